Background: an optimization exercise with open tools, aiming at small area. Do not read the settings as production practice. In this exercise RTL edits were held to simulation tests only and were not proved equivalent to the original. Order is by start time. A run may have started before the one above it ended, and the first run may already hold edits. Not every run is shown, and edits may drop behaviour that the tests do not exercise. No driver is modelled on the clock port, so clocking that relies on it looks cheaper here than on a real chip. Power figures rest on the tool's default switching activity, not on a simulated workload.

==> flow/design.v <==
module spi_drive#(
    parameter                           P_DATA_WIDTH        = 8                 ,  
    parameter                           P_OP_LEN            = 32                ,  
    parameter                           P_CPOL              = 0                 ,   
    parameter                           P_CPHL              = 0                 ,  
    parameter                           P_READ_DATA_WIDTH   = 8                 
)(
    input                               i_clk                               ,        
    input                               i_rst                               ,        
    output                              o_spi_clk                           ,        
    output                              o_spi_cs                            ,        
    output                              o_spi_mosi                          ,        
    input                               i_spi_miso                          ,        
    input   [P_OP_LEN- 1:0]             i_user_op_data                      ,        
    input   [1:0]                       i_user_op_type                      ,        
    input   [15:0]                      i_user_op_len                       ,        
    input   [15:0]                      i_user_clk_len                      ,        
    input                               i_user_op_valid                     ,        
    output                              o_user_op_ready                     ,        
    input   [P_DATA_WIDTH-1:0]          i_user_write_data                   ,        
    output                              o_user_write_req                    ,        
    output  [P_READ_DATA_WIDTH - 1:0]   o_user_read_data                    ,        
    output                              o_user_read_valid                            
);
localparam                                      P_OP_TYPE_INS   =   0       ,
                                                P_OP_READ       =   1       ,
                                                P_OP_WRITE      =   2       ;
reg                                                     ro_spi_clk                                              ;
reg                                                     ro_spi_cs                                               ;
reg                                                     ro_spi_mosi                                             ;
reg                                                     ro_user_op_ready                                        ; 
reg                                                     ro_user_write_req                                       ;     
reg [P_READ_DATA_WIDTH - 1:0]                           ro_user_read_data                                       ;     
reg                                                     ro_user_read_valid                                      ;     
assign                                                  o_spi_clk                =     ro_spi_clk               ;
assign                                                  o_spi_cs                 =     ro_spi_cs                ;
assign                                                  o_spi_mosi               =     ro_spi_mosi              ;
assign                                                  o_user_op_ready          =     ro_user_op_ready         ;
assign                                                  o_user_write_req         =     ro_user_write_req        ;
assign                                                  o_user_read_data         =     ro_user_read_data        ;
assign                                                  o_user_read_valid        =     ro_user_read_valid       ;
reg                                                     r_run                                                   ;
reg [15:0]                                              r_cnt                                                   ;
reg                                                     r_spi_cnt                                               ;
reg [15:0]                                              r_req_cnt                                               ;        
reg                                                     ro_user_write_req_1d                                    ;
reg [15:0]                                              r_read_cnt                                              ;
reg [P_OP_LEN - 1:0]                                    r_user_op_data                                          ;
reg [1:0]                                               r_user_op_type                                          ;
reg [15:0]                                              r_user_op_len                                           ;
reg [15:0]                                              r_user_clk_len                                          ;
reg [P_DATA_WIDTH - 1:0]                                r_user_write_data                                       ;
wire                                                    w_spi_active                                            ;
assign                                                  w_spi_active = i_user_op_valid & o_user_op_ready        ;
always@(posedge i_clk or posedge i_rst)
begin
    if (i_rst) begin
        r_user_op_type <= 'd0;
        r_user_op_len  <= 'd0;
        r_user_clk_len <= 'd0;
    end else if (w_spi_active) begin
        r_user_op_type <= i_user_op_type;
        r_user_op_len  <= i_user_op_len ;
        r_user_clk_len <= i_user_clk_len;
    end else begin
        r_user_op_type <= r_user_op_type;
        r_user_op_len  <= r_user_op_len ;
        r_user_clk_len <= r_user_clk_len;
    end
end
always@(posedge i_clk or posedge i_rst)
begin
    if (i_rst)
        r_run <= 'd0;
    else if (r_spi_cnt && r_cnt == r_user_clk_len - 1)                   
        r_run <= 'd0;
    else if (w_spi_active)
        r_run <= 'd1;
    else
        r_run <= r_run;
end
always@(posedge i_clk or posedge i_rst)
begin
    if (i_rst)
        r_spi_cnt <= 'd0;
    else if (r_run && r_spi_cnt)
        r_spi_cnt <= 'd0;
    else if (r_run)
        r_spi_cnt <= r_spi_cnt + 1;
    else 
        r_spi_cnt <= r_spi_cnt;
end
always@(posedge i_clk or posedge i_rst)
begin
    if (i_rst)
        r_cnt <= 'd0;
    else if (r_run && r_spi_cnt && r_cnt == r_user_clk_len - 1)
        r_cnt <= 'd0;
    else if (r_run && r_spi_cnt)
        r_cnt <= r_cnt + 1;
    else    
        r_cnt <= r_cnt;
end 
always@(posedge i_clk or posedge i_rst)
begin
    if (i_rst)
        ro_spi_clk <= P_CPOL;
    else if (r_run)
        ro_spi_clk <= ~ro_spi_clk;
    else    
        ro_spi_clk <= P_CPOL;
end
always@(posedge i_clk or posedge i_rst)
begin
    if (i_rst)
        ro_spi_cs <= 'd1;
    else if (w_spi_active)
        ro_spi_cs <= 'd0;
    else if (!r_run)                 
        ro_spi_cs <= 'd1;
    else 
        ro_spi_cs <= ro_spi_cs;
end
always@(posedge i_clk or posedge i_rst)
begin
    if (i_rst)
        ro_user_op_ready <= 'd1;
    else if (w_spi_active)
        ro_user_op_ready <= 'd0;
    else if (!r_run)
        ro_user_op_ready <= 'd1;         
    else 
        ro_user_op_ready <= ro_user_op_ready;
end
always@(posedge i_clk or posedge i_rst)
begin
    if (i_rst)
        r_user_op_data <= 'd0;
    else if (w_spi_active)
        r_user_op_data <= i_user_op_data << 1;
    else if (r_spi_cnt)
        r_user_op_data <= r_user_op_data << 1;
    else 
        r_user_op_data <= r_user_op_data;
end
always@(posedge i_clk or posedge i_rst)
begin
    if (i_rst)
        ro_user_write_req <= 'd0;
    else if (                       r_cnt > r_user_clk_len - 5                     ) 
        ro_user_write_req <= 'd0;
    else if (i_user_op_type == P_OP_WRITE && r_cnt === r_user_op_len -3 &&   r_spi_cnt   ||    i_user_op_type == P_OP_WRITE && r_req_cnt == 'd15           )
        ro_user_write_req <= 'd1;
    else 
        ro_user_write_req <= 'd0;
end
always@(posedge i_clk or posedge i_rst)
begin
    if (i_rst)
        r_req_cnt <= 'd0;
    else if (r_req_cnt == 'd15)
        r_req_cnt <= 'd0;
    else if (ro_user_write_req || (i_user_op_type == P_OP_WRITE && r_req_cnt > 0))
        r_req_cnt <= r_req_cnt + 1;
    else 
        r_req_cnt <= 'd0;
end
always@(posedge i_clk or posedge i_rst)
begin
    if (i_rst)
        ro_spi_mosi <= 'd0;
    else if (w_spi_active)  
        ro_spi_mosi <= i_user_op_data[i_user_op_len - 1];     
    else if (r_spi_cnt && r_cnt < r_user_op_len -1)
        ro_spi_mosi <= r_user_op_data[r_user_op_len - 1];
    else if (i_user_op_type == P_OP_WRITE && r_spi_cnt && r_cnt >= r_user_op_len -1)      
        ro_spi_mosi <= r_user_write_data[7];
    else 
        ro_spi_mosi <= ro_spi_mosi;
end
always@(posedge i_clk or posedge i_rst)
begin
    if (i_rst)
        ro_user_write_req_1d <= 'd0;
    else
        ro_user_write_req_1d <= ro_user_write_req;       
end
always@(posedge i_clk or posedge i_rst)
begin
    if (i_rst)
        r_user_write_data <= 'd0;
    else if (ro_user_write_req_1d)
        r_user_write_data <= i_user_write_data;
    else if (i_user_op_type == P_OP_WRITE && r_spi_cnt && r_cnt >= r_user_op_len -1)
        r_user_write_data <= r_user_write_data << 1;
    else 
        r_user_write_data <= r_user_write_data;
end
always@(posedge i_clk or posedge i_rst)
begin
    if (i_rst)
        r_read_cnt <= 'd0;
    else if (r_read_cnt == P_DATA_WIDTH - 1 && r_spi_cnt)                
        r_read_cnt <= 'd0;
    else if (r_user_op_type == P_OP_READ && r_cnt >= r_user_op_len && r_spi_cnt)
        r_read_cnt <= r_read_cnt + 1;
    else 
        r_read_cnt <= r_read_cnt;
end
always@(posedge i_clk or posedge i_rst)
begin
    if (i_rst)
        ro_user_read_data <= 'd0;
    else if (r_cnt == r_user_clk_len - 1 && r_spi_cnt)
        ro_user_read_data <= 'd0;
    else if (r_user_op_type == P_OP_READ && r_cnt >= r_user_op_len - 1 && r_spi_cnt)
        ro_user_read_data <= {ro_user_read_data[P_DATA_WIDTH-2:0], i_spi_miso};
    else 
        ro_user_read_data <= ro_user_read_data;
end
always@(posedge i_clk or posedge i_rst)
begin
    if (i_rst)
        ro_user_read_valid <= 'd0;
    else if (r_user_op_type == P_OP_READ && r_cnt >= r_user_op_len - 1 && r_read_cnt == P_READ_DATA_WIDTH - 2 && r_spi_cnt)
        ro_user_read_valid <= 'd1;
    else 
        ro_user_read_valid <= 'd0;
end
endmodule
==> flow/run.sh <==
#!/bin/bash
# synth_recipe.tcl (not shown) runs the flow's synth.tcl, then flattens the netlist and writes it again
# the make line also repeats each setting of config.mk as NAME=value (left out here)
make -C /OpenROAD-flow-scripts/flow DESIGN_CONFIG=/design/flow/config.mk WORK_HOME=/design/flow/orfs CLKGATE_MAP_FILE= SYNTH_SCRIPT=/design/flow/synth_recipe.tcl finish
==> flow/config.mk <==
export PLATFORM = sky130hd
export DESIGN_NAME = spi_drive
export DESIGN_NICKNAME = spi_drive
export VERILOG_FILES = /design/flow/design.v
export SDC_FILE = /design/flow/constraint.sdc
export NUM_CORES = 4
export LEC_CHECK = 0
export CAP_MARGIN = 20
export CORE_MARGIN = 2
export CORE_UTILIZATION = 40
export SLEW_MARGIN = 20
==> flow/constraint.sdc <==
create_clock -name core_clock -period 5.0 [get_ports {i_clk}]
set_input_delay 1.0000 -clock core_clock [delete_from_list [all_inputs] [get_ports {i_clk}]]
set_output_delay 1.0000 -clock core_clock [all_outputs]
set_load 0.01 [all_outputs]
==> metrics.csv, run 1 <==
stage,metric,value,unit
worst_setup_path,CP Class,reg -> reg,
clock_network,clock-pin slew on the worst setup and hold paths,0.07,ns
power,pwr dens,472.6,nW/um^2
worst_setup_path,CP arrival,4.37,ns
timing,worst-margin pin slew,0.9706,ns
worst_hold_path,hold crit path type,reg -> reg,
power,worst-case vdd ir drop,198.4,uV
worst_setup_path,worst-path cell chain,nor4_4 -> and3_1 -> nand4_1 -> xnor2_1 -> ha_1 -> nand4_1 -> or3_1 -> nor3_1 -> a211oi_1 -> nor3b_2 -> buf_4 -> mux2_1 -> a311o_1,
timing,"Slew Viols, Final",0,
detailed_routing,drt pass-1 iters,5,
yosys,Syn Area/Cell,9.737,um^2
clock_network,Hold Buf Count CTS,0,
floorplan,die area,25130,um^2
placement,Final GP Congestion,0.8775,
worst_hold_path,WHS Path Cells,1,
yosys,Netlist cell types,82,
timing,final setup fails,0,
global_routing,largest net degree at the start of global routing,99,
timing,Final TNS setup,0,ns
detailed_routing,vias post-DR,7326,
floorplan,Die W,158.5,um
worst_setup_path,CP endpoint kind,register,
global_routing,vias in the first global route,7105,
clock_network,post-CTS setup buffers,0,
floorplan,Core ar.,23470,um^2
timing,Rel. slew slack,34.81,%
timing,fmax,246.2,MHz
detailed_routing,wire per inst,16.09,um
timing,WHS,0.4254,ns
clock_network,root buffer cell,clkbuf_16,
floorplan,row count,56,
timing,final worst-path cycle share,81.22,%
detailed_routing,vias per cell,5.297,
yosys,Post-Syn Area,9552,um^2
clock_network,CTS Buf Count,17,
finish,fin nets,1186,
clock_network,post-CTS resize count,0,
worst_setup_path,most used cell along the critical path,nand4_1,
clock_network,Worst-Skew Late Latency,0.42,ns
finish,share of cells above drive strength 1,13.06,%
global_routing,initial antenna violation count,0,
worst_setup_path,Crit-path slowest cell,dfrtp_1,
worst_setup_path,Critical Path RT,5.31,ns
finish,Inserted Diodes,0,
placement,IO Port Bufs,91,
detailed_routing,Remaining DRCs,0,
clock_network,Sink Count,137,
floorplan,initial core utilization,40.69,%
timing,Final Hold Viols,0,
global_routing,first-pass GRT wire length,36.69,mm
yosys,register area share after synthesis,35.91,%
floorplan,Die H,158.5,um
worst_setup_path,Worst Path Max Fanout,10,
clock_network,CTS tree,built,
timing,final worst path period need,4.061,ns
run,Max Cap Violations,0,
yosys,Syn Inst Count,981,
power,Leak,4.771,nW
clock_network,H-Tree Depth,4,
yosys,top_reg_cell synth,dfrtp_1,
yosys,"EDFF count, synth",0,
finish,"most common cell after layout, fill and taps aside",dfrtp_1,
timing,RSZ-0062 raised after global routing,no,
placement,DP Wirelength,16.53,mm
run_status,status,finished clean,
floorplan,# IOs,92,
worst_setup_path,CP Launch Type,register,
finish,area growth from synthesis to layout,18.18,%
worst_setup_path,Worst path max stage delay,0.52,ns
global_routing,Total Routing Usage GR,18.51,%
clock_network,Clock Tree Buf Depth,2,
worst_setup_path,R2R cell count,13,
yosys,number of synthesis warnings,1,
yosys,asr flop ratio synth,100.0,%
detailed_routing,WL final,22.25,mm
timing,Layout Skew,0.01377,ns
finish,most frequent cells in the layout,"135 x dfrtp_1, 105 x nor2_1, 91 x clkdlybuf4s50_1",
yosys,syn nets,1116,
yosys,post-synthesis register bit count,137,
detailed_routing,post-route ant nets,0,
global_routing,total grt overflow,0,
detailed_routing,DR iter-0 viols,335,
[cells in the mapped netlist, types with 17 or more instances]
library cell,instances,area [um^2]
mux2i_1,54,540.5
xnor2_1,49,429.2
o21ai_0,31,155.2
nand4_1,18,112.6
a21oi_1,57,285.3
nor3_1,22,110.1
dfrtp_1,136,3403
nor2_1,105,394.1
and3_1,17,106.4
nand3_1,27,135.1
mux4_2,17,382.9
clkbuf_1,29,108.9
inv_1,38,142.6
ha_1,57,713.2
nand2_1,69,259.0
mux2_2,36,405.4
xor2_1,46,402.9
[critical path: cells and delay by family (launching register included)]
| kind | cells | cell delay (ns) |
|---|---|---|
| simple gates | 7 | 1.95 |
| flops | 1 | 0.52 |
| compound gates | 2 | 0.44 |
| mux | 1 | 0.34 |
| fa+ha+maj | 1 | 0.31 |
| buf+inv | 1 | 0.21 |
| xor+xnor | 1 | 0.16 |
[sequential cells by signal, indices dropped and copies added, names as in the netlist, 2 cells and up]
register	flops
r_req_cnt	16
r_cnt	16
r_user_op_len	16
r_user_op_type	2
ro_user_read_data	8
r_user_op_data	31
r_read_cnt	16
r_user_clk_len	16
r_user_write_data	8
[per-layer routing]
| metal | vias up | global-route usage, % | share of wire (%) |
|---|---|---|---|
| met5 | - | 0 | 0 |
| met4 | 0 | 5.877 | 1.5 |
| met2 | 143 | 27.58 | 45 |
| met3 | 22 | 2.776 | 3.6 |
| met1 | 3513 | 27.55 | 50 |
| li1 | 3648 | - | - |
[cells by family after synthesis]
kind of cell,Yosys count,share of synthesized area [%]
fa+ha+maj,57,7.467
simple gates,347,19.64
mux,109,14.27
xor+xnor,96,8.881
flops,137,35.91
buf+inv,89,3.982
compound gates,146,9.864
[per-stage QoR]
step	setup slack (ns)	instance area, um^2	instances	total power [mW]	util [%]
2_1_floorplan	0.3338	9552	981	3.582	-
3_3_place_gp	1.042	10730	1351	4.107	45.69
3_5_place_dp	0.9276	10730	1351	4.140	45.69
4_1_cts	0.9220	11290	1383	5.373	48.09
5_1_grt	0.5995	11290	1383	5.745	48.09
6_report	0.9389	11290	1383	5.334	48.09
[power by group]
group	switching [mW]	internal, mW
combinational	1.16	1.12
clock	0.558	0.655
sequential	0.460	1.39
total	2.17	3.16
[path summary, 6_finish.rpt]
kind | from | slack (ns) | to
setup / recovery | r_user_op_len[2]$_DFFE_PP0P_ | 0.94 | ro_spi_mosi$_DFFE_PP0P_
hold / removal | ro_spi_clk$_DFF_PP0_ | 0.43 | ro_spi_clk$_DFF_PP0_
setup reg to reg | r_user_op_len[2]$_DFFE_PP0P_ | 0.94 | ro_spi_mosi$_DFFE_PP0P_
hold reg to reg | ro_spi_clk$_DFF_PP0_ | 0.43 | ro_spi_clk$_DFF_PP0_
max in group asynchronous | i_rst | 2.99 | ro_spi_cs$_DFFE_PP1P_
min in group asynchronous | i_rst | 1.12 | r_user_op_data[9]$_DFFE_PP0P_
[layout make-up]
| type | instances | area (um^2) |
|---|---|---|
| clock buffer | 17 | 425.4 |
| fill | 2172 | 12180 |
| timing repair buffer | 102 | 993.5 |
| tap | 319 | 399.1 |
| inverter | 38 | 147.6 |
| clock inverter | 15 | 137.6 |
| multi-input combinational | 755 | 5754 |
| sequential | 137 | 3431 |
==> inputs of run 2 (changes only) <==
==> flow/design.v (replaced) <==
module spi_drive#(
    parameter                           P_DATA_WIDTH        = 8                 ,
    parameter                           P_OP_LEN            = 32                ,
    parameter                           P_CPOL              = 0                 ,
    parameter                           P_CPHL              = 0                 ,
    parameter                           P_READ_DATA_WIDTH   = 8
)(
    input                               i_clk                               ,
    input                               i_rst                               ,
    output                              o_spi_clk                           ,
    output                              o_spi_cs                            ,
    output                              o_spi_mosi                          ,
    input                               i_spi_miso                          ,
    input   [P_OP_LEN- 1:0]             i_user_op_data                      ,
    input   [1:0]                       i_user_op_type                      ,
    input   [15:0]                      i_user_op_len                       ,
    input   [15:0]                      i_user_clk_len                      ,
    input                               i_user_op_valid                     ,
    output                              o_user_op_ready                     ,
    input   [P_DATA_WIDTH-1:0]          i_user_write_data                   ,
    output                              o_user_write_req                    ,
    output  [P_READ_DATA_WIDTH - 1:0]   o_user_read_data                    ,
    output                              o_user_read_valid
);
reg             r_idle;          
reg             r_sck;           
reg [15:0]      r_rem;           
reg [1:0]       r_grp;           
reg             r_dph;           
reg [31:0]      r_dat;
wire            w_wr    = i_user_op_type[1];
wire            w_rd    = i_user_op_type[0];
wire            w_hi_nz = |r_rem[15:3];
wire            w_run   = w_hi_nz | (|r_rem[2:0]);
wire            w_lo1   = r_rem[2:0] == 3'd1;
wire            w_lo2   = r_rem[2:0] == 3'd2;
wire            w_last  = w_lo1 & (r_grp == 2'd0);       
wire            w_req   = ~r_idle & w_wr & w_lo2 & w_hi_nz & (r_dph | (r_grp == 2'd0));
always @(posedge i_clk or posedge i_rst)
begin
    if (i_rst) begin
        r_idle <= 1'b1;
        r_sck  <= 1'b0;
    end else begin
        r_idle <= r_idle ? ~i_user_op_valid : ~w_run;
        r_sck  <= ~r_idle & ~r_sck & w_run;
    end
end
wire [4:0]      w_len_m1 = i_user_op_len[4:0] - 5'd1;
always @(posedge i_clk)
begin
    if (r_idle) begin
        r_rem <= i_user_clk_len;
        r_grp <= w_len_m1[4:3];
        r_dph <= 1'b0;
    end else if (r_sck) begin
        r_rem <= r_rem - 16'd1;
        if (w_lo1)
            r_grp <= r_grp - 2'd1;
        if (w_last)
            r_dph <= 1'b1;
    end
end
always @(posedge i_clk)
begin
    if (r_idle)
        r_dat <= i_user_op_data;
    else begin
        if (w_req & r_sck & ~r_grp[0])
            r_dat[15:8] <= i_user_write_data;
        if (w_req & r_sck &  r_grp[0])
            r_dat[7:0]  <= i_user_write_data;
        if (r_sck & (r_dph | w_last))
            r_dat[31:24] <= {r_dat[30:24], i_spi_miso};
    end
end
wire [31:0]     w_perm;
genvar g, b;
generate
    for (g = 0; g < 4; g = g + 1) begin : gperm
        for (b = 0; b < 8; b = b + 1) begin : bperm
            assign w_perm[8*g + b] = r_dat[8*g + ((b + 7) % 8)];
        end
    end
endgenerate
wire [1:0]      w_sel_grp = r_dph ? {1'b0, r_grp[0]} : r_grp;
wire            w_bit     = w_perm[{w_sel_grp, r_rem[2:0]}];
assign o_spi_clk         = r_sck;
assign o_spi_cs          = r_idle;
assign o_user_op_ready   = r_idle;
assign o_spi_mosi        = r_dph ? (w_wr ? (w_bit & w_run) : r_dat[0]) : w_bit;
assign o_user_write_req  = w_req & ~r_sck;
assign o_user_read_data  = r_dat[31:24];
assign o_user_read_valid = ~r_idle & w_rd & r_dph & ~r_sck & w_lo1;
endmodule
==> run 2 against run 1 <==
Effect of this change:
- still clean on timing, DRC and antenna
- cell area is 66% lower
- global-route usage fell by 3.2 points
- critical path depth shrank 5
- clock power down 76%
- register-to-register slack improved by 1.5 ns
- clock-buffer cell count down 12
- die area fell by 68%
- clock skew shrank 0.0085 ns
- sequential power shrank 67%
==> metrics.csv, run 2 <==
stage,metric,value,unit
finish,Biggest register,r_dat,
timing,Layout Skew,0.005284,ns
finish,Inserted Diodes,0,
yosys,Syn Area/Cell,11.25,um^2
placement,Cells after DPL,421,
timing,RSZ-0062 raised after global routing,no,
run,Max Cap Violations,0,
worst_setup_path,Critical Path RT,4.00,ns
worst_setup_path,CP endpoint kind,primary output,
floorplan,row count,31,
worst_setup_path,CP Launch Type,register,
worst_setup_path,R2R Path End,r_dat[6]$_DFFE_PP_,
placement,Final GP Congestion,0.7697,
power,sequential share of power,52.8,%
timing,fmax,238.9,MHz
floorplan,Core ar.,7176,um^2
worst_setup_path,worst-path cell chain,inv_1 -> ha_1 -> ha_1 -> nor4b_1 -> nand4_1 -> a21oi_1 -> a311oi_1 -> clkdlybuf4s50_1,
worst_setup_path,R2R cell count,6,
finish,Top Registers,"r_dat: 32 flops, r_rem: 16 flops, r_grp: 2 flops",
power,sw frac,26.15,%
power,pwr dens,296.6,nW/um^2
worst_hold_path,WHS Path Cells,1,
power,Psw,298.6,uW
finish,most frequent cells in the layout,"80 x clkdlybuf4s50_1, 60 x nand2_1, 50 x edfxtp_1",
worst_setup_path,CP Class,reg -> out,
global_routing,total grt overflow,0,
clock_network,post-CTS resize count,0,
global_routing,first-pass GRT wire length,9.356,mm
detailed_routing,DR iter-0 viols,68,
worst_setup_path,Top delay family on crit path,flip-flops,
floorplan,die area,8043,um^2
clock_network,H-Tree Depth,2,
detailed_routing,vias per cell,4.862,
yosys,top-count cell post-synth,nand2_1,
global_routing,Total Routing Usage GR,15.31,%
global_routing,initial antenna violation count,0,
yosys,register area share after synthesis,53.56,%
yosys,post-synth top area share,51.13,%
clock_network,CTS tree,built,
placement,DP Wirelength,4.349,mm
timing,final setup fails,0,
clock_network,clock-pin slew on the worst setup and hold paths,0.09,ns
timing,final worst path period need,4.186,ns
floorplan,Die H,89.68,um
yosys,Synth area leader,edfxtp_1,
clock_network,CTS Buf Count,5,
worst_setup_path,worst r2r src,r_rem[0]$_DFFE_PN_,
yosys,"EDFF count, synth",50,
yosys,number of synthesis warnings,1,
worst_setup_path,Worst Path Max Fanout,17,
power,Int Power,843.1,uW
worst_setup_path,CP arrival,3.19,ns
finish,share of cells above drive strength 1,7.576,%
power,Logic pwr share,21.6,%
detailed_routing,WL final,5.976,mm
placement,IO Port Bufs,80,
worst_setup_path,most used cell along the critical path,ha_1,
clock_network,root buffer cell,clkbuf_8,
worst_setup_path,Worst path max stage delay,0.96,ns
timing,final worst-path cycle share,83.72,%
yosys,Synth area leaders,"edfxtp_1 51%, nand2_1 7.7%, mux2i_1 4.1%, mux2_2 3.5%, o21ai_0 3.2%",
detailed_routing,Remaining DRCs,0,
worst_hold_path,Hold EP,r_dat[26]$_DFFE_PP_,
timing,"Slew Viols, Final",0,
finish,Final Instance Area,3850,um^2
clock_network,Hold Buf Count CTS,0,
yosys,asr flop ratio synth,3.774,%
placement,DP Area,3737,um^2
run_status,status,finished clean,
power,clock share of power,25.7,%
worst_hold_path,hold crit path type,reg -> reg,
detailed_routing,drt pass-1 iters,4,
power,worst-case vdd ir drop,118.6,uV
timing,Rel. slew slack,38.81,%
detailed_routing,post-route ant nets,0,
timing,worst-margin pin slew,0.9178,ns
yosys,syn nets,344,
timing,Final Hold Viols,0,
clock_network,Worst-Skew Late Latency,0.31,ns
yosys,post-synthesis register bit count,53,
finish,"most common cell after layout, fill and taps aside",clkdlybuf4s50_1,
floorplan,Die W,89.68,um
global_routing,vias in the first global route,1993,
finish,number of flip-flops in the largest register,32,
clock_network,Sink Count,53,
finish,Layout Cells excl Fill,429,
detailed_routing,wire per inst,13.93,um
worst_hold_path,Hold Crit Start,r_dat[25]$_DFFE_PP_,
yosys,Syn Inst Count,261,
yosys,top_reg_cell synth,edfxtp_1,
worst_setup_path,Reg2Reg Setup Slack,2.42,ns
global_routing,largest net degree at the start of global routing,64,
floorplan,# IOs,92,
worst_setup_path,Setup crit start,r_rem[0]$_DFFE_PN_,
finish,area growth from synthesis to layout,31.10,%
yosys,Post-Syn Area,2937,um^2
yosys,Netlist cell types,44,
worst_setup_path,Crit path buffers/inverters,2,
yosys,Post-synth top cells,"60 x nand2_1, 50 x edfxtp_1, 19 x o21ai_0, 12 x mux2i_1",
detailed_routing,vias post-DR,2086,
timing,Final TNS setup,0,ns
worst_setup_path,Crit-path slowest cell,edfxtp_1,
finish,fin nets,412,
power,Leak,1.373,nW
clock_network,post-CTS setup buffers,0,
power,Tot Pwr,1.142,mW
floorplan,initial core utilization,40.92,%
clock_network,Clock Tree Buf Depth,2,
==> run 2: changes by cell type after synthesis, moves of 38 or more <==
cell and delta:
xnor2_1 -46, dfrtp_1 -135, edfxtp_1 +50, ha_1 -52, mux2i_1 -42, nor2_1 -95, a21oi_1 -53, xor2_1 -38
==> run 2: worst max-delay path by stage <==
| stage | to | slack [ns] | depth (start not counted) |
|---|---|---|---|
| finish | o_spi_mosi | 0.81 | 8 |
| global route | o_spi_mosi | 0.57 | 8 |
| CTS | o_spi_mosi | 0.74 | 8 |
| detailed placement | o_spi_mosi | 1.10 | 8 |
| global placement | o_spi_mosi | 1.10 | 8 |
| floorplan | o_spi_mosi | 2.18 | 4 |
==> run 2: worst reg2reg max path, delay by kind of cell (launching register included) <==
family,cells,cell delay (ns)
compound gates,2,0.84
flops,1,0.77
buf+inv,1,0.21
simple gates,2,0.24
fa+ha+maj,1,0.17
==> run 2: layout make-up <==
cell class / instances / area [um^2]
multi-input cells: 177 / 1187
clock buffers: 5 / 68.82
fillers: 654 / 3326
well taps: 99 / 123.9
inverters: 10 / 37.54
flip-flops and latches: 53 / 1573
repair buffers: 82 / 815.8
clock inverters: 3 / 43.79
==> run 2: per-stage QoR <==
step,setup slack (ns),hold slack (ns),util (%)
global route,0.5700,0.6464,53.65
detailed placement,1.104,0.6038,52.08
finish,0.8138,0.6215,53.65
floorplan,2.184,0.5476,-
global placement,1.102,0.5960,52.08
CTS,0.7393,0.6209,53.65
==> run 2: power groups by stage <==
stage	Sequential, mW	Combinational, mW	Clock, mW
6_report	0.602	0.246	0.293
5_1_grt	0.610	0.273	0.323
4_1_cts	0.602	0.251	0.303
3_5_place_dp	0.612	0.250	0
3_3_place_gp	0.612	0.246	0
2_1_floorplan	0.582	0.167	0
==> run 2: kinds of logic after synthesis <==
| kind of cell | count (synthesis) | share of synthesized area [%] |
|---|---|---|
| AOI/OAI and AO/OA | 34 | 6.988 |
| xor gates and xnor gates | 11 | 3.281 |
| adders and majority gates | 5 | 2.130 |
| buffers and inverters | 31 | 6.008 |
| DFF | 53 | 53.56 |
| muxes | 26 | 11.76 |
| and+or+nand+nor | 101 | 16.28 |
==> run 2: routing by layer <==
metal	share of wire (%)	GRT usage [%]	wire length (um)
met1	45	19.81	2664
met2	49	25.87	2958
met4	0.85	4.206	51
met3	5.1	3.473	302
met5	0	0	0
==> inputs of run 3 (changes only) <==
--- a/flow/design.v
+++ b/flow/design.v
@@ -32,10 +32,12 @@
 wire            w_rd    = i_user_op_type[0];
 wire            w_hi_nz = |r_rem[15:3];
 wire            w_run   = w_hi_nz | (|r_rem[2:0]);
+wire            w_lo0   = r_rem[2:0] == 3'd0;
 wire            w_lo1   = r_rem[2:0] == 3'd1;
 wire            w_lo2   = r_rem[2:0] == 3'd2;
 wire            w_last  = w_lo1 & (r_grp == 2'd0);       
 wire            w_req   = ~r_idle & w_wr & w_lo2 & w_hi_nz & (r_dph | (r_grp == 2'd0));
+wire            w_wload = w_req & r_sck;
 always @(posedge i_clk or posedge i_rst)
 begin
     if (i_rst) begin
@@ -46,19 +48,16 @@
         r_sck  <= ~r_idle & ~r_sck & w_run;
     end
 end
-wire [4:0]      w_len_m1 = i_user_op_len[4:0] - 5'd1;
 always @(posedge i_clk)
 begin
     if (r_idle) begin
         r_rem <= i_user_clk_len;
-        r_grp <= w_len_m1[4:3];
+        r_grp <= i_user_op_len[4:3];
         r_dph <= 1'b0;
-    end else if (r_sck) begin
-        r_rem <= r_rem - 16'd1;
-        if (w_lo1)
-            r_grp <= r_grp - 2'd1;
-        if (w_last)
-            r_dph <= 1'b1;
+    end else begin
+        r_rem <= r_rem - {15'd0, r_sck};
+        r_grp <= r_grp - {1'b0, r_sck & w_lo0};
+        r_dph <= r_dph | (r_sck & w_last);
     end
 end
 always @(posedge i_clk)
@@ -66,30 +65,26 @@
     if (r_idle)
         r_dat <= i_user_op_data;
     else begin
-        if (w_req & r_sck & ~r_grp[0])
-            r_dat[15:8] <= i_user_write_data;
-        if (w_req & r_sck &  r_grp[0])
-            r_dat[7:0]  <= i_user_write_data;
+        if (w_wload) begin
+            r_dat[7]    <= i_user_write_data[7];
+            r_dat[14:9] <= i_user_write_data[6:1];
+            if (r_grp[0])
+                r_dat[0] <= i_user_write_data[0];
+            else
+                r_dat[8] <= i_user_write_data[0];
+        end
         if (r_sck & (r_dph | w_last))
-            r_dat[31:24] <= {r_dat[30:24], i_spi_miso};
+            r_dat[23:16] <= {r_dat[22:16], i_spi_miso};
     end
 end
-wire [31:0]     w_perm;
-genvar g, b;
-generate
-    for (g = 0; g < 4; g = g + 1) begin : gperm
-        for (b = 0; b < 8; b = b + 1) begin : bperm
-            assign w_perm[8*g + b] = r_dat[8*g + ((b + 7) % 8)];
-        end
-    end
-endgenerate
-wire [1:0]      w_sel_grp = r_dph ? {1'b0, r_grp[0]} : r_grp;
-wire            w_bit     = w_perm[{w_sel_grp, r_rem[2:0]}];
+wire [31:0]     w_rot   = {r_dat[30:0], r_dat[31]};
+wire [1:0]      w_sel   = {r_grp[1] & ~r_dph, r_grp[0] | (r_dph & ~w_lo1)};
+wire            w_bit   = w_rot[{w_sel, r_rem[2:0]}];
 assign o_spi_clk         = r_sck;
 assign o_spi_cs          = r_idle;
 assign o_user_op_ready   = r_idle;
 assign o_spi_mosi        = r_dph ? (w_wr ? (w_bit & w_run) : r_dat[0]) : w_bit;
 assign o_user_write_req  = w_req & ~r_sck;
-assign o_user_read_data  = r_dat[31:24];
+assign o_user_read_data  = r_dat[23:16];
 assign o_user_read_valid = ~r_idle & w_rd & r_dph & ~r_sck & w_lo1;
 endmodule
--- a/flow/config.mk
+++ b/flow/config.mk
@@ -7,5 +7,5 @@
 export LEC_CHECK = 0
 export CAP_MARGIN = 20
 export CORE_MARGIN = 2
-export CORE_UTILIZATION = 40
+export CORE_UTILIZATION = 75
 export SLEW_MARGIN = 20
==> run 3 against run 2 <==
Effect of this change:
- the run now fails in 3_3_place_gp
- synthesized cell count fell by 11%
- area after synthesis fell by 10%
==> metrics.csv, run 3 <==
stage,metric,value,unit
yosys,Syn Area/Cell,11.41,um^2
yosys,top-count cell post-synth,edfxtp_1,
yosys,syn nets,312,
yosys,"EDFF count, synth",32,
yosys,Post-synth top cells,"32 x edfxtp_1, 27 x nand2_1, 19 x dfxtp_1, 16 x mux2_2, 16 x o21ai_0",
yosys,asr flop ratio synth,3.774,%
floorplan,# IOs,92,
yosys,Post-Syn Area,2635,um^2
run_status,First Err,[ERROR GPL-0301] Utilization 106.623 % exceeds 100%.,
yosys,post-synth top area share,36.47,%
run_status,status,did not finish,
floorplan,row count,21,
yosys,Synth area leaders,"edfxtp_1 36%, dfxtp_1 14%, mux2_2 6.8%, mux2i_1 5.3%, nand2_1 3.8%",
floorplan,initial core utilization,78.35,%
yosys,top_reg_cell synth,edfxtp_1,
yosys,post-synthesis register bit count,53,
yosys,Netlist cell types,38,
yosys,Syn Inst Count,231,
floorplan,Die H,63.28,um
yosys,Synth area leader,edfxtp_1,
run_status,Fail Step,3_3_place_gp,
floorplan,Die W,63.28,um
placement,IO Port Bufs,77,
yosys,number of synthesis warnings,1,
yosys,register area share after synthesis,52.85,%
==> run 3: kinds of logic after synthesis <==
logic type               synth area share (%)
multiplexers                            13.86
flip-flops                              52.85
buffers and inverters                   5.271
AND/OR/NAND/NOR                         14.58
adder cells (fa/ha/maj)                 1.425
XOR/XNOR                                4.986
AO/OA/AOI/OAI                           7.027
==> inputs of run 4 (changes only) <==
--- a/flow/config.mk
+++ b/flow/config.mk
@@ -7,5 +7,5 @@
 export LEC_CHECK = 0
 export CAP_MARGIN = 20
 export CORE_MARGIN = 2
-export CORE_UTILIZATION = 75
+export CORE_UTILIZATION = 55
 export SLEW_MARGIN = 20
==> run 4 against run 3 <==
Effect of this change:
- synthesized cell count unchanged
- area after synthesis unchanged
- now clean on timing, DRC and antenna
==> metrics.csv, run 4 <==
stage,metric,value,unit
global_routing,total grt overflow,0,
run_status,status,finished clean,
placement,IO Port Bufs,77,
floorplan,# IOs,92,
timing,RSZ-0062 raised after global routing,no,
yosys,top-count cell post-synth,edfxtp_1,
yosys,post-synthesis register bit count,53,
clock_network,clock-pin slew on the worst setup and hold paths,0.09,ns
worst_setup_path,R2R cell count,9,
clock_network,H-Tree Depth,2,
floorplan,initial core utilization,56.54,%
power,clock share of power,18.5,%
placement,DP Wirelength,3.792,mm
worst_hold_path,WHS Path Cells,2,
yosys,Syn Area/Cell,11.41,um^2
detailed_routing,wire per inst,14.67,um
detailed_routing,vias post-DR,1926,
finish,"most common cell after layout, fill and taps aside",clkdlybuf4s50_1,
yosys,register area share after synthesis,52.85,%
yosys,Post-Syn Area,2635,um^2
finish,Biggest register,r_dat,
finish,utilization after layout,74.63,%
clock_network,Worst-Skew Late Latency,0.30,ns
timing,"Slew Viols, Final",0,
clock_network,post-CTS resize count,0,
global_routing,initial antenna violation count,0,
yosys,top_reg_cell synth,edfxtp_1,
floorplan,Die H,73.22,um
floorplan,Die W,73.22,um
power,worst-case vdd ir drop,308.7,uV
timing,fmax,272.6,MHz
power,Leak,1.222,nW
global_routing,first-pass GRT wire length,8.659,mm
worst_setup_path,CP Class,reg -> out,
worst_setup_path,CP endpoint kind,primary output,
power,Int Power,1.018,mW
clock_network,Sink Count,53,
floorplan,Core ar.,4661,um^2
detailed_routing,WL final,5.164,mm
detailed_routing,DR iter-0 viols,182,
detailed_routing,Remaining DRCs,0,
timing,Rel. slew slack,64.21,%
yosys,Synth area leaders,"edfxtp_1 36%, dfxtp_1 14%, mux2_2 6.8%, mux2i_1 5.3%, nand2_1 3.8%",
yosys,post-synth top area share,36.47,%
global_routing,largest net degree at the start of global routing,60,
worst_setup_path,R2R Path End,r_rem[14]$_DFF_P_,
clock_network,Hold Buf Count CTS,0,
yosys,asr flop ratio synth,3.774,%
clock_network,root buffer cell,clkbuf_8,
worst_setup_path,Critical Path RT,4.00,ns
finish,most frequent cells in the layout,"77 x clkdlybuf4s50_1, 32 x edfxtp_1, 27 x nand2_1",
timing,final worst-path cycle share,73.36,%
timing,Final TNS setup,0,ns
timing,worst-margin pin slew,0.5361,ns
yosys,Synth area leader,edfxtp_1,
detailed_routing,drt pass-1 iters,4,
yosys,syn nets,312,
global_routing,Total Routing Usage GR,21.56,%
yosys,Post-synth top cells,"32 x edfxtp_1, 27 x nand2_1, 19 x dfxtp_1, 16 x mux2_2, 16 x o21ai_0",
worst_hold_path,Hold EP,r_rem[14]$_DFF_P_,
power,pwr dens,433.4,nW/um^2
finish,# fillers,348,
finish,area growth from synthesis to layout,32.00,%
worst_hold_path,hold crit path type,reg -> reg,
power,Logic pwr share,33.0,%
power,Psw,489.6,uW
floorplan,row count,25,
timing,final worst path period need,3.668,ns
yosys,number of synthesis warnings,1,
power,sw frac,32.48,%
finish,number of flip-flops in the largest register,32,
yosys,"EDFF count, synth",32,
yosys,Syn Inst Count,231,
global_routing,vias in the first global route,1817,
clock_network,post-CTS setup buffers,0,
clock_network,Clock Tree Buf Depth,2,
yosys,Netlist cell types,38,
worst_hold_path,Hold Crit Start,r_rem[14]$_DFF_P_,
power,sequential share of power,48.4,%
timing,final setup fails,0,
worst_setup_path,CP arrival,2.67,ns
finish,Top Registers,"r_dat: 32 flops, r_rem: 16 flops, r_grp: 2 flops",
clock_network,CTS Buf Count,5,
worst_setup_path,Reg2Reg Setup Slack,2.45,ns
worst_setup_path,worst r2r src,r_rem[0]$_DFF_P_,
finish,share of cells above drive strength 1,10.07,%
timing,Final Hold Viols,0,
run,Max Cap Violations,0,
placement,Final GP Congestion,0.8615,
timing,Layout Skew,0.003966,ns
finish,Inserted Diodes,0,
worst_setup_path,Worst Path Max Fanout,9,
clock_network,CTS tree,built,
detailed_routing,vias per cell,5.472,
worst_setup_path,CP Launch Type,register,
detailed_routing,post-route ant nets,0,
floorplan,die area,5360,um^2
finish,fin nets,378,
run 4: cell counts after synthesis:
Identical to the previous run, type by type.
run 4: kinds of logic after synthesis:
family                     synth area share [%]
AOI/OAI and AO/OA                         7.027
xor gates and xnor gates                  4.986
adders and majority gates                 1.425
buffers and inverters                     5.271
DFF                                       52.85
muxes                                     13.86
and+or+nand+nor                           14.58
run 4: critical path, cell delays in order (launching register included):
cell,delay (ns)
dfxtp_1,0.67
mux4_2,0.58
mux2_2,0.29
o221ai_1,0.19
a41oi_1,0.13
clkdlybuf4s50_1,0.51
run 4: how the worst max path moves through the flow:
stage	start	end	slack [ns]	cells after the start
3_5_place_dp	i_user_op_type[1]	o_user_write_req	1.42	5
6_report	r_rem[0]$_DFF_P_	o_spi_mosi	1.33	5
3_3_place_gp	i_user_op_type[1]	o_user_write_req	1.43	5
2_1_floorplan	r_rem[0]$_DFF_P_	o_spi_mosi	2.44	5
4_1_cts	r_rem[0]$_DFF_P_	o_spi_mosi	1.32	5
5_1_grt	r_rem[0]$_DFF_P_	o_spi_mosi	1.21	5
run 4: through the flow:
stage,hold slack [ns],cell area [um^2],std cells,power (mW),worst slack (ns)
after floorplan,0.5089,2635,231,1.062,2.437
after global placement,0.5266,3372,344,1.219,1.426
after detailed placement,0.5557,3372,344,1.234,1.419
after CTS,0.5778,3478,352,1.514,1.315
after global routing,0.6077,3478,352,1.610,1.206
final,0.5665,3478,352,1.507,1.332
run 4: per-layer routing:
metal | up-vias | part of all wire, % | track usage (%)
met1 | 904 | 44 | 28.93
li1 | 954 | - | -
met5 | - | 0 | 0
met4 | 0 | 1.4 | 7.407
met2 | 61 | 49 | 34.93
met3 | 7 | 5.8 | 4.282
run 4: final cells by class:
class,count,area [um^2],share of cell area (%)
multi-input combinational,152,1104,31.73
clock inverter,2,33.78,0.9712
clock buffer,6,72.57,2.086
tap,54,67.56,1.942
inverter,6,22.52,0.6475
sequential,53,1393,40.04
timing repair buffer,79,785.8,22.59
run 4: power groups by stage:
| stage | Combinational [mW] | Sequential (mW) | Clock (mW) |
|---|---|---|---|
| detailed placement | 0.494 | 0.740 | 0 |
| CTS | 0.499 | 0.730 | 0.285 |
| global route | 0.552 | 0.754 | 0.305 |
| finish | 0.498 | 0.730 | 0.279 |
| floorplan | 0.392 | 0.670 | 0 |
| global placement | 0.482 | 0.737 | 0 |
==> inputs of run 5 (changes only) <==
==> flow/flow/run.sh (new file) <==
#!/bin/bash
# Standard layout, with the smallest buffer on the ports instead of ORFS's default choice.
set -euo pipefail
export BUFFER_PORTS_ARGS="-buffer_cell sky130_fd_sc_hd__buf_1"
bash standard.sh finish > standard.log 2>&1
==> flow/standard.sh (new file) <==
#!/bin/bash
# synth_recipe.tcl (not shown) runs the flow's synth.tcl, then flattens the netlist and writes it again
# the make line also repeats each setting of config.mk as NAME=value (left out here)
make -C /OpenROAD-flow-scripts/flow DESIGN_CONFIG=/design/flow/config.mk WORK_HOME=/design/flow/orfs CLKGATE_MAP_FILE= SYNTH_SCRIPT=/design/flow/synth_recipe.tcl "${@:-finish}"
--- a/flow/config.mk
+++ b/flow/config.mk
@@ -7,5 +7,6 @@
 export LEC_CHECK = 0
 export CAP_MARGIN = 20
 export CORE_MARGIN = 2
-export CORE_UTILIZATION = 55
+export CORE_UTILIZATION = 75
+export CTS_BUF_LIST = sky130_fd_sc_hd__clkbuf_8
 export SLEW_MARGIN = 20
removed: flow/run.sh
==> run 5 against run 4 <==
Effect of this change:
- clock skew hardly changed
- clock-buffer cell count down 1
- global-route usage grew 9.5 points
- via count rose by 5.5%
- die area decreased by 25%
- largest cell class unchanged
- highest routed layer unchanged
==> metrics.csv, run 5 <==
stage,metric,value,unit
run_status,status,finished clean,
yosys,adder-cell share of the synthesized area,1.425,%
global_routing,largest net degree at the start of global routing,47,
finish,Top Registers,"r_dat: 32 flops, r_rem: 16 flops, r_grp: 2 flops",
yosys,top-count cell post-synth,edfxtp_1,
yosys,Syn Inst Count,231,
worst_setup_path,worst r2r src,r_rem[0]$_DFF_P_,
worst_setup_path,CP Launch Type,register,
yosys,Synth area leader,edfxtp_1,
worst_setup_path,CP endpoint kind,primary output,
yosys,"EDFF count, synth",32,
finish,Biggest register,r_dat,
finish,FF/Latch Area,1393,um^2
placement,Final GP Congestion,0.8859,
detailed_routing,M1 wire length,2.134,mm
floorplan,row count,21,
worst_setup_path,R2R Path End,r_rem[10]$_DFF_P_,
clock_network,root buffer cell,clkbuf_8,
global_routing,Total Routing Usage GR,31.09,%
timing,Layout Skew,0.004119,ns
run,Max Cap Violations,0,
finish,# fillers,179,
worst_setup_path,Critical Path RT,4.00,ns
floorplan,Die W,63.28,um
yosys,simple-gate portion of the synthesized area,14.58,%
worst_setup_path,worst-path cell chain,mux4_2 -> mux2_2 -> o221ai_1 -> a41oi_1 -> buf_1,
finish,Inserted Diodes,0,
global_routing,initial antenna violation count,0,
clock_network,CTS Buf Count,5,
detailed_routing,wire per inst,16.54,um
clock_network,post-CTS setup buffers,0,
worst_setup_path,Top delay family on crit path,flip-flops,
floorplan,# IOs,92,
finish,most frequent cells in the layout,"77 x buf_1, 32 x edfxtp_1, 27 x nand2_1",
yosys,number of synthesis warnings,1,
global_routing,total grt overflow,0,
yosys,asr flop ratio synth,3.774,%
timing,final setup fails,0,
timing,final worst path period need,3.643,ns
yosys,post-synthesis register bit count,53,
clock_network,clock-pin slew on the worst setup and hold paths,0.08,ns
floorplan,initial core utilization,78.35,%
global_routing,vias in the first global route,1979,
finish,number of flip-flops in the largest register,32,
yosys,post-synth top area share,36.47,%
placement,DP Wirelength,3.861,mm
worst_setup_path,Crit-path slowest cell,dfxtp_1,
worst_setup_path,Worst Path Max Fanout,16,
detailed_routing,vias per cell,5.921,
yosys,mux cell area share after synthesis,13.87,%
power,Tot Pwr,1.410,mW
finish,fin nets,377,
worst_setup_path,Crit path buffers/inverters,1,
clock_network,Hold Buf Count CTS,0,
detailed_routing,post-route ant nets,0,
finish,area taken by multi-input logic gates,1104,um^2
yosys,Syn Area/Cell,11.41,um^2
yosys,syn nets,312,
clock_network,Clock Tree Buf Depth,2,
placement,IO Port Bufs,77,
finish,utilization after layout,87.80,%
clock_network,Sink Count,53,
yosys,Netlist cell types,38,
detailed_routing,DR iter-0 viols,177,
worst_setup_path,Reg2Reg Setup Slack,2.46,ns
global_routing,first-pass GRT wire length,9.384,mm
finish,"most common cell after layout, fill and taps aside",buf_1,
yosys,Synth Area in XOR/XNOR,4.986,%
power,worst-case vdd ir drop,378.8,uV
power,pwr dens,477.6,nW/um^2
finish,area growth from synthesis to layout,12.06,%
timing,"Slew Viols, Final",0,
clock_network,H-Tree Depth,2,
timing,final worst-path cycle share,72.86,%
detailed_routing,DR top layer,met4,
yosys,register area share after synthesis,52.85,%
yosys,top_reg_cell synth,edfxtp_1,
detailed_routing,WL final,5.673,mm
detailed_routing,vias post-DR,2031,
worst_setup_path,R2R cell count,8,
timing,fmax,274.5,MHz
floorplan,die area,4004,um^2
detailed_routing,drt pass-1 iters,6,
worst_setup_path,CP arrival,2.64,ns
worst_setup_path,CP Class,reg -> out,
detailed_routing,WL met2,2.968,mm
timing,Rel. slew slack,38.47,%
yosys,Post-synth top cells,"32 x edfxtp_1, 27 x nand2_1, 19 x dfxtp_1, 16 x mux2_2, 16 x o21ai_0",
yosys,Post-Syn Area,2635,um^2
worst_setup_path,Worst path max stage delay,0.93,ns
detailed_routing,Remaining DRCs,0,
floorplan,Core ar.,3363,um^2
finish,share of cells above drive strength 1,9.428,%
clock_network,post-CTS resize count,0,
clock_network,Worst-Skew Late Latency,0.30,ns
worst_hold_path,hold crit path type,in -> async,
timing,RSZ-0062 raised after global routing,no,
floorplan,Die H,63.28,um
detailed_routing,met3 wire len,425,um
timing,Final TNS setup,0,ns
clock_network,CTS tree,built,
timing,Final Hold Viols,0,
yosys,Synth Area in Compound Gates,7.028,%
power,Leak,1.009,nW
yosys,combinational family with the most area after synthesis,simple AND/OR/NAND/NOR gates,
yosys,Synth area leaders,"edfxtp_1 36%, dfxtp_1 14%, mux2_2 6.8%, mux2i_1 5.3%, nand2_1 3.8%",
timing,worst-margin pin slew,0.9216,ns
==> run 5: logic make-up (layout without fill, tap and decap cells) <==
logic type / after synthesis / count (layout)
buf+inv: 26 / 92
simple gates: 70 / 70
compound gates: 32 / 32
fa+ha+maj: 3 / 3
mux: 32 / 32
xor+xnor: 15 / 15
flops: 53 / 53
==> run 5: layout make-up <==
class / count / share of cell area [%]
sequential: 53 / 47.16
tap: 46 / 1.949
multi-input combinational: 152 / 37.37
timing repair buffer: 78 / 10.04
clock buffer: 5 / 2.331
clock inverter: 3 / 0.3814
inverter: 6 / 0.7627
==> run 5: power breakdown <==
group	leakage [nW]	total, mW	switching (mW)	internal, mW
combinational	0.483	0.431	0.213	0.218
clock	0.0519	0.224	0.130	0.0936
sequential	0.474	0.756	0.175	0.581
total	1.01	1.41	0.518	0.892
==> run 5: worst max-delay path by stage <==
stage | slack, ns | startpoint | endpoint | depth (start not counted)
after floorplan | 2.44 | r_rem[0]$_DFF_P_ | o_spi_mosi | 5
after global placement | 1.74 | r_rem[0]$_DFF_P_ | o_spi_mosi | 5
after detailed placement | 1.72 | r_rem[0]$_DFF_P_ | o_spi_mosi | 5
after CTS | 1.38 | r_rem[0]$_DFF_P_ | o_spi_mosi | 5
after global routing | 1.19 | r_rem[0]$_DFF_P_ | o_spi_mosi | 5
final | 1.36 | r_rem[0]$_DFF_P_ | o_spi_mosi | 5
==> run 5: stage by stage <==
stage / setup WS, ns / hold WS [ns] / std cells / cell area, um^2
after floorplan: 2.437 / 0.5089 / 231 / 2635
after global placement: 1.740 / 0.5317 / 335 / 2873
after detailed placement: 1.722 / 0.5407 / 335 / 2873
after CTS: 1.378 / 0.5010 / 343 / 2953
after global routing: 1.190 / 0.4916 / 343 / 2953
final: 1.357 / 0.5040 / 343 / 2953
==> run 5: routing by layer <==
layer,GRT usage (%),up-vias
met5,0,-
met4,12.23,0
met3,7.500,22
met2,55.85,122
met1,35.68,930
li1,-,957
==> inputs of run 6 (changes only) <==
==> flow/flow/run.sh (replaced) <==
#!/bin/bash
# Standard layout, except: abc maps for area (flow/synth_area.tcl), and the ports get the
# smallest buffer instead of ORFS's default choice.
set -euo pipefail
export BUFFER_PORTS_ARGS="-buffer_cell sky130_fd_sc_hd__buf_1"
bash standard.sh SYNTH_SCRIPT="$PWD/flow/synth_area.tcl" finish > standard.log 2>&1
==> flow/flow/area.abc (new file) <==
&get -n
&st
&syn2
&synch2
&nf -a -R 1000
&put
==> flow/flow/synth_area.tcl (new file) <==
# The standard synthesis (synth_recipe.tcl), with abc mapping for area instead of speed:
# abc gets flow/area.abc as its script. Registers are mapped before abc, so they are unchanged.
set ::area_abc [file normalize [file join [file dirname [file normalize [info script]]] area.abc]]
proc ::swap_abc {n1 n2 op} {
  set i [lsearch -exact $::abc_args -script]
  if {$i >= 0} {
    set ::abc_args [lreplace $::abc_args [expr {$i + 1}] [expr {$i + 1}] $::area_abc]
  }
}
trace add variable ::abc_args write ::swap_abc
source [file join [file dirname [file dirname [file normalize [info script]]]] synth_recipe.tcl]
==> run 6 against run 5 <==
Effect of this change:
- cell area decreased by 3.1%
- combinational power is 17% lower
- critical path depth up 1
- wire length is 14% lower
- global-route usage shrank 2.4 points
- via count fell by 11%
- sequential power down 7.7%
- area after synthesis decreased by 5.8%
- sequential share of layout area grew 1.5 points
- cell count decreased by 6.4%
- worst hold slack got worse by 0.011 ns
- clock skew grew 0.0034 ns
- largest power group unchanged
==> metrics.csv, run 6 <==
stage,metric,value,unit
yosys,syn nets,281,
worst_setup_path,Top delay family on crit path,flip-flops,
clock_network,Sink Count,53,
power,worst-case vdd ir drop,303.1,uV
power,pwr dens,455.7,nW/um^2
finish,fin nets,357,
yosys,"EDFF count, synth",32,
yosys,Netlist cell types,30,
clock_network,post-CTS resize count,0,
worst_hold_path,hold crit path type,in -> async,
worst_setup_path,worst-path cell chain,nand2_1 -> a21oi_1 -> mux4_2 -> a41oi_1 -> o21ai_0 -> buf_1,
global_routing,Total Routing Usage GR,28.65,%
finish,most frequent cells in the layout,"77 x buf_1, 32 x edfxtp_1, 30 x nand2_1",
floorplan,# IOs,92,
yosys,Synth Area in XOR/XNOR,4.589,%
worst_setup_path,worst r2r src,r_rem[0]$_DFF_P_,
detailed_routing,drt pass-1 iters,4,
timing,final worst path period need,3.654,ns
timing,Layout Skew,0.007504,ns
global_routing,total grt overflow,0,
yosys,adder-cell share of the synthesized area,1.513,%
floorplan,initial core utilization,79.96,%
detailed_routing,post-route ant nets,0,
worst_setup_path,CP arrival,2.65,ns
clock_network,Worst-Skew Late Latency,0.31,ns
global_routing,vias in the first global route,1675,
timing,Rel. slew slack,54.10,%
detailed_routing,vias per cell,5.645,
timing,final setup fails,0,
worst_setup_path,Crit-path slowest cell,dfxtp_1,
global_routing,first-pass GRT wire length,7.389,mm
worst_setup_path,R2R cell count,9,
clock_network,post-CTS setup buffers,0,
yosys,Synth area leader,edfxtp_1,
worst_setup_path,Critical Path RT,4.00,ns
yosys,register area share after synthesis,56.13,%
detailed_routing,wire per inst,15.17,um
yosys,top_reg_cell synth,edfxtp_1,
yosys,number of synthesis warnings,1,
yosys,asr flop ratio synth,3.774,%
placement,DP Area,2765,um^2
run_status,status,finished clean,
timing,RSZ-0062 raised after global routing,no,
clock_network,clock-pin slew on the worst setup and hold paths,0.09,ns
timing,final worst-path cycle share,73.07,%
global_routing,initial antenna violation count,0,
power,Leak,0.9443,nW
placement,DP Wirelength,3.576,mm
detailed_routing,vias post-DR,1812,
worst_setup_path,CP endpoint kind,primary output,
finish,Top Registers,"r_dat: 32 flops, r_rem: 16 flops, r_grp: 2 flops",
detailed_routing,DR iter-0 viols,164,
yosys,top-count cell post-synth,edfxtp_1,
worst_setup_path,Crit path buffers/inverters,1,
yosys,mux cell area share after synthesis,16.69,%
worst_setup_path,Setup crit start,r_rem[0]$_DFF_P_,
floorplan,Core ar.,3103,um^2
yosys,Synth Area in Compound Gates,6.404,%
placement,Final GP Congestion,0.7828,
worst_setup_path,CP Class,reg -> out,
placement,IO Port Bufs,77,
yosys,post-synth top area share,38.73,%
worst_setup_path,R2R Path End,r_rem[12]$_DFF_P_,
timing,"Slew Viols, Final",0,
clock_network,CTS tree,built,
detailed_routing,WL final,4.869,mm
yosys,post-synthesis register bit count,53,
finish,number of flip-flops in the largest register,32,
worst_setup_path,CP Launch Type,register,
finish,Inserted Diodes,0,
yosys,simple-gate portion of the synthesized area,11.04,%
floorplan,die area,3784,um^2
clock_network,CTS Buf Count,5,
worst_setup_path,Worst path max stage delay,0.77,ns
yosys,combinational family with the most area after synthesis,multiplexers,
finish,share of cells above drive strength 1,7.220,%
yosys,Synth area leaders,"edfxtp_1 39%, dfxtp_1 15%, mux4_2 9.1%, mux2_1 6.8%, nand2_1 4.5%",
timing,fmax,273.7,MHz
yosys,Syn Inst Count,200,
detailed_routing,Remaining DRCs,0,
clock_network,root buffer cell,clkbuf_8,
yosys,Syn Area/Cell,12.41,um^2
clock_network,Clock Tree Buf Depth,2,
timing,Final TNS setup,0,ns
power,Tot Pwr,1.304,mW
clock_network,Hold Buf Count CTS,0,
worst_setup_path,Worst Path Max Fanout,11,
worst_setup_path,Reg2Reg Setup Slack,2.25,ns
floorplan,Die W,61.52,um
floorplan,row count,20,
yosys,Post-synth top cells,"32 x edfxtp_1, 30 x nand2_1, 19 x dfxtp_1, 18 x o21ai_0, 15 x mux2_1",
global_routing,largest net degree at the start of global routing,40,
finish,area growth from synthesis to layout,15.33,%
timing,worst-margin pin slew,0.6876,ns
clock_network,H-Tree Depth,2,
floorplan,Die H,61.52,um
timing,Final Hold Viols,0,
finish,Final Instance Area,2861,um^2
run,Max Cap Violations,0,
finish,"most common cell after layout, fill and taps aside",buf_1,
yosys,Post-Syn Area,2481,um^2
finish,Biggest register,r_dat,
==> run 6: how the worst max path moves through the flow <==
stage,endpoint,slack (ns),depth (start not counted)
after floorplan,o_spi_mosi,1.98,4
after global placement,o_spi_mosi,1.68,6
after detailed placement,o_spi_mosi,1.66,6
after CTS,o_spi_mosi,1.32,6
after global routing,o_spi_mosi,1.13,6
final,o_spi_mosi,1.35,6
==> run 6: power by group <==
| part | internal, mW | leakage, nW | switching (mW) | total, mW |
|---|---|---|---|---|
| clock | 0.112 | 0.0512 | 0.134 | 0.247 |
| combinational | 0.204 | 0.419 | 0.155 | 0.359 |
| sequential | 0.563 | 0.474 | 0.135 | 0.698 |
==> run 6: stage by stage <==
step / utilization, % / hold WS [ns] / setup slack (ns) / cells
after detailed placement: 89.11 / 0.4706 / 1.655 / 313
final: 92.22 / 0.4933 / 1.346 / 321
after global placement: 89.11 / 0.4619 / 1.679 / 313
after floorplan: - / 0.4506 / 1.985 / 200
after global routing: 92.22 / 0.4939 / 1.127 / 321
after CTS: 92.22 / 0.4930 / 1.322 / 321
==> run 6: layout make-up <==
cell class,instances,area (um^2)
fill,123,241.5
tap,44,55.05
multi-input combinational,132,998.5
timing repair buffer,78,296.5
inverter,6,22.52
sequential,53,1393
clock buffer,6,82.58
clock inverter,2,13.76
==> run 6: logic make-up after synthesis <==
kind of cell             Yosys count
flip-flops                        53
buffers and inverters             15
multiplexers                      27
XOR/XNOR                          13
adder cells (fa/ha/maj)            3
AO/OA/AOI/OAI                     29
AND/OR/NAND/NOR                   60
==> run 6: per-layer routing <==
metal	global-route usage, %	routed length (um)
met3	6.933	319
met5	0	0
met2	47.67	2400
met4	14.59	155
met1	34.93	1992
==> run 6: worst register-to-register path: stages (launching register included) <==
cell	delay, ns
dfxtp_1	0.53
clkinv_1	0.17
ha_1	0.19
ha_1	0.21
nor3b_1	0.45
nand2_1	0.18
or3_1	0.40
nor4_1	0.26
xnor2_1	0.17
o21ai_0	0.09
==> inputs of run 7 (changes only) <==
==> flow/flow/run.sh (replaced) <==
#!/bin/bash
# Standard layout, except: abc maps for area (flow/synth_area.tcl); the ports get the
# smallest buffer instead of ORFS's default choice; CTS adds no dummy loads, and each clock
# buffer is then sized down as far as the clock pin slews allow (flow/post_cts.tcl).
set -euo pipefail
export BUFFER_PORTS_ARGS="-buffer_cell sky130_fd_sc_hd__buf_1"
export CTS_ARGS="-sink_clustering_enable -repair_clock_nets -dont_use_dummy_load -buf_list sky130_fd_sc_hd__clkbuf_8"
export POST_CTS_TCL="$PWD/flow/post_cts.tcl"
bash standard.sh SYNTH_SCRIPT="$PWD/flow/synth_area.tcl" finish > standard.log 2>&1
==> flow/flow/post_cts.tcl (new file) <==
set clk_sizes {sky130_fd_sc_hd__clkbuf_2 sky130_fd_sc_hd__clkbuf_4 sky130_fd_sc_hd__clkbuf_8 sky130_fd_sc_hd__clkbuf_16}
set clk_slew_target 0.105

proc worst_clk_pin_slew {} {
  set w 0
  foreach pin [get_pins -hierarchical */CLK] {
    set s [get_property $pin slew_max]
    if {$s > $w} { set w $s }
  }
  return $w
}

set clk_bufs {}
foreach inst [[ord::get_db_block] getInsts] {
  if {[string match clkbuf_* [$inst getName]] && [string match sky130_fd_sc_hd__clkbuf_* [[$inst getMaster] getName]]} {
    lappend clk_bufs $inst
  }
}
# the root (clkbuf_0_*) first, then the leaves
set clk_bufs [lsort -command {apply {{a b} {string compare [$a getName] [$b getName]}}} $clk_bufs]
estimate_parasitics -placement
puts "post_cts: worst clock pin slew before [worst_clk_pin_slew]"
foreach inst $clk_bufs {
  set name [$inst getName]
  set orig [[$inst getMaster] getName]
  set chosen $orig
  foreach size $clk_sizes {
    if {$size eq $orig} { break }
    replace_cell [get_cells $name] $size
    estimate_parasitics -placement
    if {[worst_clk_pin_slew] < $clk_slew_target} { set chosen $size; break }
  }
  if {[[$inst getMaster] getName] ne $chosen} {
    replace_cell [get_cells $name] $chosen
  }
  puts "post_cts: $name $orig -> $chosen"
}
estimate_parasitics -placement
puts "post_cts: worst clock pin slew after [worst_clk_pin_slew]"
detailed_placement
check_placement -verbose
==> run 7 against run 6 <==
Effect of this change:
- wire length grew 1.6%
- via count up 0.72%
- critical path type unchanged
- cell count fell by 0.93%
- core utilization down 1.4 points
- clock skew up 0.014 ns
- maximum frequency down 2.7%
- sequential power barely moved
- non-clock buffer count did not move
- flip-flop and latch count unchanged
- largest cell class unchanged
- die area did not move
- combinational power is 2% higher
==> metrics.csv, run 7 <==
stage,metric,value,unit
run,Max Cap Violations,0,
timing,"Slew Viols, Final",0,
worst_setup_path,CP Class,reg -> out,
placement,DP Wirelength,3.576,mm
finish,share of cells above drive strength 1,6.204,%
detailed_routing,DR iter-0 viols,173,
yosys,register area share after synthesis,56.13,%
finish,Biggest register,r_dat,
yosys,Synth area leader,edfxtp_1,
timing,Final TNS setup,0,ns
power,Int Power,835.1,uW
yosys,Post-Syn Area,2481,um^2
power,Tot Pwr,1.254,mW
detailed_routing,Remaining DRCs,0,
floorplan,Core ar.,3103,um^2
placement,Final GP Congestion,0.7828,
timing,fmax,266.2,MHz
power,clock share of power,15.1,%
yosys,"EDFF count, synth",32,
power,sw frac,33.39,%
power,Leak,0.9234,nW
finish,Inserted Diodes,0,
yosys,number of synthesis warnings,1,
worst_setup_path,Top delay family on crit path,flip-flops,
finish,Top Registers,"r_dat: 32 flops, r_rem: 16 flops, r_grp: 2 flops",
worst_setup_path,worst-path cell chain,nand2_1 -> a21oi_1 -> mux4_2 -> a41oi_1 -> o21ai_0 -> buf_1,
worst_setup_path,CP Launch Type,register,
yosys,combinational family with the most area after synthesis,multiplexers,
finish,Final Instance Area,2819,um^2
global_routing,largest net degree at the start of global routing,40,
yosys,Post-synth top cells,"32 x edfxtp_1, 30 x nand2_1, 19 x dfxtp_1, 18 x o21ai_0, 15 x mux2_1",
yosys,Netlist cell types,30,
floorplan,Die H,61.52,um
timing,final worst-path cycle share,75.12,%
timing,Final Hold Viols,0,
detailed_routing,wire per inst,15.56,um
run_status,status,finished clean,
yosys,adder-cell share of the synthesized area,1.513,%
worst_setup_path,Worst path max stage delay,0.77,ns
placement,DP Area,2765,um^2
yosys,Syn Inst Count,200,
finish,number of flip-flops in the largest register,32,
floorplan,die area,3784,um^2
timing,RSZ-0062 raised after global routing,no,
global_routing,Total Routing Usage GR,28.99,%
power,sequential share of power,55.7,%
yosys,Synth area leaders,"edfxtp_1 39%, dfxtp_1 15%, mux4_2 9.1%, mux2_1 6.8%, nand2_1 4.5%",
worst_setup_path,Worst Path Max Fanout,11,
worst_hold_path,hold crit path type,in -> async,
floorplan,row count,20,
worst_setup_path,CP endpoint kind,primary output,
clock_network,Sink Count,53,
global_routing,vias in the first global route,1714,
timing,final worst path period need,3.756,ns
floorplan,# IOs,92,
yosys,top-count cell post-synth,edfxtp_1,
detailed_routing,post-route ant nets,0,
detailed_routing,drt pass-1 iters,4,
finish,fin nets,357,
yosys,post-synthesis register bit count,53,
yosys,asr flop ratio synth,3.774,%
power,Psw,418.7,uW
yosys,Syn Area/Cell,12.41,um^2
finish,area growth from synthesis to layout,13.62,%
timing,final setup fails,0,
yosys,syn nets,281,
timing,Layout Skew,0.02140,ns
global_routing,first-pass GRT wire length,7.438,mm
worst_setup_path,Crit path buffers/inverters,1,
yosys,mux cell area share after synthesis,16.69,%
timing,Rel. slew slack,54.45,%
clock_network,Worst-Skew Late Latency,0.42,ns
timing,worst-margin pin slew,0.6823,ns
power,worst-case vdd ir drop,309.5,uV
placement,pre-CTS WS,1.655,ns
finish,most frequent cells in the layout,"77 x buf_1, 32 x edfxtp_1, 30 x nand2_1",
detailed_routing,vias post-DR,1825,
yosys,Synth Area in XOR/XNOR,4.589,%
global_routing,total grt overflow,0,
timing,worst setup margin,1.244,ns
worst_setup_path,CP arrival,2.76,ns
detailed_routing,vias per cell,5.739,
power,Logic pwr share,29.2,%
floorplan,Die W,61.52,um
worst_setup_path,Crit-path slowest cell,dfxtp_1,
power,pwr dens,444.8,nW/um^2
yosys,Synth Area in Compound Gates,6.404,%
yosys,simple-gate portion of the synthesized area,11.04,%
finish,"most common cell after layout, fill and taps aside",buf_1,
global_routing,initial antenna violation count,0,
worst_setup_path,Critical Path RT,4.00,ns
yosys,top_reg_cell synth,edfxtp_1,
floorplan,initial core utilization,79.96,%
placement,IO Port Bufs,77,
clock_network,clock-pin slew on the worst setup and hold paths,0.08,ns
yosys,post-synth top area share,38.73,%
clock_network,CTS tree,built,
detailed_routing,WL final,4.948,mm
-- run 7: cell counts after synthesis --
Identical to the previous run, type by type.
-- run 7: area by class of cell --
cell class | instances | area [um^2]
sequential | 53 | 1393
multi-input combinational | 132 | 998.5
timing repair buffer | 78 | 296.5
fill | 130 | 284.0
tap | 44 | 55.05
clock buffer | 5 | 53.80
inverter | 6 | 22.52
-- run 7: cells by family after synthesis --
family                   Yosys count
buffers and inverters             15
adder cells (fa/ha/maj)            3
AO/OA/AOI/OAI                     29
multiplexers                      27
flip-flops                        53
AND/OR/NAND/NOR                   60
XOR/XNOR                          13
-- run 7: worst paths after layout --
path | depth (start not counted) | start | to | slack, ns
worst max-delay path | 6 | r_rem[0]$_DFF_P_ | o_spi_mosi | 1.24
worst min-delay path | 2 | i_rst | r_sck$_DFF_PP0_ | 0.41
worst max register to register | 9 | r_rem[0]$_DFF_P_ | r_rem[12]$_DFF_P_ | 2.33
worst min register to register | 2 | r_rem[6]$_DFF_P_ | r_rem[6]$_DFF_P_ | 0.50
max in group asynchronous | 2 | i_rst | r_idle$_DFF_PP1_ | 4.41
min in group core_clock | 2 | r_rem[6]$_DFF_P_ | r_rem[6]$_DFF_P_ | 0.50
-- run 7: per-layer routing --
layer  global-route usage [%]  vias up  wire (um)
met5                        0        -          0
met4                    17.33        0        189
met3                    5.252       20        368
met2                    49.17      108       2501
met1                    34.39      816       1889
li1                         -      881          -
-- run 7: per-stage QoR --
| step | hold WS, ns | util (%) | instances |
|---|---|---|---|
| after floorplan | 0.4506 | - | 200 |
| after global placement | 0.4619 | 89.11 | 313 |
| after detailed placement | 0.4706 | 89.11 | 313 |
| after global routing | 0.4110 | 90.85 | 318 |
| final | 0.4064 | 90.85 | 318 |
-- run 7: worst reg2reg max path, delay by kind of cell, from the launching register on --
kind	cells	cell delay, ns
flip-flops	1	0.53
AO/OA/AOI/OAI	1	0.09
adder cells (fa/ha/maj)	2	0.37
buffers and inverters	1	0.18
AND/OR/NAND/NOR	4	1.25
XOR/XNOR	1	0.17
-- run 7: power by group through the flow --
stage                     Clock, mW  Combinational, mW  Sequential [mW]
after floorplan                   0              0.294            0.666
after detailed placement          0              0.357            0.702
after global routing          0.203              0.402            0.716
final                         0.190              0.366            0.698
after global placement            0              0.340            0.699
==> inputs of run 8 (changes only) <==
--- a/flow/design.v
+++ b/flow/design.v
@@ -31,13 +31,22 @@
 wire            w_wr    = i_user_op_type[1];
 wire            w_rd    = i_user_op_type[0];
 wire            w_hi_nz = |r_rem[15:3];
-wire            w_run   = w_hi_nz | (|r_rem[2:0]);
+wire            w_run;
 wire            w_lo0   = r_rem[2:0] == 3'd0;
 wire            w_lo1   = r_rem[2:0] == 3'd1;
 wire            w_lo2   = r_rem[2:0] == 3'd2;
 wire            w_last  = w_lo1 & (r_grp == 2'd0);       
 wire            w_req   = ~r_idle & w_wr & w_lo2 & w_hi_nz & (r_dph | (r_grp == 2'd0));
 wire            w_wload = w_req & r_sck;
+wire [16:0]     w_zero;
+assign w_zero[0] = 1'b1;
+genvar k;
+generate
+    for (k = 0; k < 16; k = k + 1) begin : gzero
+        assign w_zero[k+1] = w_zero[k] & ~r_rem[k];
+    end
+endgenerate
+assign w_run = ~w_zero[16];
 always @(posedge i_clk or posedge i_rst)
 begin
     if (i_rst) begin
@@ -55,7 +64,7 @@
         r_grp <= i_user_op_len[4:3];
         r_dph <= 1'b0;
     end else begin
-        r_rem <= r_rem - {15'd0, r_sck};
+        r_rem <= r_rem ^ (w_zero[15:0] & {16{r_sck}});
         r_grp <= r_grp - {1'b0, r_sck & w_lo0};
         r_dph <= r_dph | (r_sck & w_last);
     end
==> flow/flow/run.sh (replaced) <==
#!/bin/bash
# Standard layout, except: abc maps for area (flow/synth_area.tcl) and maps the adders too
# (no ADDER_MAP_FILE); the ports get the
# smallest buffer instead of ORFS's default choice; CTS adds no dummy loads, and each clock
# buffer is then sized down as far as the clock pin slews allow (flow/post_cts.tcl).
set -euo pipefail
export BUFFER_PORTS_ARGS="-buffer_cell sky130_fd_sc_hd__buf_1"
export CTS_ARGS="-sink_clustering_enable -repair_clock_nets -dont_use_dummy_load -buf_list sky130_fd_sc_hd__clkbuf_8"
export POST_CTS_TCL="$PWD/flow/post_cts.tcl"
bash standard.sh SYNTH_SCRIPT="$PWD/flow/synth_area.tcl" ADDER_MAP_FILE= finish > standard.log 2>&1
==> run 8 against run 7 <==
Effect of this change:
- largest power group unchanged
- largest cell class unchanged
- worst hold slack better by 0.031 ns
- first-iteration DRC count down 15%
- area after synthesis down 1.4%
- cell count down 0.31%
- clock-buffer cell count unchanged
- register-to-register slack worse by 0.14 ns
- via count up 1.9%
==> metrics.csv, run 8 <==
stage,metric,value,unit
placement,pre-CTS WS,1.658,ns
timing,fmax,264.3,MHz
yosys,syn nets,277,
global_routing,largest net degree at the start of global routing,41,
timing,final setup fails,0,
global_routing,total grt overflow,0,
clock_network,Worst-Skew Late Latency,0.39,ns
power,Leak,0.9165,nW
yosys,asr flop ratio synth,3.774,%
detailed_routing,vias per cell,5.864,
detailed_routing,post-route ant nets,0,
yosys,post-synth top area share,39.26,%
yosys,Post-synth top cells,"32 x edfxtp_1, 30 x nand2_1, 19 x dfxtp_1, 16 x nor2_1, 16 x o21ai_0",
floorplan,initial core utilization,79.51,%
finish,fin nets,353,
yosys,top_reg_cell synth,edfxtp_1,
detailed_routing,Remaining DRCs,0,
clock_network,Sink Count,53,
floorplan,Die W,61.13,um
timing,RSZ-0062 raised after global routing,no,
yosys,Post-Syn Area,2447,um^2
power,worst-case vdd ir drop,333.4,uV
worst_setup_path,Critical Path RT,4.00,ns
finish,most frequent cells in the layout,"77 x buf_1, 32 x edfxtp_1, 30 x nand2_1",
worst_setup_path,R2R cell count,8,
yosys,post-synthesis register bit count,53,
worst_setup_path,CP Launch Type,register,
clock_network,CTS tree,built,
worst_setup_path,worst r2r src,r_rem[5]$_DFF_P_,
global_routing,Total Routing Usage GR,29.69,%
worst_setup_path,CP Class,reg -> out,
detailed_routing,drt pass-1 iters,4,
timing,Final TNS setup,0,ns
timing,worst setup margin,1.216,ns
timing,Final Hold Viols,0,
placement,Final GP Congestion,0.8114,
yosys,Synth area leaders,"edfxtp_1 39%, dfxtp_1 16%, mux4_2 9.2%, mux2_1 6.9%, nand2_1 4.6%",
detailed_routing,WL final,5.174,mm
finish,Biggest register,r_dat,
finish,utilization after layout,90.69,%
yosys,Syn Inst Count,199,
timing,final worst-path cycle share,75.68,%
detailed_routing,wire per inst,16.32,um
yosys,register area share after synthesis,56.90,%
finish,Inserted Diodes,0,
run,Max Cap Violations,0,
yosys,"EDFF count, synth",32,
floorplan,die area,3736,um^2
worst_setup_path,CP endpoint kind,primary output,
placement,DP Wirelength,3.721,mm
floorplan,Die H,61.13,um
worst_hold_path,hold crit path type,in -> async,
placement,Cells after DPL,312,
clock_network,clock-pin slew on the worst setup and hold paths,0.08,ns
finish,"most common cell after layout, fill and taps aside",buf_1,
detailed_routing,DR iter-0 viols,147,
worst_setup_path,R2R Path End,r_dat[12]$_DFFE_PP_,
run_status,status,finished clean,
yosys,Netlist cell types,31,
yosys,top-count cell post-synth,edfxtp_1,
finish,area growth from synthesis to layout,14.06,%
placement,IO Port Bufs,77,
yosys,Syn Area/Cell,12.30,um^2
timing,Layout Skew,0.01429,ns
global_routing,initial antenna violation count,0,
floorplan,Core ar.,3078,um^2
power,Tot Pwr,1.269,mW
finish,# fillers,131,
global_routing,vias in the first global route,1711,
worst_setup_path,Worst Path Max Fanout,14,
timing,"Slew Viols, Final",0,
floorplan,row count,20,
floorplan,# IOs,92,
finish,share of cells above drive strength 1,6.227,%
worst_setup_path,Reg2Reg Setup Slack,2.19,ns
timing,worst-margin pin slew,0.7562,ns
yosys,number of synthesis warnings,1,
timing,Rel. slew slack,49.52,%
power,pwr dens,454.7,nW/um^2
yosys,Synth area leader,edfxtp_1,
global_routing,first-pass GRT wire length,7.859,mm
finish,Top Registers,"r_dat: 32 flops, r_rem: 16 flops, r_grp: 2 flops",
worst_setup_path,CP arrival,2.78,ns
detailed_routing,vias post-DR,1859,
finish,number of flip-flops in the largest register,32,
finish,Layout Cells excl Fill,317,
timing,final worst path period need,3.784,ns
==> run 8: cell types whose count changed in the layout (fill, tap and decap cells not counted), sizes merged, moves of 2 or more <==
cell	previous run	this run
nor2	11	16
clkinv	6	3
a21oi	7	5
o21a	0	2
nand2b	0	2
nor3	4	8
nor4	4	2
o21ai	18	16
a31oi	1	3
nor3b	3	0
ha	3	0
==> run 8: how the worst max path moves through the flow <==
stage / startpoint / to / slack (ns) / cells past startpoint
after global placement: r_rem[0]$_DFF_P_ / o_spi_mosi / 1.67 / 6
after global routing: r_rem[0]$_DFF_P_ / o_spi_mosi / 1.03 / 6
after detailed placement: r_rem[0]$_DFF_P_ / o_spi_mosi / 1.66 / 6
after floorplan: r_rem[0]$_DFF_P_ / o_spi_mosi / 2.05 / 4
final: r_rem[0]$_DFF_P_ / o_spi_mosi / 1.22 / 6
==> run 8: per-layer routing <==
| metal | GRT usage (%) | part of all wire [%] | vias to the layer above |
|---|---|---|---|
| met1 | 35.29 | 37 | 848 |
| met2 | 53.65 | 53 | 109 |
| li1 | - | - | 884 |
| met3 | 5.462 | 7.6 | 18 |
| met5 | 0 | 0 | - |
| met4 | 10.87 | 2.5 | 0 |
==> run 8: cell type report <==
type                            count  area [um^2]  area share, %
Tap cell                           44        55.05          1.972
Timing Repair Buffer               78        296.5          10.62
Clock buffer                        5        60.06          2.151
Multi-Input combinational cell    134        975.9          34.96
Sequential cell                    53         1393          49.89
Inverter                            3        11.26         0.4034
==> run 8: report_power, final <==
group,switching [mW],internal (mW),total [mW]
Clock,0.119,0.0765,0.196
Sequential,0.132,0.564,0.696
Combinational,0.171,0.207,0.378
==> run 8: stage by stage <==
stage,instance area [um^2],hold WS [ns]
global placement,2731,0.4640
detailed placement,2731,0.4765
floorplan,2447,0.4506
global route,2791,0.4469
finish,2791,0.4371
==> run 8: cell families after synthesis <==
family / synth area share, %
buf+inv: 3.221
flops: 56.90
compound gates: 7.567
simple gates: 11.09
mux: 16.92
xor+xnor: 4.294
==> run 8: worst max-delay path, cell delays in order, from the launching register on <==
cell,delay [ns]
dfxtp_1,0.82
nand2_1,0.20
a21oi_1,0.36
mux4_2,0.57
mux2i_1,0.19
o22ai_1,0.11
buf_1,0.14
==> inputs of run 9 (changes only) <==
--- a/flow/flow/post_cts.tcl
+++ b/flow/flow/post_cts.tcl
@@ -1,5 +1,5 @@
-set clk_sizes {sky130_fd_sc_hd__clkbuf_2 sky130_fd_sc_hd__clkbuf_4 sky130_fd_sc_hd__clkbuf_8 sky130_fd_sc_hd__clkbuf_16}
-set clk_slew_target 0.105
+set clk_sizes {sky130_fd_sc_hd__clkbuf_1 sky130_fd_sc_hd__clkbuf_2 sky130_fd_sc_hd__clkbuf_4 sky130_fd_sc_hd__clkbuf_8 sky130_fd_sc_hd__clkbuf_16}
+set clk_slew_target 0.115
 
 proc worst_clk_pin_slew {} {
   set w 0
==> run 9 against run 8 <==
Effect of this change:
- maximum frequency fell by 4.9%
- sequential power about the same
- first-iteration DRC count is 3.4% higher
- sequential share of layout area hardly changed
- global-route usage unchanged
- area after synthesis unchanged
- power is essentially flat
- worst setup slack worse by 0.19 ns
- critical endpoint unchanged
- via count increased by 0.97%
- core utilization barely moved
- clock-buffer cell count unchanged
- largest cell class unchanged
==> metrics.csv, run 9 <==
stage,metric,value,unit
worst_setup_path,R2R Path End,r_dat[12]$_DFFE_PP_,
yosys,Syn Inst Count,199,
global_routing,initial antenna violation count,0,
floorplan,initial core utilization,79.51,%
timing,RSZ-0062 raised after global routing,no,
finish,Top Registers,"r_dat: 32 flops, r_rem: 16 flops, r_grp: 2 flops",
worst_setup_path,R2R cell count,8,
global_routing,Total Routing Usage GR,29.69,%
placement,Final GP Congestion,0.8114,
placement,DP Wirelength,3.721,mm
detailed_routing,Remaining DRCs,0,
detailed_routing,drt pass-1 iters,4,
detailed_routing,wire per inst,16.46,um
finish,Biggest register,r_dat,
worst_setup_path,CP endpoint kind,primary output,
clock_network,Sink Count,53,
timing,final setup fails,0,
placement,Cells after DPL,312,
placement,IO Port Bufs,77,
power,pwr dens,454.5,nW/um^2
finish,Layout Cells excl Fill,317,
yosys,syn nets,277,
yosys,Post-synth top cells,"32 x edfxtp_1, 30 x nand2_1, 19 x dfxtp_1, 16 x nor2_1, 16 x o21ai_0",
detailed_routing,DR iter-0 viols,152,
timing,worst setup margin,1.022,ns
detailed_routing,post-route ant nets,0,
worst_setup_path,Reg2Reg Setup Slack,2.17,ns
timing,worst-margin pin slew,0.7696,ns
worst_setup_path,Critical Path RT,4.00,ns
worst_hold_path,hold crit path type,in -> async,
yosys,number of synthesis warnings,1,
finish,Final Instance Area,2790,um^2
yosys,Synth area leaders,"edfxtp_1 39%, dfxtp_1 16%, mux4_2 9.2%, mux2_1 6.9%, nand2_1 4.6%",
yosys,post-synthesis register bit count,53,
floorplan,row count,20,
worst_setup_path,Worst path max stage delay,0.83,ns
run_status,status,finished clean,
detailed_routing,vias post-DR,1877,
placement,DP Area,2731,um^2
yosys,asr flop ratio synth,3.774,%
worst_setup_path,CP Class,reg -> out,
worst_setup_path,CP arrival,2.98,ns
floorplan,Core ar.,3078,um^2
yosys,top_reg_cell synth,edfxtp_1,
detailed_routing,WL final,5.217,mm
worst_setup_path,CP Launch Type,register,
worst_setup_path,Crit-path slowest cell,dfxtp_1,
yosys,post-synth top area share,39.26,%
finish,Inserted Diodes,0,
power,Leak,0.9135,nW
finish,fin nets,353,
finish,"most common cell after layout, fill and taps aside",buf_1,
detailed_routing,vias per cell,5.921,
timing,final worst-path cycle share,79.56,%
worst_setup_path,Crit path buffers/inverters,1,
run,Max Cap Violations,0,
yosys,Post-Syn Area,2447,um^2
clock_network,CTS tree,built,
global_routing,vias in the first global route,1711,
floorplan,Die W,61.13,um
worst_setup_path,worst r2r src,r_rem[5]$_DFF_P_,
timing,final worst path period need,3.978,ns
timing,Final Hold Viols,0,
placement,pre-CTS WS,1.658,ns
floorplan,die area,3736,um^2
yosys,"EDFF count, synth",32,
clock_network,Worst-Skew Late Latency,0.54,ns
global_routing,first-pass GRT wire length,7.859,mm
yosys,Syn Area/Cell,12.30,um^2
finish,number of flip-flops in the largest register,32,
global_routing,largest net degree at the start of global routing,41,
timing,Rel. slew slack,48.63,%
worst_setup_path,Worst Path Max Fanout,14,
yosys,Netlist cell types,31,
finish,most frequent cells in the layout,"77 x buf_1, 32 x edfxtp_1, 30 x nand2_1",
finish,share of cells above drive strength 1,5.861,%
timing,fmax,251.4,MHz
timing,Layout Skew,0.01194,ns
finish,area growth from synthesis to layout,14.01,%
timing,"Slew Viols, Final",0,
worst_setup_path,Top delay family on crit path,flip-flops,
power,worst-case vdd ir drop,331.3,uV
floorplan,Die H,61.13,um
worst_setup_path,worst-path cell chain,nand2_1 -> a21oi_1 -> mux4_2 -> mux2i_1 -> o22ai_1 -> buf_1,
yosys,top-count cell post-synth,edfxtp_1,
yosys,Synth area leader,edfxtp_1,
clock_network,clock-pin slew on the worst setup and hold paths,0.09,ns
timing,Final TNS setup,0,ns
yosys,register area share after synthesis,56.90,%
floorplan,# IOs,92,
global_routing,total grt overflow,0,
run 9: cell counts after synthesis:
No cell type changed its count.
run 9: final cells by class:
type,instances,area (um^2)
Inverter,3,11.26
Timing Repair Buffer,78,296.5
Sequential cell,53,1393
Multi-Input combinational cell,134,975.9
Tap cell,44,55.05
Clock buffer,5,58.81
Fill cell,132,287.8
run 9: stage by stage:
stage                     hold WS (ns)  util, %  total power, mW
after floorplan                 0.4506        -           0.9617
after global placement          0.4640    88.74            1.036
after detailed placement        0.4765    88.74            1.063
after global routing            0.2932    90.65            1.327
final                           0.2764    90.65            1.268
run 9: cells by family after synthesis:
| family | Yosys count | synth area share, % |
|---|---|---|
| simple gates | 63 | 11.09 |
| flops | 53 | 56.90 |
| compound gates | 32 | 7.567 |
| mux | 27 | 16.92 |
| xor+xnor | 12 | 4.294 |
| buf+inv | 12 | 3.221 |
run 9: worst max-delay path by stage:
stage	startpoint	end	slack [ns]	depth (start not counted)
6_report	r_rem[0]$_DFF_P_	o_spi_mosi	1.02	6
5_1_grt	r_rem[0]$_DFF_P_	o_spi_mosi	0.88	6
3_5_place_dp	r_rem[0]$_DFF_P_	o_spi_mosi	1.66	6
3_3_place_gp	r_rem[0]$_DFF_P_	o_spi_mosi	1.67	6
2_1_floorplan	r_rem[0]$_DFF_P_	o_spi_mosi	2.05	4
run 9: metal layers:
layer / track usage [%] / vias to the layer above / wire length (um)
met4: 10.87 / 0 / 145
met5: 0 / - / 0
met3: 5.462 / 21 / 442
li1: - / 884 / -
met2: 53.65 / 124 / 2749
met1: 35.29 / 848 / 1879
run 9: worst register-to-register path: cells and delay by family, from the launching register on:
kind / cells / cell delay, ns
and+or+nand+nor: 6 / 1.60
DFF: 1 / 0.33
AOI/OAI and AO/OA: 1 / 0.30
buffers and inverters: 1 / 0.29
run 9: power by group:
part           internal [mW]  switching [mW]
Clock                 0.0736           0.120
Sequential             0.564           0.133
Combinational          0.207           0.171
Total                  0.845           0.424
==> inputs of run 10 (changes only) <==
--- a/flow/config.mk
+++ b/flow/config.mk
@@ -5,8 +5,8 @@
 export SDC_FILE = /design/flow/constraint.sdc
 export NUM_CORES = 4
 export LEC_CHECK = 0
-export CAP_MARGIN = 20
+export CAP_MARGIN = 0
 export CORE_MARGIN = 2
 export CORE_UTILIZATION = 75
 export CTS_BUF_LIST = sky130_fd_sc_hd__clkbuf_8
-export SLEW_MARGIN = 20
+export SLEW_MARGIN = 0
==> run 10 against run 9 <==
Effect of this change:
- still clean
- register-to-register slack is essentially flat
- synthesized cell count is the same
- via count is the same
- critical path type unchanged
- largest cell class unchanged
- clock skew is the same
- sequential share of layout area is the same
- highest routed layer unchanged
- critical endpoint unchanged
- clock-buffer cell count is the same
- power is the same
- global-route usage is the same
- maximum frequency is the same
==> metrics.csv, run 10 <==
stage,metric,value,unit
yosys,Syn Area/Cell,12.30,um^2
yosys,Netlist cell types,31,
power,Tot Pwr,1.268,mW
detailed_routing,post-route ant nets,0,
worst_setup_path,R2R Path End,r_dat[12]$_DFFE_PP_,
yosys,number of synthesis warnings,1,
yosys,post-synth top area share,39.26,%
yosys,Synth area leaders,"edfxtp_1 39%, dfxtp_1 16%, mux4_2 9.2%, mux2_1 6.9%, nand2_1 4.6%",
worst_setup_path,CP Launch Type,register,
worst_setup_path,worst setup path endpoint,o_spi_mosi,
placement,IO Port Bufs,77,
yosys,top-count cell post-synth,edfxtp_1,
worst_hold_path,hold crit path type,in -> async,
placement,Final GP Congestion,0.8114,
worst_setup_path,R2R cell count,8,
yosys,syn nets,277,
timing,fmax,251.4,MHz
floorplan,row count,20,
global_routing,largest net degree at the start of global routing,41,
power,worst-case vdd ir drop,331.3,uV
detailed_routing,drt pass-1 iters,4,
worst_setup_path,worst r2r src,r_rem[5]$_DFF_P_,
worst_setup_path,Setup crit start,r_rem[0]$_DFF_P_,
finish,most frequent cells in the layout,"77 x buf_1, 32 x edfxtp_1, 30 x nand2_1",
yosys,asr flop ratio synth,3.774,%
timing,"Slew Viols, Final",0,
placement,Cells after DPL,312,
clock_network,Worst-Skew Late Latency,0.54,ns
timing,final worst path period need,3.978,ns
worst_setup_path,CP endpoint kind,primary output,
placement,DP Wirelength,3.721,mm
timing,final setup fails,0,
global_routing,vias in the first global route,1711,
finish,number of flip-flops in the largest register,32,
detailed_routing,wire per inst,16.46,um
finish,fin nets,353,
detailed_routing,WL final,5.217,mm
detailed_routing,vias post-DR,1877,
timing,Final Hold Viols,0,
placement,pre-CTS WS,1.658,ns
finish,Top Registers,"r_dat: 32 flops, r_rem: 16 flops, r_grp: 2 flops",
yosys,"EDFF count, synth",32,
global_routing,first-pass GRT wire length,7.859,mm
global_routing,total grt overflow,0,
worst_setup_path,Reg2Reg Setup Slack,2.17,ns
detailed_routing,Remaining DRCs,0,
power,Logic pwr share,29.8,%
timing,Final TNS setup,0,ns
detailed_routing,DR iter-0 viols,152,
yosys,Synth area leader,edfxtp_1,
power,pwr dens,454.5,nW/um^2
finish,"most common cell after layout, fill and taps aside",buf_1,
finish,Inserted Diodes,0,
timing,worst setup margin,1.022,ns
timing,WHS,0.2764,ns
power,Leak,0.9135,nW
timing,RSZ-0062 raised after global routing,no,
run_status,status,finished clean,
yosys,Syn Inst Count,199,
clock_network,clock-pin slew on the worst setup and hold paths,0.09,ns
worst_setup_path,CP arrival,2.98,ns
detailed_routing,vias per cell,5.921,
floorplan,Core ar.,3078,um^2
timing,Rel. slew slack,48.63,%
yosys,Post-synth top cells,"32 x edfxtp_1, 30 x nand2_1, 19 x dfxtp_1, 16 x nor2_1, 16 x o21ai_0",
yosys,Post-Syn Area,2447,um^2
clock_network,CTS tree,built,
power,sw frac,33.40,%
global_routing,Total Routing Usage GR,29.69,%
floorplan,# IOs,92,
finish,share of cells above drive strength 1,5.861,%
yosys,post-synthesis register bit count,53,
power,clock share of power,15.2,%
run,Max Cap Violations,0,
worst_setup_path,Critical Path RT,4.00,ns
floorplan,initial core utilization,79.51,%
finish,Biggest register,r_dat,
power,sequential share of power,55.0,%
yosys,register area share after synthesis,56.90,%
timing,final worst-path cycle share,79.56,%
timing,Layout Skew,0.01194,ns
timing,worst-margin pin slew,0.7696,ns
floorplan,die area,3736,um^2
finish,Layout Cells excl Fill,317,
power,Int Power,844.7,uW
worst_setup_path,Worst Path Max Fanout,14,
global_routing,initial antenna violation count,0,
worst_setup_path,CP Class,reg -> out,
floorplan,Die H,61.13,um
yosys,top_reg_cell synth,edfxtp_1,
power,Psw,423.5,uW
floorplan,Die W,61.13,um
finish,area growth from synthesis to layout,14.01,%
clock_network,Sink Count,53,
==> run 10: cell counts after synthesis <==
Identical to the previous run, type by type.
==> run 10: layout make-up <==
type	instances	area (um^2)
fillers	132	287.8
flip-flops and latches	53	1393
multi-input cells	134	975.9
clock buffers	5	58.81
well taps	44	55.05
repair buffers	78	296.5
inverters	3	11.26
==> run 10: cells by family (layout without fill, tap and decap cells) <==
family | count (synthesis) | after routing | synth area share (%)
xor gates and xnor gates | 12 | 12 | 4.294
DFF | 53 | 53 | 56.90
AOI/OAI and AO/OA | 32 | 32 | 7.567
muxes | 27 | 27 | 16.92
buffers and inverters | 12 | 86 | 3.221
and+or+nand+nor | 63 | 63 | 11.09
==> run 10: how the worst min path moves through the flow <==
stage	from	end	cells past startpoint
2_1_floorplan	r_rem[13]$_DFF_P_	r_rem[13]$_DFF_P_	2
5_1_grt	i_rst	r_sck$_DFF_PP0_	2
3_3_place_gp	r_rem[13]$_DFF_P_	r_rem[13]$_DFF_P_	2
3_5_place_dp	r_rem[12]$_DFF_P_	r_rem[12]$_DFF_P_	2
6_report	i_rst	r_sck$_DFF_PP0_	2
==> run 10: metal layers <==
metal | part of all wire [%] | global-route usage [%]
met3 | 8.5 | 5.462
met1 | 36 | 35.29
met4 | 2.8 | 10.87
met2 | 53 | 53.65
met5 | 0 | 0
==> run 10: stage by stage <==
stage / utilization, % / instance area, um^2
2_1_floorplan: - / 2447
3_3_place_gp: 88.74 / 2731
3_5_place_dp: 88.74 / 2731
5_1_grt: 90.65 / 2790
6_report: 90.65 / 2790
==> run 10: power by group through the flow <==
stage               clock network [mW]  registers [mW]  logic [mW]
floorplan                            0           0.664       0.297
global placement                     0           0.691       0.345
detailed placement                   0           0.701       0.362
global route                     0.204           0.711       0.413
finish                           0.193           0.697       0.378
==> run 10: worst max-delay path: stages (launching register included) <==
cell     delay (ns)
dfxtp_1        0.83
nand2_1        0.21
a21oi_1        0.37
mux4_2         0.56
mux2i_1        0.21
o22ai_1        0.12
buf_1          0.14
==> inputs of run 11 (changes only) <==
--- a/flow/config.mk
+++ b/flow/config.mk
@@ -5,8 +5,9 @@
 export SDC_FILE = /design/flow/constraint.sdc
 export NUM_CORES = 4
 export LEC_CHECK = 0
-export CAP_MARGIN = 0
+export CAP_MARGIN = 20
 export CORE_MARGIN = 2
 export CORE_UTILIZATION = 75
 export CTS_BUF_LIST = sky130_fd_sc_hd__clkbuf_8
-export SLEW_MARGIN = 0
+export GPL_TIMING_DRIVEN = 0
+export SLEW_MARGIN = 20
==> run 11 against run 10 <==
Effect of this change:
- sequential power increased by 0.9%
- die area is the same
- worst setup slack got worse by 0.13 ns
- combinational power up 11%
- critical path type unchanged
==> metrics.csv, run 11 <==
stage,metric,value,unit
worst_setup_path,R2R Path End,r_dat[14]$_DFFE_PP_,
detailed_routing,wire per inst,19.53,um
finish,Top Registers,"r_dat: 32 flops, r_rem: 16 flops, r_grp: 2 flops",
worst_setup_path,CP endpoint kind,primary output,
yosys,Post-synth top cells,"32 x edfxtp_1, 30 x nand2_1, 19 x dfxtp_1, 16 x nor2_1, 16 x o21ai_0",
detailed_routing,DR top layer,met4,
detailed_routing,WL final,6.346,mm
placement,Cells after DPL,320,
timing,final worst-path cycle share,82.24,%
finish,Biggest register,r_dat,
floorplan,row count,20,
finish,number of flip-flops in the largest register,32,
finish,area growth from synthesis to layout,16.10,%
run_status,status,finished clean,
clock_network,CTS tree,built,
finish,share of cells above drive strength 1,8.541,%
worst_setup_path,Reg2Reg Setup Slack,2.22,ns
placement,Final GP Congestion,0.7920,
finish,fin nets,361,
yosys,top-count cell post-synth,edfxtp_1,
floorplan,# IOs,92,
worst_setup_path,CP Class,reg -> out,
yosys,syn nets,277,
detailed_routing,M1 wire length,2.159,mm
timing,Final Hold Viols,0,
timing,worst setup margin,0.8880,ns
timing,fmax,243.2,MHz
timing,Rel. slew slack,48.60,%
placement,pre-CTS WS,1.578,ns
yosys,post-synthesis register bit count,53,
worst_setup_path,Critical Path RT,4.00,ns
yosys,register area share after synthesis,56.90,%
global_routing,Total Routing Usage GR,37.14,%
clock_network,clock-pin slew on the worst setup and hold paths,0.10,ns
global_routing,initial antenna violation count,0,
detailed_routing,post-route ant nets,0,
finish,Inserted Diodes,0,
timing,final worst path period need,4.112,ns
worst_setup_path,CP arrival,3.11,ns
yosys,asr flop ratio synth,3.774,%
finish,Layout Cells excl Fill,325,
yosys,Synth area leaders,"edfxtp_1 39%, dfxtp_1 16%, mux4_2 9.2%, mux2_1 6.9%, nand2_1 4.6%",
detailed_routing,vias per cell,6.215,
power,pwr dens,456.6,nW/um^2
worst_hold_path,hold crit path type,in -> async,
detailed_routing,drt pass-1 iters,5,
placement,IO Port Bufs,77,
clock_network,Sink Count,53,
floorplan,initial core utilization,79.51,%
floorplan,die area,3736,um^2
clock_network,Worst-Skew Late Latency,0.51,ns
worst_setup_path,R2R cell count,8,
power,Leak,0.9478,nW
global_routing,first-pass GRT wire length,9.494,mm
timing,"Slew Viols, Final",0,
detailed_routing,DR iter-0 viols,147,
floorplan,Die W,61.13,um
yosys,Netlist cell types,31,
worst_setup_path,Worst Path Max Fanout,4,
yosys,number of synthesis warnings,1,
timing,worst-margin pin slew,0.7700,ns
yosys,"EDFF count, synth",32,
yosys,Post-Syn Area,2447,um^2
run,Max Cap Violations,0,
detailed_routing,vias post-DR,2020,
yosys,Syn Area/Cell,12.30,um^2
yosys,Syn Inst Count,199,
detailed_routing,met3 wire len,487,um
timing,final setup fails,0,
timing,Final TNS setup,0,ns
global_routing,vias in the first global route,1957,
worst_setup_path,CP Launch Type,register,
yosys,post-synth top area share,39.26,%
global_routing,largest net degree at the start of global routing,72,
global_routing,total grt overflow,0,
detailed_routing,Remaining DRCs,0,
yosys,Synth area leader,edfxtp_1,
power,worst-case vdd ir drop,354.4,uV
timing,WHS,0.3327,ns
placement,DP Wirelength,4.227,mm
floorplan,Core ar.,3078,um^2
finish,"most common cell after layout, fill and taps aside",buf_1,
yosys,top_reg_cell synth,edfxtp_1,
worst_setup_path,worst r2r src,r_rem[5]$_DFF_P_,
finish,most frequent cells in the layout,"77 x buf_1, 32 x edfxtp_1, 30 x nand2_1",
timing,Layout Skew,0.03546,ns
floorplan,Die H,61.13,um
detailed_routing,WL met2,3.409,mm
timing,RSZ-0062 raised after global routing,no,
[run 11: cell counts after synthesis]
Identical to the previous run, type by type.
[run 11: how the worst max path moves through the flow]
| stage | startpoint | endpoint | slack, ns |
|---|---|---|---|
| 6_report | r_rem[5]$_DFF_P_ | o_spi_mosi | 0.89 |
| 5_1_grt | r_rem[0]$_DFF_P_ | o_spi_mosi | 0.73 |
| 3_5_place_dp | r_rem[5]$_DFF_P_ | o_spi_mosi | 1.58 |
| 3_3_place_gp | r_rem[0]$_DFF_P_ | o_spi_mosi | 1.67 |
| 2_1_floorplan | r_rem[0]$_DFF_P_ | o_spi_mosi | 2.05 |
[run 11: cell type report]
cell class	instances	area (um^2)
buffer	9	67.56
inverter	3	11.26
clock buffer	5	46.29
sequential	53	1396
tap	44	55.05
multi-input combinational	134	975.9
fill	114	236.5
timing repair buffer	77	289.0
[run 11: power breakdown]
group | switching (mW) | internal, mW | total [mW]
Sequential | 0.139 | 0.564 | 0.703
Clock | 0.116 | 0.0569 | 0.173
Combinational | 0.197 | 0.224 | 0.421
[run 11: logic make-up (layout without fill, tap and decap cells)]
kind of cell           Yosys count  after routing  share of synthesized area [%]
buffers and inverters           12             94                          3.221
flip-flops                      53             53                          56.90
AO/OA/AOI/OAI                   32             32                          7.567
multiplexers                    27             27                          16.92
XOR/XNOR                        12             12                          4.294
AND/OR/NAND/NOR                 63             63                          11.09
[run 11: metrics by stage]
| step | instance area, um^2 | power, mW | util, % |
|---|---|---|---|
| final | 2841 | 1.297 | 92.32 |
| after global routing | 2841 | 1.355 | 92.32 |
| after detailed placement | 2795 | 1.098 | 90.81 |
| after global placement | 2791 | 1.055 | 90.69 |
| after floorplan | 2447 | 0.9617 | - |
[run 11: per-layer routing]
layer / vias up / GRT usage (%)
met3: 31 / 13.03
met2: 134 / 63.68
met5: - / 0
met1: 959 / 40.14
li1: 896 / -
met4: 0 / 20.19
[run 11: critical path: stages, from the launching register on]
cell and delay [ns]:
dfxtp_1 0.33, or3_1 0.39, or4_1 0.49, nor2_1 0.12, nand2_1 0.07, nor3_1 0.41
nand2_1 0.19, a21boi_0 0.35, o22ai_1 0.14, buf_1 0.14
==> inputs of run 12 (changes only) <==
==> flow/flow/post_cts.tcl (replaced) <==
set root_sizes {sky130_fd_sc_hd__clkbuf_1 sky130_fd_sc_hd__clkbuf_2 sky130_fd_sc_hd__clkbuf_4 sky130_fd_sc_hd__clkbuf_8}
set leaf_sizes {sky130_fd_sc_hd__clkbuf_4 sky130_fd_sc_hd__clkbuf_8 sky130_fd_sc_hd__clkbuf_16}
set clk_slew_target 0.118

proc worst_clk_pin_slew {} {
  set w 0
  foreach pin [get_pins -hierarchical */CLK] {
    set s [get_property $pin slew_max]
    if {$s > $w} { set w $s }
  }
  return $w
}
proc master_area {name} {
  set m [[ord::get_db] findMaster $name]
  return [expr {[$m getWidth] * [$m getHeight] / 1e6}]
}

set root {}
set leaves {}
foreach inst [[ord::get_db_block] getInsts] {
  set n [$inst getName]
  if {[string match clkbuf_* $n] && [string match sky130_fd_sc_hd__clkbuf_* [[$inst getMaster] getName]]} {
    if {[string match clkbuf_0_* $n]} { set root $n } else { lappend leaves $n }
  }
}
estimate_parasitics -placement
puts "post_cts: root $root leaves $leaves worst clock pin slew before [worst_clk_pin_slew]"

set orig {}
foreach n [concat $root $leaves] { lappend orig [[[ord::get_db_block] findInst $n] getMaster] }

if {$root ne "" && [llength $leaves] >= 1 && [llength $leaves] <= 6} {
  set best_area 1e9
  set best {}
  # all assignments of sizes, as index lists
  set combos {{}}
  foreach b [concat $root $leaves] {
    set sizes [expr {$b eq $root ? $root_sizes : $leaf_sizes}]
    set next {}
    foreach c $combos { foreach s $sizes { lappend next [concat $c [list $s]] } }
    set combos $next
  }
  foreach c $combos {
    set area 0
    foreach s $c { set area [expr {$area + [master_area $s]}] }
    if {$area >= $best_area} { continue }
    foreach b [concat $root $leaves] s $c { replace_cell [get_cells $b] $s }
    estimate_parasitics -placement
    if {[worst_clk_pin_slew] < $clk_slew_target} { set best_area $area; set best $c }
  }
  if {$best ne {}} {
    foreach b [concat $root $leaves] s $best { replace_cell [get_cells $b] $s }
  } else {
    foreach b [concat $root $leaves] m $orig { replace_cell [get_cells $b] [$m getName] }
  }
  puts "post_cts: chose $best (area $best_area)"
}
estimate_parasitics -placement
puts "post_cts: worst clock pin slew after [worst_clk_pin_slew]"
detailed_placement
check_placement -verbose
--- a/flow/config.mk
+++ b/flow/config.mk
@@ -9,5 +9,4 @@
 export CORE_MARGIN = 2
 export CORE_UTILIZATION = 75
 export CTS_BUF_LIST = sky130_fd_sc_hd__clkbuf_8
-export GPL_TIMING_DRIVEN = 0
 export SLEW_MARGIN = 20
==> run 12 against run 11 <==
Effect of this change:
- still clean on timing, DRC and antenna
- via count fell by 6.9%
- clock power rose by 6%
- critical path depth fell by 3
- clock skew fell by 0.0046 ns
- non-clock buffer count fell by 8
- flip-flop and latch count did not move
- combinational power fell by about 10%
- sequential power fell by 1%
- wire length fell by 17%
- worst setup slack improved by 0.18 ns
- critical endpoint unchanged
- largest cell class unchanged
==> metrics.csv, run 12 <==
stage,metric,value,unit
worst_setup_path,CP Launch Type,register,
timing,final worst-path cycle share,78.72,%
floorplan,initial core utilization,79.51,%
timing,"Slew Viols, Final",0,
placement,DP Area,2731,um^2
yosys,syn nets,277,
timing,final setup fails,0,
floorplan,Die W,61.13,um
clock_network,clock-pin slew on the worst setup and hold paths,0.11,ns
floorplan,die area,3736,um^2
placement,IO Port Bufs,77,
worst_setup_path,CP arrival,2.94,ns
placement,DP Wirelength,3.721,mm
global_routing,total grt overflow,0,
floorplan,Die H,61.13,um
global_routing,first-pass GRT wire length,7.859,mm
finish,number of flip-flops in the largest register,32,
placement,Final GP Congestion,0.8114,
worst_setup_path,CP Class,reg -> out,
detailed_routing,post-route ant nets,0,
power,Logic pwr share,30.0,%
worst_setup_path,Levels on crit path,6,
yosys,register area share after synthesis,56.90,%
clock_network,Sink Count,53,
floorplan,Core ar.,3078,um^2
global_routing,initial antenna violation count,0,
detailed_routing,vias post-DR,1881,
power,sequential share of power,55.4,%
yosys,Synth area leader,edfxtp_1,
finish,# fillers,134,
finish,Top Registers,"r_dat: 32 flops, r_rem: 16 flops, r_grp: 2 flops",
finish,area growth from synthesis to layout,13.75,%
worst_setup_path,Top delay family on crit path,flip-flops,
detailed_routing,wire per inst,16.52,um
floorplan,# IOs,92,
finish,Final Instance Area,2784,um^2
worst_setup_path,Critical Path RT,4.00,ns
finish,Biggest register,r_dat,
run_status,status,finished clean,
yosys,number of synthesis warnings,1,
power,Int Power,836.2,uW
power,Psw,421.5,uW
detailed_routing,vias per cell,5.934,
timing,Layout Skew,0.03084,ns
detailed_routing,Remaining DRCs,0,
global_routing,Total Routing Usage GR,29.69,%
worst_setup_path,Worst Path Max Fanout,14,
worst_setup_path,Crit path buffers/inverters,1,
finish,"most common cell after layout, fill and taps aside",buf_1,
timing,fmax,254.1,MHz
yosys,Netlist cell types,31,
worst_setup_path,worst-path cell chain,nand2_1 -> a21oi_1 -> mux4_2 -> mux2i_1 -> o22ai_1 -> buf_1,
timing,Final Hold Viols,0,
worst_setup_path,Reg2Reg Setup Slack,2.19,ns
yosys,top_reg_cell synth,edfxtp_1,
run,Max Cap Violations,0,
power,sw frac,33.51,%
floorplan,row count,20,
worst_setup_path,R2R cell count,8,
worst_hold_path,hold crit path type,in -> async,
timing,Rel. slew slack,50.05,%
timing,RSZ-0062 raised after global routing,no,
yosys,"EDFF count, synth",32,
power,worst-case vdd ir drop,330.9,uV
finish,Inserted Diodes,0,
power,clock share of power,14.7,%
finish,share of cells above drive strength 1,5.861,%
power,Leak,0.9109,nW
detailed_routing,WL final,5.238,mm
clock_network,CTS tree,built,
power,pwr dens,451.8,nW/um^2
timing,final worst path period need,3.936,ns
detailed_routing,DR iter-0 viols,152,
yosys,Post-synth top cells,"32 x edfxtp_1, 30 x nand2_1, 19 x dfxtp_1, 16 x nor2_1, 16 x o21ai_0",
worst_setup_path,Crit-path slowest cell,dfxtp_1,
global_routing,vias in the first global route,1711,
worst_setup_path,Worst path max stage delay,0.82,ns
timing,worst-margin pin slew,0.7482,ns
worst_setup_path,CP endpoint kind,primary output,
yosys,Post-Syn Area,2447,um^2
finish,most frequent cells in the layout,"77 x buf_1, 32 x edfxtp_1, 30 x nand2_1",
yosys,Syn Area/Cell,12.30,um^2
detailed_routing,drt pass-1 iters,4,
yosys,post-synth top area share,39.26,%
clock_network,Worst-Skew Late Latency,0.56,ns
timing,Final TNS setup,0,ns
yosys,post-synthesis register bit count,53,
finish,fin nets,353,
global_routing,largest net degree at the start of global routing,41,
yosys,top-count cell post-synth,edfxtp_1,
yosys,Syn Inst Count,199,
yosys,asr flop ratio synth,3.774,%
yosys,Synth area leaders,"edfxtp_1 39%, dfxtp_1 16%, mux4_2 9.2%, mux2_1 6.9%, nand2_1 4.6%",
[run 12: final timing paths]
kind	endpoint	from
max	o_spi_mosi	r_rem[0]$_DFF_P_
min	r_sck$_DFF_PP0_	i_rst
max reg2reg	r_dat[7]$_DFFE_PP_	r_rem[5]$_DFF_P_
min reg2reg	r_rem[13]$_DFF_P_	r_rem[13]$_DFF_P_
max in group asynchronous	r_idle$_DFF_PP1_	i_rst
min in group core_clock	r_rem[13]$_DFF_P_	r_rem[13]$_DFF_P_
[run 12: per-stage QoR]
stage	std cells	utilization, %	worst slack, ns	hold WS [ns]	power [mW]
floorplan	199	-	2.046	0.4506	0.9617
global placement	312	88.74	1.670	0.4640	1.036
detailed placement	312	88.74	1.658	0.4765	1.063
global route	317	90.45	0.8985	0.2615	1.317
finish	317	90.45	1.064	0.2439	1.258
[run 12: cell families (layout without fill, tap and decap cells)]
kind of cell    count (synthesis)  after routing  synth area share [%]
mux                            27             27                 16.92
buf+inv                        12             86                 3.221
simple gates                   63             63                 11.09
flops                          53             53                 56.90
xor+xnor                       12             12                 4.294
compound gates                 32             32                 7.567
[run 12: power by group through the flow]
stage	Combinational [mW]	Clock [mW]	Sequential [mW]
after global routing	0.413	0.194	0.711
final	0.377	0.184	0.696
after floorplan	0.297	0	0.664
after detailed placement	0.362	0	0.701
after global placement	0.345	0	0.691
[run 12: cell type report]
type	count	area [um^2]	share of cell area [%]
flip-flops and latches	53	1393	50.02
multi-input cells	134	975.9	35.06
repair buffers	78	296.5	10.65
well taps	44	55.05	1.978
clock buffers	5	52.55	1.888
inverters	3	11.26	0.4045
[run 12: routing by layer]
layer	vias to the layer above	wire length [um]	part of all wire (%)	track usage, %
met5	-	0	0	0
met2	122	2787	53	53.65
li1	882	-	-	-
met4	0	142	2.7	10.87
met1	857	1867	36	35.29
met3	20	439	8.4	5.462
==> inputs of run 13 (changes only) <==
--- a/flow/config.mk
+++ b/flow/config.mk
@@ -7,6 +7,6 @@
 export LEC_CHECK = 0
 export CAP_MARGIN = 20
 export CORE_MARGIN = 2
-export CORE_UTILIZATION = 75
+export CORE_UTILIZATION = 85
 export CTS_BUF_LIST = sky130_fd_sc_hd__clkbuf_8
 export SLEW_MARGIN = 20
==> run 13 against run 12 <==
Effect of this change:
- the flow now stops in 3_3_place_gp
- synthesized cell count stayed put
- area after synthesis is the same
==> metrics.csv, run 13 <==
stage,metric,value,unit
yosys,Synth area leader,edfxtp_1,
yosys,Synth area leaders,"edfxtp_1 39%, dfxtp_1 16%, mux4_2 9.2%, mux2_1 6.9%, nand2_1 4.6%",
yosys,Syn Inst Count,199,
yosys,post-synthesis register bit count,53,
run_status,Fail Step,3_3_place_gp,
floorplan,initial core utilization,88.75,%
yosys,Netlist cell types,31,
yosys,register area share after synthesis,56.90,%
yosys,Syn Area/Cell,12.30,um^2
yosys,Post-synth top cells,"32 x edfxtp_1, 30 x nand2_1, 19 x dfxtp_1, 16 x nor2_1, 16 x o21ai_0",
yosys,"EDFF count, synth",32,
floorplan,# IOs,92,
run_status,status,did not finish,
yosys,number of synthesis warnings,1,
floorplan,row count,19,
yosys,asr flop ratio synth,3.774,%
placement,IO Port Bufs,77,
yosys,Post-Syn Area,2447,um^2
yosys,top_reg_cell synth,edfxtp_1,
floorplan,Die W,57.66,um
floorplan,Die H,57.66,um
yosys,post-synth top area share,39.26,%
yosys,top-count cell post-synth,edfxtp_1,
yosys,syn nets,277,
run_status,First Err,[ERROR GPL-0301] Utilization 101.100 % exceeds 100%.,
-- run 13: kinds of logic after synthesis --
group / synth area share, %
compound gates: 7.567
simple gates: 11.09
xor+xnor: 4.294
buf+inv: 3.221
mux: 16.92
flops: 56.90
==> inputs of run 14 (changes only) <==
--- a/flow/config.mk
+++ b/flow/config.mk
@@ -7,6 +7,6 @@
 export LEC_CHECK = 0
 export CAP_MARGIN = 20
 export CORE_MARGIN = 2
-export CORE_UTILIZATION = 85
+export CORE_UTILIZATION = 80
 export CTS_BUF_LIST = sky130_fd_sc_hd__clkbuf_8
 export SLEW_MARGIN = 20
==> run 14 against run 13 <==
Effect of this change:
- now clean on timing, DRC and antenna
- synthesized cell count unchanged
- area after synthesis unchanged
==> metrics.csv, run 14 <==
stage,metric,value,unit
yosys,register area share after synthesis,56.90,%
finish,Biggest register,r_dat,
timing,Final TNS setup,0,ns
finish,"most common cell after layout, fill and taps aside",buf_1,
worst_setup_path,worst r2r src,r_rem[4]$_DFF_P_,
timing,"Slew Viols, Final",0,
power,worst-case vdd ir drop,306.9,uV
run,Max Cap Violations,0,
finish,Inserted Diodes,0,
clock_network,CTS tree,built,
global_routing,vias in the first global route,1886,
worst_hold_path,hold crit path type,in -> async,
detailed_routing,drt pass-1 iters,5,
timing,fmax,240.9,MHz
detailed_routing,vias per cell,6.405,
yosys,Post-synth top cells,"32 x edfxtp_1, 30 x nand2_1, 19 x dfxtp_1, 16 x nor2_1, 16 x o21ai_0",
timing,final worst-path cycle share,83.01,%
yosys,Post-Syn Area,2447,um^2
finish,area growth from synthesis to layout,13.19,%
finish,fin nets,353,
worst_setup_path,CP arrival,3.15,ns
yosys,top-count cell post-synth,edfxtp_1,
worst_setup_path,CP endpoint kind,primary output,
power,pwr dens,459.2,nW/um^2
power,Leak,0.9109,nW
timing,Layout Skew,0.03883,ns
yosys,Synth area leader,edfxtp_1,
yosys,top_reg_cell synth,edfxtp_1,
yosys,post-synthesis register bit count,53,
timing,final worst path period need,4.151,ns
yosys,asr flop ratio synth,3.774,%
worst_setup_path,Reg2Reg Setup Slack,2.06,ns
yosys,number of synthesis warnings,1,
finish,Top Registers,"r_dat: 32 flops, r_rem: 16 flops, r_grp: 2 flops",
global_routing,total grt overflow,0,
timing,RSZ-0062 raised after global routing,no,
placement,IO Port Bufs,77,
power,Tot Pwr,1.272,mW
worst_setup_path,R2R cell count,8,
clock_network,clock-pin slew on the worst setup and hold paths,0.12,ns
finish,share of cells above drive strength 1,5.861,%
placement,Final GP Congestion,0.8301,
yosys,"EDFF count, synth",32,
detailed_routing,vias post-DR,1960,
clock_network,Worst-Skew Late Latency,0.57,ns
yosys,Syn Inst Count,199,
timing,Rel. slew slack,43.65,%
floorplan,Die H,59.31,um
yosys,syn nets,277,
detailed_routing,DR iter-0 viols,150,
placement,DP Wirelength,3.693,mm
global_routing,initial antenna violation count,0,
detailed_routing,wire per inst,18.74,um
floorplan,initial core utilization,82.18,%
run_status,status,finished clean,
floorplan,Die W,59.31,um
timing,Final Hold Viols,0,
detailed_routing,post-route ant nets,0,
floorplan,row count,20,
worst_setup_path,Critical Path RT,4.00,ns
global_routing,largest net degree at the start of global routing,43,
yosys,Syn Area/Cell,12.30,um^2
worst_setup_path,Worst Path Max Fanout,4,
floorplan,Core ar.,2978,um^2
global_routing,first-pass GRT wire length,8.569,mm
floorplan,die area,3518,um^2
yosys,Netlist cell types,31,
worst_setup_path,CP Launch Type,register,
worst_setup_path,R2R Path End,r_dat[10]$_DFFE_PP_,
yosys,post-synth top area share,39.26,%
yosys,Synth area leaders,"edfxtp_1 39%, dfxtp_1 16%, mux4_2 9.2%, mux2_1 6.9%, nand2_1 4.6%",
detailed_routing,Remaining DRCs,0,
floorplan,# IOs,92,
timing,worst-margin pin slew,0.8452,ns
finish,most frequent cells in the layout,"77 x buf_1, 32 x edfxtp_1, 30 x nand2_1",
finish,number of flip-flops in the largest register,32,
detailed_routing,WL final,5.733,mm
finish,# fillers,97,
global_routing,Total Routing Usage GR,34.24,%
worst_setup_path,CP Class,reg -> out,
clock_network,Sink Count,53,
timing,final setup fails,0,
==> run 14: critical path: stages (launching register included) <==
cell      delay [ns]
dfxtp_1         0.34
or3_1           0.36
or4_1           0.48
nor2_1          0.13
nand2_1         0.07
nor3_1          0.43
nand2_1         0.20
a21boi_0        0.28
o22ai_1         0.13
buf_1           0.15
==> run 14: area by class of cell <==
class,instances,area [um^2],share of cell area [%]
clock buffers,5,52.55,1.897
repair buffers,78,296.5,10.70
multi-input cells,134,975.9,35.23
well taps,33,41.29,1.491
flip-flops and latches,53,1393,50.27
inverters,3,11.26,0.4065
==> run 14: logic make-up (layout without fill, tap and decap cells) <==
kind of cell           after synthesis  in the layout  share of synthesized area, %
AO/OA/AOI/OAI                       32             32                         7.567
XOR/XNOR                            12             12                         4.294
buffers and inverters               12             86                         3.221
flip-flops                          53             53                         56.90
multiplexers                        27             27                         16.92
AND/OR/NAND/NOR                     63             63                         11.09
==> run 14: metrics by stage <==
| stage | std cells | worst slack (ns) | utilization (%) | area (um^2) | hold slack (ns) |
|---|---|---|---|---|---|
| final | 306 | 0.8495 | 93.03 | 2770 | 0.2573 |
| after global routing | 306 | 0.5595 | 93.03 | 2770 | 0.2440 |
| after detailed placement | 301 | 1.667 | 91.26 | 2718 | 0.4699 |
| after global placement | 301 | 1.702 | 91.26 | 2718 | 0.4650 |
| after floorplan | 199 | 2.046 | - | 2447 | 0.4506 |
==> run 14: how the worst max path moves through the flow <==
stage / slack (ns) / cells after the start / start / end
after global placement: 1.70 / 6 / r_rem[0]$_DFF_P_ / o_spi_mosi
after detailed placement: 1.67 / 6 / r_rem[0]$_DFF_P_ / o_spi_mosi
after global routing: 0.56 / 9 / r_rem[4]$_DFF_P_ / o_spi_mosi
final: 0.85 / 9 / r_rem[4]$_DFF_P_ / o_spi_mosi
after floorplan: 2.05 / 4 / r_rem[0]$_DFF_P_ / o_spi_mosi
==> run 14: layer usage <==
layer / wire length [um] / track usage, % / part of all wire (%) / vias up
li1: - / - / - / 878
met1: 1946 / 38.74 / 34 / 880
met2: 3012 / 61.22 / 53 / 160
met3: 492 / 7.205 / 8.6 / 42
met4: 282 / 15.91 / 4.9 / 0
met5: 0 / 0 / 0 / -
==> run 14: power by group <==
| group | internal, mW | switching, mW |
|---|---|---|
| registers | 0.564 | 0.135 |
| clock network | 0.0653 | 0.124 |
| logic | 0.207 | 0.177 |
| total | 0.836 | 0.436 |

## re-timing with driven ports
In the flow no input, the clock included, has a driving cell. The finished layouts below were timed again as built, in two steps. Step 1 sets driving cells, clkbuf_16 on the clock port and buf_2 on the other inputs (assumed; they add their load-dependent delay and slew). Step 2, shift: input delay + t, output delay - t, t = (earliest + latest rising clock arrival at the registers) / 2. This alone moves slack from input paths to output paths. Slacks: ideal ports / drivers / drivers and shift; pairs: ideal ports / drivers.
run | t (ns) | setup WS [ns] | worst setup path after step 2 | clock arrival spread, ns | worst slew at a driven data input, ns
run 1 | 0.465 | 0.939 / 0.939 / 0.939 | register to register | 0.014 / 0.014 | 0.05
run 2 | 0.332 | 0.814 / 0.785 / 1.112 | input to output | 0.006 / 0.006 | 0.04
run 4 | 0.329 | 1.332 / 1.303 / 1.384 | input to output | 0.004 / 0.004 | 0.05
run 5 | 0.328 | 1.357 / 1.332 / 1.659 | register to output | 0.005 / 0.005 | 0.04
run 6 | 0.334 | 1.346 / 1.318 / 1.652 | register to output | 0.008 / 0.008 | 0.04
run 7 | 0.432 | 1.244 / 1.219 / 1.651 | register to output | 0.022 / 0.021 | 0.05
run 8 | 0.399 | 1.216 / 1.195 / 1.594 | register to output | 0.014 / 0.015 | 0.05
run 9 | 0.559 | 1.022 / 1.000 / 1.559 | register to output | 0.012 / 0.012 | 0.05
run 10 | 0.559 | 1.022 / 1.000 / 1.559 | register to output | 0.012 / 0.012 | 0.05
run 11 | 0.516 | 0.888 / 0.865 / 1.381 | register to output | 0.035 / 0.036 | 0.05
run 12 | 0.561 | 1.064 / 1.042 / 1.604 | register to output | 0.032 / 0.031 | 0.05
run 14 | 0.574 | 0.849 / 0.830 / 1.403 | register to output | 0.039 / 0.039 | 0.05
After both steps every run listed still meets setup and hold.
